Source: an optimization exercise on an open RTL-to-GDS flow (aim: a short achievable clock period and few clock cycles). Production flows keep margins and buffers that such runs may drop.
In this exercise RTL edits were held to simulation tests only and were not proved equivalent to the original.
The runs stand in the order in which they began. Some may have run side by side, so a run need not build on the results above it, and the first need not be the original design.
Not every run is shown, and edits may drop behaviour that the tests do not exercise.
Power is estimated from default activity; no workload was simulated.

==> design.v <==
`default_nettype none
module nnrv_if
(
i_clk,
i_rst,
o_ram_rd_addr,
o_ram_rd_en,
o_ram_rd_mask,
i_ram_rd_data,
o_id_instr,
o_id_cur_pc,
i_id_jmp_stall,
i_id_jmp_pc,
i_id_hazard_stall
);
parameter INSTR_WIDTH = 32;
parameter ADDR_WIDTH = 8;
parameter XLEN = 32;
input wire i_clk;
input wire i_rst;
output wire [XLEN-1:0] o_ram_rd_addr;
output wire o_ram_rd_en;
output wire [3:0] o_ram_rd_mask;
input wire [INSTR_WIDTH-1:0] i_ram_rd_data;
output wire [INSTR_WIDTH-1:0] o_id_instr;
output wire [XLEN-1:0] o_id_cur_pc;
input wire i_id_jmp_stall;
input wire [XLEN-1:0] i_id_jmp_pc;
input wire i_id_hazard_stall;
reg [XLEN-1:0] pc;
reg [INSTR_WIDTH-1:0] instr;
reg [XLEN-1:0] cur_pc;
assign o_ram_rd_addr = (i_id_jmp_stall) ? i_id_jmp_pc : (i_id_hazard_stall) ? cur_pc : pc;
assign o_id_instr = instr;
assign o_id_cur_pc = cur_pc;
assign o_ram_rd_en = 1'b1;
assign o_ram_rd_mask = 4'b1111;
always @ (posedge i_clk or posedge i_rst) begin
    if (i_rst) begin
        pc <= {XLEN{1'b0}};
    end else if (i_id_jmp_stall) begin
        pc <= i_id_jmp_pc + 4;
    end else if (i_id_hazard_stall) begin
        pc <= pc;
    end else begin
        pc <= pc + 4;
    end
end
always @ (posedge i_clk or posedge i_rst) begin
    if (i_rst) begin
        instr <= {XLEN{1'b0}};
        cur_pc <= {XLEN{1'b0}};
    end else if (i_id_jmp_stall) begin
        instr <= i_ram_rd_data;
        cur_pc <= i_id_jmp_pc;
    end else if (i_id_hazard_stall) begin
        instr <= i_ram_rd_data;
        cur_pc <= cur_pc;
    end else begin
        instr <= i_ram_rd_data;
        cur_pc <= pc;
    end
end
endmodule
`default_nettype none
module nnrv_reg
(
i_clk,
i_rst,
i_r1_en,
i_r1,
i_r2_en,
i_r2,
i_w_en,
i_w,
i_w_reg,
o_r1_reg,
o_r2_reg
);
parameter XLEN = 32;
parameter REG_NUM = 32;
input wire i_clk;
input wire i_rst;
input wire i_r1_en;
input wire [4:0] i_r1;
input wire i_r2_en;
input wire [4:0] i_r2;
input wire i_w_en;
input wire [4:0] i_w;
input wire [XLEN-1:0] i_w_reg;
output wire [XLEN-1:0] o_r1_reg;
output wire [XLEN-1:0] o_r2_reg;
reg [XLEN-1:0] regs [0:REG_NUM-1];
assign o_r1_reg = (i_r1_en) ? regs[i_r1] : {XLEN{1'b0}};
assign o_r2_reg = (i_r2_en) ? regs[i_r2] : {XLEN{1'b0}};
integer i;
always @ (posedge i_clk or posedge i_rst) begin
    if (i_rst) begin
        for (i = 0; i < REG_NUM; i = i + 1) begin
            regs[i] <= {XLEN{1'b0}};
        end
    end else if (i_w_en && i_w) begin
            regs[i_w] <= i_w_reg;
    end
end
endmodule
`default_nettype none
module nnrv_id
(
i_clk,
i_rst,
i_if_instr,
i_if_pc,
o_if_jmp_stall,
o_if_jmp_pc,
o_if_hazard_stall,
o_exec_pc,
o_exec_op1,
o_exec_op2,
o_exec_type,
o_exec_rd_en,
o_exec_rd,
o_exec_ram_mask,
o_exec_sign,
o_reg_r1_en,
o_reg_r1,
i_reg_r1_reg,
o_reg_r2_en,
o_reg_r2,
i_reg_r2_reg,
i_exec_rd_en,
i_exec_rd_ready,
i_exec_rd,
i_exec_rd_reg,
i_mem_rd_en,
i_mem_rd_ready,
i_mem_rd,
i_mem_rd_reg
);
parameter INSTR_WIDTH = 32;
parameter XLEN = 32;
input wire i_clk;
input wire i_rst;
input wire [INSTR_WIDTH-1:0] i_if_instr;
input wire [XLEN-1:0] i_if_pc;
output wire o_if_jmp_stall;
output wire [XLEN-1:0] o_if_jmp_pc;
output wire o_if_hazard_stall;
output wire [XLEN-1:0] o_exec_pc;
output wire [XLEN-1:0] o_exec_op1;
output wire [XLEN-1:0] o_exec_op2;
output wire [3:0] o_exec_type;
output wire o_exec_rd_en;
output wire [4:0] o_exec_rd;
output wire [3:0] o_exec_ram_mask;
output wire o_exec_sign;
output wire o_reg_r1_en;
output wire [4:0] o_reg_r1;
input wire [XLEN-1:0] i_reg_r1_reg;
output wire o_reg_r2_en;
output wire [4:0] o_reg_r2;
input wire [XLEN-1:0] i_reg_r2_reg;
input wire i_exec_rd_en;
input wire i_exec_rd_ready;
input wire [4:0] i_exec_rd;
input wire [XLEN-1:0]i_exec_rd_reg;
input wire i_mem_rd_en;
input wire i_mem_rd_ready;
input wire [4:0] i_mem_rd;
input wire [XLEN-1:0]i_mem_rd_reg;
wire [6:0] opcode;
wire [4:0] rd_idx;
wire [4:0] rs1_idx;
wire [4:0] rs2_idx;
wire [2:0] funct3;
wire [6:0] funct7;
wire [5:0] imm_30_25;
wire [3:0] imm_24_21;
wire [3:0] imm_11_8;
wire [7:0] imm_19_12;
wire [10:0] imm_30_20;
wire imm_30;
wire imm_20;
wire imm_7;
wire imm_sign;
wire [4:0] shamt_5;
wire [XLEN-1:0] i_imm;
wire [XLEN-1:0] s_imm;
wire [XLEN-1:0] b_imm;
wire [XLEN-1:0] u_imm;
wire [XLEN-1:0] j_imm;
wire [INSTR_WIDTH-1:0] id_instr;
wire rs1_valid;
wire rs2_valid;
wire id_hazard_stall;
wire exec_hazard_stall;
wire exec_rd_rs1_ready;
wire exec_rd_rs2_ready;
wire mem_hazard_stall;
wire mem_rd_rs1_ready;
wire mem_rd_rs2_ready;
wire hazard_stall;
reg [XLEN-1:0] exec_op1;
reg [XLEN-1:0] exec_op2;
reg [3:0] exec_type;
reg exec_rd_en;
reg [4:0] exec_rd;
reg [XLEN-1:0] exec_pc;
reg [3:0] exec_ram_mask;
reg exec_sign;
wire reg_r1_en = 1'b1;
wire reg_r2_en = 1'b1;
reg jmp_stall;
reg [XLEN-1:0] jmp_pc;
wire [XLEN-1:0] r1_reg;
wire [XLEN-1:0] r2_reg;
assign id_instr = (jmp_stall) ? 32'h00000013 : i_if_instr;
assign opcode = id_instr[6:0];
assign rd_idx = id_instr[11:7];
assign rs1_idx = id_instr[19:15];
assign rs2_idx = id_instr[24:20];
assign funct3 = id_instr[14:12];
assign funct7 = id_instr[31:25];
assign imm_30_25 = id_instr[30:25];
assign imm_24_21 = id_instr[24:21];
assign imm_11_8 = id_instr[11:8];
assign imm_19_12 = id_instr[19:12];
assign imm_30_20 = id_instr[30:20];
assign imm_sign = id_instr[31];
assign imm_7 = id_instr[7];
assign imm_20 = id_instr[20];
assign imm_30 = id_instr[30];
assign i_imm =  {{21{imm_sign}}, imm_30_25, imm_24_21, imm_20};
assign s_imm = {{21{imm_sign}}, imm_30_25, imm_11_8, imm_7};
assign b_imm = {{20{imm_sign}}, imm_7, imm_30_25, imm_11_8, 1'b0};
assign u_imm = {imm_sign, imm_30_20, imm_19_12, 12'b0};
assign j_imm = {{12{imm_sign}}, imm_19_12, imm_20, imm_30_25, imm_24_21, 1'b0};
assign shamt_5 = id_instr[24:20];
assign rs1_valid = (opcode == 7'b1100111) || (opcode == 7'b1100011) || (opcode == 7'b0000011)
                        || (opcode == 7'b0100011) || (opcode == 7'b0110011) || (opcode == 7'b0010011);
assign rs2_valid = (opcode == 7'b1100011) || (opcode == 7'b0100011) || (opcode == 7'b0110011);
assign o_if_jmp_stall = jmp_stall;
assign o_if_jmp_pc = jmp_pc;
assign o_reg_r1_en = reg_r1_en;
assign o_reg_r2_en = reg_r2_en;
assign o_reg_r1 = rs1_idx;
assign o_reg_r2 = rs2_idx;
assign o_exec_op1 = exec_op1;
assign o_exec_op2 = exec_op2;
assign o_exec_type = exec_type;
assign o_exec_rd_en = exec_rd_en;
assign o_exec_rd = exec_rd;
assign o_exec_pc = exec_pc;
assign o_exec_ram_mask = exec_ram_mask;
assign o_exec_sign = exec_sign;
assign id_hazard_stall = (exec_rd_en) && (exec_rd != 0) &&
                (((rs1_valid) && (exec_rd == rs1_idx)) || ((rs2_valid) && (exec_rd == rs2_idx)));
assign exec_hazard_stall = (i_exec_rd_en) && (!i_exec_rd_ready) && (i_exec_rd != 0) &&
                (((rs1_valid) && (i_exec_rd == rs1_idx)) || ((rs2_valid) && (i_exec_rd == rs2_idx)));
assign exec_rd_rs1_ready = (i_exec_rd_en) && (i_exec_rd_ready) && (i_exec_rd != 0) && (rs1_valid) && (i_exec_rd == rs1_idx);
assign exec_rd_rs2_ready = (i_exec_rd_en) && (i_exec_rd_ready) && (i_exec_rd != 0) && (rs2_valid) && (i_exec_rd == rs2_idx);
assign mem_hazard_stall = (i_mem_rd_en) && (!i_mem_rd_ready) && (i_mem_rd != 0) &&
                (((rs1_valid) && (i_mem_rd == rs1_idx)) || ((rs2_valid) && (i_mem_rd == rs2_idx)));
assign mem_rd_rs1_ready = (i_mem_rd_en) && (i_mem_rd_ready) && (i_mem_rd != 0) && (rs1_valid) && (i_mem_rd == rs1_idx);
assign mem_rd_rs2_ready = (i_mem_rd_en) && (i_mem_rd_ready) && (i_mem_rd != 0) && (rs2_valid) && (i_mem_rd == rs2_idx);
assign hazard_stall = id_hazard_stall || exec_hazard_stall || mem_hazard_stall;
assign o_if_hazard_stall = hazard_stall;
assign r1_reg = (exec_rd_rs1_ready) ? i_exec_rd_reg : (mem_rd_rs1_ready) ? i_mem_rd_reg : i_reg_r1_reg;
assign r2_reg = (exec_rd_rs2_ready) ? i_exec_rd_reg : (mem_rd_rs2_ready) ? i_mem_rd_reg : i_reg_r2_reg;
always @ (posedge i_clk or posedge i_rst) begin
    if (i_rst) begin
        exec_rd <= 5'b0;
        exec_op1 <= {XLEN{1'b0}};
        exec_op2 <= {XLEN{1'b0}};
        exec_type <= 4'b0000;
        jmp_stall <= 1'b0;
        exec_rd_en <= 1'b0;
        exec_pc <= 0;
        jmp_pc <= 0;
        exec_ram_mask <= 0;
        exec_sign <= 0;
    end else if (hazard_stall) begin
        exec_rd <= 5'b0;
        exec_op1 <= {XLEN{1'b0}};
        exec_op2 <= {XLEN{1'b0}};
        exec_type <= 4'b0000;
        jmp_stall <= 1'b0;
        exec_rd_en <= 1'b0;
        exec_pc <= 0;
        jmp_pc <= 0;
        exec_ram_mask <= 0;
        exec_sign <= 0;
    end else begin
        exec_rd <= rd_idx;
        exec_pc <= i_if_pc;
        case(opcode)
        7'b0010011 :   begin
                    jmp_stall <= 1'b0;
                    exec_op1 <= r1_reg;
                    exec_rd_en <= 1'b1;
                    case(funct3)
                    3'b000: begin
                                exec_type <= 4'b0001;
                                exec_op2 <= i_imm;
                                end
                    3'b010:     begin
                                exec_type <= 4'b0011;
                                exec_op2 <= i_imm;
                                end
                    3'b011:    begin
                                exec_type <= 4'b0100;
                                exec_op2 <= i_imm;
                                end
                    3'b100:     begin
                                exec_type <= 4'b0101;
                                exec_op2 <= i_imm;
                                end
                    3'b110:      begin
                                exec_type <= 4'b0110;
                                exec_op2 <= i_imm;
                                end
                    3'b111:     begin
                                exec_type <= 4'b0111;
                                exec_op2 <= i_imm;
                                end
                    3'b001:     begin
                                exec_type <= 4'b1000;
                                exec_op2 <= shamt_5;
                                end
                    3'b101: begin
                                case(imm_30)
                                1'b0:    begin
                                        exec_type <= 4'b1001;
                                        end
                                1'b1:    begin
                                        exec_type <= 4'b1010;
                                        end
                                endcase
                                exec_op2 <= shamt_5;
                                end
                    endcase
                    end
        7'b0110111      : begin
                    jmp_stall <= 1'b0;
                    exec_op1 <= {XLEN{1'b0}};
                    exec_op2 <= u_imm;
                    exec_type <= 4'b0001;
                    exec_rd_en <= 1'b1;
                    end
        7'b0010111    : begin
                    jmp_stall <= 1'b0;
                    exec_op1 <= i_if_pc;
                    exec_op2 <= u_imm;
                    exec_type <= 4'b0001;
                    exec_rd_en <= 1'b1;
                    end
        7'b0110011       : begin
                    jmp_stall <= 1'b0;
                    exec_op1 <= r1_reg;
                    exec_op2 <= r2_reg;
                    exec_rd_en <= 1'b1;
                    case(funct3)
                    3'b000: begin
                                case(imm_30)
                                1'b0:    begin
                                        exec_type <= 4'b0001;
                                        end
                                1'b1:    begin
                                        exec_type <= 4'b0010;
                                        end
                                endcase
                                end
                    3'b010:     begin
                                exec_type <= 4'b0011;
                                end
                    3'b011:    begin
                                exec_type <= 4'b0100;
                                end
                    3'b100:     begin
                                exec_type <= 4'b0101;
                                end
                    3'b110:      begin
                                exec_type <= 4'b0110;
                                end
                    3'b111:     begin
                                exec_type <= 4'b0111;
                                end
                    3'b001:     begin
                                exec_type <= 4'b1000;
                                exec_op2 <= {{(XLEN-5){1'b0}}, r2_reg[4:0]};
                                end
                    3'b101: begin
                                case(imm_30)
                                1'b0:    begin
                                        exec_type <= 4'b1001;
                                        end
                                1'b1:    begin
                                        exec_type <= 4'b1010;
                                        end
                                endcase
                                exec_op2 <= {{(XLEN-5){1'b0}}, r2_reg[4:0]};
                                end
                    endcase
                    end
        7'b1101111      : begin
                    jmp_stall <= 1'b1;
                    jmp_pc <= j_imm + i_if_pc;
                    exec_type <= 4'b1011;
                    exec_rd_en <= 1'b1;
                    end
        7'b1100111     : begin
                    jmp_stall <= 1'b1;
                    jmp_pc <= (i_imm + r1_reg) & ~{{(XLEN-1){1'b0}}, 1'b1};
                    exec_type <= 4'b1011;
                    exec_rd_en <= 1'b1;
                    end
        7'b1100011   : begin
                    exec_type <= 4'b0000;
                    exec_rd_en <= 1'b0;
                    case(funct3)
                    3'b000:    begin
                                jmp_stall <= (r1_reg == r2_reg);
                                jmp_pc <= i_if_pc + b_imm;
                                end
                    3'b001:    begin
                                jmp_stall <= (r1_reg != r2_reg);
                                jmp_pc <= i_if_pc + b_imm;
                                end
                    3'b100:    begin
                                jmp_stall <= ($signed(r1_reg) < $signed(r2_reg));
                                jmp_pc <= i_if_pc + b_imm;
                                end
                    3'b101:    begin
                                jmp_stall <= ($signed(r1_reg) >= $signed(r2_reg));
                                jmp_pc <= i_if_pc + b_imm;
                                end
                    3'b110:   begin
                                jmp_stall <= (r1_reg < r2_reg);
                                jmp_pc <= i_if_pc + b_imm;
                                end
                    3'b111:   begin
                                jmp_stall <= (r1_reg >= r2_reg);
                                jmp_pc <= i_if_pc + b_imm;
                                end
                    default:    begin
                                jmp_stall <= 1'b0;
                                jmp_pc <= 0;
                                end
                    endcase
                    end
        7'b0000011     : begin
                    jmp_stall <= 1'b0;
                    exec_type <= 4'b1100;
                    exec_rd <= rd_idx;
                    exec_rd_en <= 1'b1;
                    exec_op2 <= r1_reg + i_imm;
                    case(funct3)
                    3'b000:     begin
                                exec_ram_mask <= 4'b0001;
                                exec_sign <= 1'b1;
                                end
                    3'b001:     begin
                                exec_ram_mask <= 4'b0011;
                                exec_sign <= 1'b1;
                                end
                    3'b010:     begin
                                exec_ram_mask <= 4'b1111;
                                exec_sign <= 1'b0;
                                end
                    3'b100:    begin
                                exec_ram_mask <= 4'b0001;
                                exec_sign <= 1'b0;
                                end
                    3'b101:    begin
                                exec_ram_mask <= 4'b0011;
                                exec_sign <= 1'b0;
                                end
                    default:    begin
                                exec_ram_mask <= 4'b1111;
                                exec_sign <= 1'b0;
                                end
                    endcase
                    end
        7'b0100011    : begin
                    jmp_stall <= 1'b0;
                    exec_type <= 4'b1101;
                    exec_rd_en <= 1'b0;
                    exec_op1 <= r2_reg;
                    exec_op2 <= r1_reg + s_imm;
                    exec_sign <= 1'b0;
                    case(funct3)
                    3'b000:     begin
                                exec_ram_mask <= 4'b0001;
                                end
                    3'b001:     begin
                                exec_ram_mask <= 4'b0011;
                                end
                    3'b010:     begin
                                exec_ram_mask <= 4'b1111;
                                end
                    default:    begin
                                exec_ram_mask <= 4'b1111;
                                end
                    endcase
                    end
        default  :  begin
                    jmp_stall <= 1'b0;
                    exec_type <= 4'b0000;
                    exec_rd_en <= 1'b0;
                    end
        endcase
    end
end
endmodule
`default_nettype none
module nnrv_exec
(
i_clk,
i_rst,
i_id_op1,
i_id_op2,
i_id_exec_type,
i_id_ram_mask,
i_id_sign,
i_id_rd,
i_id_rd_en,
i_id_pc,
o_id_rd_en,
o_id_rd_ready,
o_id_rd,
o_id_rd_reg,
o_mem_rd_en,
o_mem_rd,
o_mem_rd_reg,
o_mem_ram_wr_en,
o_mem_ram_rd_en,
o_mem_ram_addr,
o_mem_ram_data,
o_mem_ram_mask,
o_mem_sign
);
parameter XLEN = 32;
parameter ADDR_WIDTH = 8;
input wire i_clk;
input wire i_rst;
input wire [XLEN-1:0] i_id_op1;
input wire [XLEN-1:0] i_id_op2;
input wire [3:0] i_id_exec_type;
input wire [3:0] i_id_ram_mask;
input wire i_id_sign;
input wire [4:0] i_id_rd;
input wire i_id_rd_en;
input wire [XLEN-1:0] i_id_pc;
output wire o_id_rd_en;
output wire o_id_rd_ready;
output wire [4:0] o_id_rd;
output wire [XLEN-1:0] o_id_rd_reg;
output wire o_mem_rd_en;
output wire [4:0] o_mem_rd;
output wire [XLEN-1:0] o_mem_rd_reg;
output wire o_mem_ram_wr_en;
output wire o_mem_ram_rd_en;
output wire [XLEN-1:0] o_mem_ram_addr;
output wire [XLEN-1:0] o_mem_ram_data;
output wire [3:0] o_mem_ram_mask;
output wire o_mem_sign;
reg rd_en;
reg [4:0] rd;
reg [XLEN-1:0] rd_reg;
wire [XLEN-1:0] ram_full_mask;
wire [1:0] op2_shift;
wire [4:0] op2_full_shift;
reg mem_ram_wr_en;
reg mem_ram_rd_en;
reg [XLEN-1:0] mem_ram_addr;
reg [XLEN-1:0] mem_ram_data;
reg [3:0] mem_ram_mask;
reg mem_sign;
reg rd_ready;
assign o_mem_rd_en = rd_en;
assign o_mem_rd = rd;
assign o_mem_rd_reg = rd_reg;
assign ram_full_mask = {{8{i_id_ram_mask[3]}}, {8{i_id_ram_mask[2]}}, {8{i_id_ram_mask[1]}}, {8{i_id_ram_mask[0]}}};
assign op2_shift = i_id_op2[1:0];
assign op2_full_shift = {3'b000, op2_shift} << 3;
assign o_mem_ram_wr_en = mem_ram_wr_en;
assign o_mem_ram_rd_en = mem_ram_rd_en;
assign o_mem_ram_addr = mem_ram_addr;
assign o_mem_ram_data = mem_ram_data;
assign o_mem_ram_mask = mem_ram_mask;
assign o_mem_sign = mem_sign;
assign o_id_rd_en = rd_en;
assign o_id_rd_ready = rd_ready;
assign o_id_rd = rd;
assign o_id_rd_reg = rd_reg;
always @ (posedge i_clk or posedge i_rst) begin
    if (i_rst) begin
        rd_reg <= {XLEN{1'b0}};
        rd_en <= 1'b0;
        rd <= 5'b0;
        rd_ready <= 1'b0;
        mem_ram_rd_en <= 1'b0;
        mem_ram_wr_en <= 1'b0;
        mem_ram_addr <= 0;
        mem_ram_mask <= 0;
        mem_sign <= 0;
        mem_ram_data <= 0;
    end else begin
        rd <= i_id_rd;
        rd_en <= i_id_rd_en;
        case(i_id_exec_type)
        4'b0010  : begin
                   rd_reg <= i_id_op1 - i_id_op2;
                   mem_ram_rd_en <= 1'b0;
                   mem_ram_wr_en <= 1'b0;
                   rd_ready <= 1'b1;
                   end
        4'b0001  : begin
                   rd_reg <= (i_id_op1 + i_id_op2);
                   mem_ram_rd_en <= 1'b0;
                   mem_ram_wr_en <= 1'b0;
                   rd_ready <= 1'b1;
                   end
        4'b0011  : begin
                   rd_reg <= ($signed(i_id_op1) < $signed(i_id_op2));
                   mem_ram_rd_en <= 1'b0;
                   mem_ram_wr_en <= 1'b0;
                   rd_ready <= 1'b1;
                   end
        4'b0100 : begin
                   rd_reg <= (i_id_op1 < i_id_op2);
                   mem_ram_rd_en <= 1'b0;
                   mem_ram_wr_en <= 1'b0;
                   rd_ready <= 1'b1;
                   end
        4'b0101  : begin
                   rd_reg <= i_id_op1 ^ i_id_op2;
                   mem_ram_rd_en <= 1'b0;
                   mem_ram_wr_en <= 1'b0;
                   rd_ready <= 1'b1;
                   end
        4'b0110   : begin
                   rd_reg <= i_id_op1 | i_id_op2;
                   mem_ram_rd_en <= 1'b0;
                   mem_ram_wr_en <= 1'b0;
                   rd_ready <= 1'b1;
                   end
        4'b0111  : begin
                   rd_reg <= i_id_op1 & i_id_op2;
                   mem_ram_rd_en <= 1'b0;
                   mem_ram_wr_en <= 1'b0;
                   rd_ready <= 1'b1;
                   end
        4'b1000  : begin
                   rd_reg <= i_id_op1 << i_id_op2;
                   mem_ram_rd_en <= 1'b0;
                   mem_ram_wr_en <= 1'b0;
                   rd_ready <= 1'b1;
                   end
        4'b1001  : begin
                   rd_reg <= i_id_op1 >> i_id_op2;
                   mem_ram_rd_en <= 1'b0;
                   mem_ram_wr_en <= 1'b0;
                   rd_ready <= 1'b1;
                   end
        4'b1010  : begin
                   rd_reg <= $signed(i_id_op1) >>> i_id_op2;
                   mem_ram_rd_en <= 1'b0;
                   mem_ram_wr_en <= 1'b0;
                   rd_ready <= 1'b1;
                   end
        4'b1011  : begin
                   rd_reg <= i_id_pc + 4;
                   mem_ram_rd_en <= 1'b0;
                   mem_ram_wr_en <= 1'b0;
                   rd_ready <= 1'b1;
                   end
        4'b1100 : begin
                   mem_ram_rd_en <= 1'b1;
                   mem_ram_wr_en <= 1'b0;
                   mem_ram_addr <= i_id_op2;
                   mem_ram_mask <= i_id_ram_mask << op2_shift;
                   mem_sign <= i_id_sign;
                   rd_ready <= 1'b0;
                   end
        4'b1101: begin
                   mem_ram_rd_en <= 1'b0;
                   mem_ram_wr_en <= 1'b1;
                   mem_ram_addr <= i_id_op2;
                   mem_ram_data <= (i_id_op1 & ram_full_mask) << op2_full_shift;
                   mem_ram_mask <= i_id_ram_mask << op2_shift;
                   mem_sign <= i_id_sign;
                   rd_ready <= 1'b0;
                   end
        default  : begin
                   rd_reg <= {XLEN{1'b0}};
                   mem_ram_rd_en <= 1'b0;
                   mem_ram_wr_en <= 1'b0;
                   rd_ready <= 1'b0;
                   end
        endcase
    end
end
endmodule
`default_nettype none
module nnrv_mem
(
i_clk,
i_rst,
o_id_rd_en,
o_id_rd_ready,
o_id_rd,
o_id_rd_reg,
i_exec_rd_en,
i_exec_rd,
i_exec_rd_reg,
i_exec_ram_wr_en,
i_exec_ram_rd_en,
i_exec_ram_addr,
i_exec_ram_data,
i_exec_ram_mask,
i_exec_sign,
o_ram_rd_addr,
o_ram_rd_en,
o_ram_rd_mask,
i_ram_rd_data,
o_ram_wr_addr,
o_ram_wr_en,
o_ram_wr_mask,
o_ram_wr_data,
o_wb_rd_en,
o_wb_rd,
o_wb_rd_reg
);
parameter XLEN = 32;
input wire i_clk;
input wire i_rst;
output wire o_id_rd_en;
output wire o_id_rd_ready;
output wire [4:0] o_id_rd;
output wire [XLEN-1:0] o_id_rd_reg;
input wire i_exec_rd_en;
input wire [4:0] i_exec_rd;
input wire [XLEN-1:0] i_exec_rd_reg;
input wire i_exec_ram_wr_en;
input wire i_exec_ram_rd_en;
input wire [XLEN-1:0] i_exec_ram_addr;
input wire [XLEN-1:0] i_exec_ram_data;
input wire [3:0] i_exec_ram_mask;
input wire i_exec_sign;
output wire [XLEN-1:0] o_ram_rd_addr;
output wire o_ram_rd_en;
output wire [3:0] o_ram_rd_mask;
input wire [XLEN-1:0] i_ram_rd_data;
output wire [XLEN-1:0] o_ram_wr_addr;
output wire o_ram_wr_en;
output wire [3:0] o_ram_wr_mask;
output wire [XLEN-1:0] o_ram_wr_data;
output wire o_wb_rd_en;
output wire [4:0] o_wb_rd;
output wire [XLEN-1:0] o_wb_rd_reg;
reg rd_en;
reg [4:0] rd;
reg [XLEN-1:0] rd_reg;
reg [XLEN-1:0] rd_reg_exec;
reg [XLEN-1:0] rd_reg_nosign;
reg [4:0] mask_bits;
reg [4:0] right_shift;
reg rd_ready;
reg ram_rd_en;
reg sign;
assign o_wb_rd_en = rd_en;
assign o_wb_rd = rd;
assign o_wb_rd_reg = rd_reg;
assign o_ram_rd_en = i_exec_ram_rd_en;
assign o_ram_rd_addr = i_exec_ram_addr;
assign o_ram_rd_mask = i_exec_ram_mask;
assign o_ram_wr_en = i_exec_ram_wr_en;
assign o_ram_wr_addr = i_exec_ram_addr;
assign o_ram_wr_mask = i_exec_ram_mask;
assign o_ram_wr_data = i_exec_ram_data;
assign o_id_rd_en = rd_en;
assign o_id_rd_ready = rd_ready;
assign o_id_rd = rd;
assign o_id_rd_reg = rd_reg;
always @ * begin
    if (o_ram_rd_mask[0] == 1'b1) begin
        right_shift = 0;
    end else if (o_ram_rd_mask[1:0] == 2'b10) begin
        right_shift = 8;
    end else if (o_ram_rd_mask[2:0] == 3'b100) begin
        right_shift = 16;
    end else if (o_ram_rd_mask[3:0] == 4'b1000) begin
        right_shift = 24;
    end else begin
        right_shift = 0;
    end
end
always @ * begin
    rd_reg = {XLEN{1'b0}};
    if (ram_rd_en) begin
        if (sign) begin
            case (mask_bits)
                8:  rd_reg = {{24{rd_reg_nosign[7]}}, rd_reg_nosign[7:0]};
                16: rd_reg = {{16{rd_reg_nosign[15]}}, rd_reg_nosign[15:0]};
                default: rd_reg = rd_reg_nosign;
            endcase
        end else begin
            rd_reg = rd_reg_nosign;
        end
    end else begin
        rd_reg = rd_reg_exec;
    end
end
always @ (posedge i_clk or posedge i_rst) begin
    if (i_rst) begin
        rd_en <= 1'b0;
        rd <= 5'b0;
        rd_reg_exec <= {XLEN{1'b0}};
        rd_ready <= 1'b0;
        ram_rd_en <= 1'b0;
        sign <= 1'b0;
        mask_bits <= 0;
        rd_reg_nosign <= 0;
    end else begin
        rd_en <= i_exec_rd_en;
        rd <= i_exec_rd;
        ram_rd_en <= i_exec_ram_rd_en;
        sign <= i_exec_sign;
        if (i_exec_ram_rd_en) begin
            case(i_exec_ram_mask)
                4'b0001, 4'b0010, 4'b0100, 4'b1000 : mask_bits <= 8;
                4'b0011, 4'b0110, 4'b1100          : mask_bits <= 16;
                default : mask_bits <= 32;
            endcase
            rd_reg_nosign <= (i_ram_rd_data >> right_shift);
            rd_ready <= 1'b1;
        end else begin
            rd_reg_exec <= i_exec_rd_reg;
            rd_ready <= 1'b1;
            mask_bits <= 0;
            rd_reg_nosign <= 0;
        end
    end
end
endmodule
`default_nettype none
module nnrv_wb
(
i_clk,
i_rst,
i_mem_rd_en,
i_mem_rd,
i_mem_rd_reg,
o_reg_w_en,
o_reg_w,
o_reg_w_reg
);
parameter XLEN = 32;
input wire i_clk;
input wire i_rst;
input wire i_mem_rd_en;
input wire [4:0] i_mem_rd;
input wire [XLEN-1:0] i_mem_rd_reg;
output wire o_reg_w_en;
output wire [4:0] o_reg_w;
output wire [XLEN-1:0] o_reg_w_reg;
assign o_reg_w_en = i_mem_rd_en;
assign o_reg_w = i_mem_rd;
assign o_reg_w_reg = i_mem_rd_reg;
endmodule
`default_nettype none
module nnrv_top
(
i_clk,
i_rst,
o_imem_addr,
i_imem_data,
o_dmem_addr,
o_dmem_rd_en,
o_dmem_wr_en,
o_dmem_mask,
o_dmem_wdata,
i_dmem_rdata
);
parameter INSTR_WIDTH = 32;
parameter ADDR_WIDTH = 8;
parameter XLEN = 32;
input wire i_clk;
input wire i_rst;
output wire [XLEN-1:0] o_imem_addr;
input wire [INSTR_WIDTH-1:0] i_imem_data;
output wire [XLEN-1:0] o_dmem_addr;
output wire o_dmem_rd_en;
output wire o_dmem_wr_en;
output wire [3:0] o_dmem_mask;
output wire [XLEN-1:0] o_dmem_wdata;
input wire [XLEN-1:0] i_dmem_rdata;
wire [XLEN-1:0] ram_rd1_addr;
wire ram_rd1_en;
wire [3:0] ram_rd1_mask;
wire [INSTR_WIDTH-1:0] ram_rd1_data;
wire [XLEN-1:0] ram_rd2_addr;
wire ram_rd2_en;
wire [3:0] ram_rd2_mask;
wire [INSTR_WIDTH-1:0] ram_rd2_data;
wire [XLEN-1:0] ram_wr_addr;
wire ram_wr_en;
wire [3:0] ram_wr_mask;
wire [INSTR_WIDTH-1:0] ram_wr_data;
wire [INSTR_WIDTH-1:0] if_instr;
wire [XLEN-1:0] if_cur_pc;
wire id_reg_r1_en;
wire id_reg_r2_en;
wire [4:0] id_reg_r1;
wire [XLEN-1:0] id_reg_r1_reg;
wire [4:0] id_reg_r2;
wire [XLEN-1:0] id_reg_r2_reg;
wire id_jmp_stall;
wire [XLEN-1:0] id_jmp_pc;
wire [XLEN-1:0] id_exec_op1;
wire [XLEN-1:0] id_exec_op2;
wire [3:0] id_exec_type;
wire [4:0] id_exec_rd;
wire id_exec_rd_en;
wire [3:0] id_exec_ram_mask;
wire id_exec_sign;
wire [XLEN-1:0] i_id_pc;
wire exec_mem_rd_en;
wire [4:0] exec_mem_rd;
wire [XLEN-1:0] exec_mem_rd_reg;
wire exec_mem_ram_wr_en;
wire exec_mem_ram_rd_en;
wire [XLEN-1:0] exec_mem_ram_addr;
wire [XLEN-1:0] exec_mem_ram_data;
wire [3:0] exec_mem_ram_mask;
wire exec_mem_sign;
wire exec_id_hazard_stall;
wire exec_id_rd_en;
wire exec_id_rd_ready;
wire [4:0] exec_id_rd;
wire [XLEN-1:0] exec_id_rd_reg;
wire mem_wb_rd_en;
wire [4:0] mem_wb_rd;
wire [XLEN-1:0] mem_wb_rd_reg;
wire mem_id_rd_en;
wire mem_id_rd_ready;
wire [4:0] mem_id_rd;
wire [XLEN-1:0] mem_id_rd_reg;
wire wb_reg_rd_en;
wire [4:0] wb_reg_rd;
wire [XLEN-1:0] wb_reg_rd_reg;
wire [XLEN-1:0] ram_rd2_full_mask;
assign o_imem_addr = ram_rd1_addr;
assign ram_rd1_data = i_imem_data;
assign ram_rd2_full_mask = {{8{ram_rd2_mask[3]}}, {8{ram_rd2_mask[2]}}, {8{ram_rd2_mask[1]}}, {8{ram_rd2_mask[0]}}};
assign ram_rd2_data = (ram_rd2_en) ? (i_dmem_rdata & ram_rd2_full_mask) : {XLEN{1'b0}};
assign o_dmem_addr = ram_wr_addr;
assign o_dmem_rd_en = ram_rd2_en;
assign o_dmem_wr_en = ram_wr_en;
assign o_dmem_mask = ram_wr_mask;
assign o_dmem_wdata = ram_wr_data;
nnrv_if nnrv_if (
    .i_clk(i_clk),
    .i_rst(i_rst),
    .o_ram_rd_addr(ram_rd1_addr),
    .o_ram_rd_en(ram_rd1_en),
    .o_ram_rd_mask(ram_rd1_mask),
    .i_ram_rd_data(ram_rd1_data),
    .o_id_instr(if_instr),
    .o_id_cur_pc(if_cur_pc),
    .i_id_jmp_stall(id_jmp_stall),
    .i_id_jmp_pc(id_jmp_pc),
    .i_id_hazard_stall(exec_id_hazard_stall)
);
nnrv_reg nnrv_reg (
    .i_clk(i_clk),
    .i_rst(i_rst),
    .i_r1_en(id_reg_r1_en),
    .i_r1(id_reg_r1),
    .i_r2_en(id_reg_r2_en),
    .i_r2(id_reg_r2),
    .i_w_en(wb_reg_rd_en),
    .i_w(wb_reg_rd),
    .i_w_reg(wb_reg_rd_reg),
    .o_r1_reg(id_reg_r1_reg),
    .o_r2_reg(id_reg_r2_reg)
);
nnrv_id nnrv_id (
    .i_clk(i_clk),
    .i_rst(i_rst),
    .i_if_instr(if_instr),
    .i_if_pc(if_cur_pc),
    .o_if_jmp_stall(id_jmp_stall),
    .o_if_jmp_pc(id_jmp_pc),
    .o_if_hazard_stall(exec_id_hazard_stall),
    .o_exec_pc(i_id_pc),
    .o_exec_op1(id_exec_op1),
    .o_exec_op2(id_exec_op2),
    .o_exec_type(id_exec_type),
    .o_exec_rd_en(id_exec_rd_en),
    .o_exec_rd(id_exec_rd),
    .o_exec_ram_mask(id_exec_ram_mask),
    .o_exec_sign(id_exec_sign),
    .o_reg_r1_en(id_reg_r1_en),
    .o_reg_r1(id_reg_r1),
    .i_reg_r1_reg(id_reg_r1_reg),
    .o_reg_r2_en(id_reg_r2_en),
    .o_reg_r2(id_reg_r2),
    .i_reg_r2_reg(id_reg_r2_reg),
    .i_exec_rd_en(exec_id_rd_en),
    .i_exec_rd_ready(exec_id_rd_ready),
    .i_exec_rd(exec_id_rd),
    .i_exec_rd_reg(exec_id_rd_reg),
    .i_mem_rd_en(mem_id_rd_en),
    .i_mem_rd_ready(mem_id_rd_ready),
    .i_mem_rd(mem_id_rd),
    .i_mem_rd_reg(mem_id_rd_reg)
);
nnrv_exec nnrv_exec (
    .i_clk(i_clk),
    .i_rst(i_rst),
    .i_id_op1(id_exec_op1),
    .i_id_op2(id_exec_op2),
    .i_id_exec_type(id_exec_type),
    .i_id_ram_mask(id_exec_ram_mask),
    .i_id_sign(id_exec_sign),
    .i_id_rd(id_exec_rd),
    .i_id_rd_en(id_exec_rd_en),
    .i_id_pc(i_id_pc),
    .o_id_rd_en(exec_id_rd_en),
    .o_id_rd_ready(exec_id_rd_ready),
    .o_id_rd(exec_id_rd),
    .o_id_rd_reg(exec_id_rd_reg),
    .o_mem_rd_en(exec_mem_rd_en),
    .o_mem_rd(exec_mem_rd),
    .o_mem_rd_reg(exec_mem_rd_reg),
    .o_mem_ram_wr_en(exec_mem_ram_wr_en),
    .o_mem_ram_rd_en(exec_mem_ram_rd_en),
    .o_mem_ram_addr(exec_mem_ram_addr),
    .o_mem_ram_data(exec_mem_ram_data),
    .o_mem_ram_mask(exec_mem_ram_mask),
    .o_mem_sign(exec_mem_sign)
);
nnrv_mem nnrv_mem (
    .i_clk(i_clk),
    .i_rst(i_rst),
    .o_id_rd_en(mem_id_rd_en),
    .o_id_rd_ready(mem_id_rd_ready),
    .o_id_rd(mem_id_rd),
    .o_id_rd_reg(mem_id_rd_reg),
    .i_exec_rd_en(exec_mem_rd_en),
    .i_exec_rd(exec_mem_rd),
    .i_exec_rd_reg(exec_mem_rd_reg),
    .i_exec_ram_wr_en(exec_mem_ram_wr_en),
    .i_exec_ram_rd_en(exec_mem_ram_rd_en),
    .i_exec_ram_addr(exec_mem_ram_addr),
    .i_exec_ram_data(exec_mem_ram_data),
    .i_exec_ram_mask(exec_mem_ram_mask),
    .i_exec_sign(exec_mem_sign),
    .o_ram_rd_addr(ram_rd2_addr),
    .o_ram_rd_en(ram_rd2_en),
    .o_ram_rd_mask(ram_rd2_mask),
    .i_ram_rd_data(ram_rd2_data),
    .o_ram_wr_addr(ram_wr_addr),
    .o_ram_wr_en(ram_wr_en),
    .o_ram_wr_mask(ram_wr_mask),
    .o_ram_wr_data(ram_wr_data),
    .o_wb_rd_en(mem_wb_rd_en),
    .o_wb_rd(mem_wb_rd),
    .o_wb_rd_reg(mem_wb_rd_reg)
);
nnrv_wb nnrv_wb (
    .i_clk(i_clk),
    .i_rst(i_rst),
    .i_mem_rd_en(mem_wb_rd_en),
    .i_mem_rd(mem_wb_rd),
    .i_mem_rd_reg(mem_wb_rd_reg),
    .o_reg_w_en(wb_reg_rd_en),
    .o_reg_w(wb_reg_rd),
    .o_reg_w_reg(wb_reg_rd_reg)
);
endmodule
==> run.sh <==
#!/bin/bash
# synth_recipe.tcl (not shown) runs the flow's synth.tcl, then flattens the netlist and writes it again
# the make line also repeats each setting of config.mk as NAME=value (left out here)
make -C /OpenROAD-flow-scripts/flow DESIGN_CONFIG=/design/flow/config.mk WORK_HOME=/design/flow/orfs CLKGATE_MAP_FILE= SYNTH_SCRIPT=/design/flow/synth_recipe.tcl finish
==> config.mk <==
export PLATFORM = sky130hd
export DESIGN_NAME = nnrv_top
export DESIGN_NICKNAME = nnrv_top
export VERILOG_FILES = /design/flow/design.v
export SDC_FILE = /design/flow/constraint.sdc
export NUM_CORES = 4
export LEC_CHECK = 0
export CAP_MARGIN = 20
export CORE_MARGIN = 2
export CORE_UTILIZATION = 25
export PLACE_DENSITY = 0.5
export SLEW_MARGIN = 20
==> constraint.sdc <==
create_clock -name core_clock -period 10.0 [get_ports {i_clk}]
set_input_delay 2.0000 -clock core_clock [delete_from_list [all_inputs] [get_ports {i_clk}]]
set_output_delay 2.0000 -clock core_clock [all_outputs]
set_load 0.01 [all_outputs]
==> impl_metrics.env, run 1 <==
export IMPL_status="complete, no violations"
export IMPL_synth_seq_area_share=0.425
export IMPL_async_reset_ff_frac=1.00
export IMPL_fillers=36400
export IMPL_root_buffer="clkbuf_16"
export IMPL_syn2layout_area_growth_pct=15.0
export IMPL_vias=87400
export IMPL_min_period_ns=8.18
export IMPL_dr_first_iter_drc_count=15500
export IMPL_crit_path_max_fanout=42
export IMPL_end_kind="flop"
export IMPL_r2r_end="nnrv_id.jmp_stall"
export IMPL_hold_buffers=0
export IMPL_dpl_cell_count=14100
export IMPL_ys_flop_type="dfrtp_1"
export IMPL_synth_area_mm2=0.0852
export IMPL_ant_nets=0
export IMPL_ir_worst_vdd_uv=123
export IMPL_routedWlPerCell_um=35.0
export IMPL_required_ns=10.78
export IMPL_first_global_vias=81200
export IMPL_final_nets=10000
export IMPL_cts_tree="done"
export IMPL_max_slew_margin=0.167
export IMPL_clkPwrFrac=0.380
export IMPL_post_cts_buffers=0
export IMPL_coreArea_mm2=0.340
export IMPL_fin_area_mm2=0.0980
export IMPL_p_per_area_mw_per_mm2=178
export IMPL_clk_pin_slew_ns=0.07
export IMPL_largest_reg_flops=1024
export IMPL_dr_pass1_iters=13
export IMPL_initial_core_util=0.251
export IMPL_die_h_um=588
export IMPL_synthMuxAreaShare=0.0247
export IMPL_hold_violations=0
export IMPL_clk_path_buf_depth=4
export IMPL_finalSetupViolations=0
export IMPL_hold_class="flop to flop"
export IMPL_fmax_mhz=122
export IMPL_leakagePower_nw=39.9
export IMPL_cts_htree_levels=4
export IMPL_drt_total_wl_um=506000
export IMPL_critical_path_endpoint="nnrv_id.jmp_stall"
export IMPL_grt_pass1_wl_um=691000
export IMPL_vias_per_cell=6.05
export IMPL_cts_resized=0
export IMPL_drcViolationCount=0
export IMPL_synth_ff_latch_count=1448
export IMPL_setup_ws_ns=1.82
export IMPL_clock_latency_ns=0.91
export IMPL_startpoint_type="flop"
export IMPL_whs_ns=0.390
export IMPL_grt_max_degree=170
export IMPL_place_ws_ns=2.32
export IMPL_synth_top_family_by_area="compound AO/OA/AOI/OAI gates"
export IMPL_grt_antenna_before_repair=57
export IMPL_worstSetupPathType="flop to flop"
export IMPL_overflow=0
export IMPL_placed_area_mm2=0.0921
export IMPL_setup_tns_ns=0
export IMPL_grtUsageTotal=0.281
export IMPL_reg2reg_from="nnrv_id.jmp_stall"
export IMPL_synth_compound_area_share=0.283
export IMPL_synth_xor_xnor_area_share=0.0177
export IMPL_netlist_instances=10100
export IMPL_fp_row_count=214
export IMPL_rr_worst_depth=21
export IMPL_yosys_area_share_simple=0.165
export IMPL_drv_cap=0
export IMPL_power_total_mw=17.5
export IMPL_r2r_slack_ns=1.82
export IMPL_switching_power_mw=6.23
export IMPL_power_switching_share=0.356
export IMPL_rsz0062_at_grt="no"
export IMPL_fin_cells=14400
export IMPL_cts_sinks=1448
export IMPL_sequentialPowerShare=0.407
export IMPL_io_buffers=167
export IMPL_cts_made_buffers=174
export IMPL_drive_gt1_frac=0.0894
export IMPL_die_w_um=588
export IMPL_syn_area_per_cell_um2=8.48
export IMPL_yosysWarnings=6
export IMPL_cp_arrival_ns=8.96
export IMPL_boundaryPins=168
export IMPL_power_frac_comb=0.213
export IMPL_slew_viol_final=0
export IMPL_setup_worst_path_start="nnrv_id.jmp_stall"
export IMPL_synth_edf_count=0
export IMPL_gp_congestion=1.02
export IMPL_die_area_mm2=0.346
export IMPL_worst_pin_slew_ns=1.25
export IMPL_synth_fa_ha_area_frac=0.0317
export IMPL_period_share=0.818
export IMPL_internal_power_mw=11.3
export IMPL_skew_ns=0.0970
export IMPL_dp_hpwl_um=338000
export IMPL_yosys_cell_types_count=102
export IMPL_post_route_util=0.289
==> Yosys cell counts, drive strengths merged (16+ instances only) <==
master   number  area (um2)
clkbuf      731        2750
o211ai       59         443
a31oi        57         357
nor3        125         631
nand3       184         921
a222oi       70         701
a22oi       964        7240
and4         21         184
o221ai       30         263
inv         177         664
nor4         56         382
a221oi       85         744
and2         93         584
a21oi       434        2180
nand4       176        1100
nand2      1786        6710
dfrtp      1448       36200
buf         213        1070
nand2b       37         231
o311ai       16         140
nor2b        74         463
o21a         27         203
a221o        18         183
a21o         61         459
a211o        17         149
ha          204        2550
o22ai        50         313
nor2        453        1700
mux4         33         743
o21ai      1494        7480
o31ai        20         155
a211oi      100         761
a22o         74         648
a2111oi      40         388
and3         76         475
xor2         75         657
xnor2        97         850
o21bai       30         229
mux2i        55         551
or2          19         119
mux2         72         811
==> layout make-up <==
| type | instances | area (um2) | share of cell area |
|---|---|---|---|
| timing repair buffer | 475 | 4270 | 0.0436 |
| antenna | 30 | 75.1 | 0.000766 |
| multi-input combinational | 7480 | 45300 | 0.463 |
| clock inverter | 59 | 818 | 0.00835 |
| inverter | 178 | 672 | 0.00686 |
| tap | 4536 | 5680 | 0.0579 |
| sequential | 1448 | 36300 | 0.370 |
| clock buffer | 233 | 4860 | 0.0496 |
==> placed cells by master, fill, tap and decap left out, drive strengths merged, types with 20 or more instances in the layout <==
| cell type | instances |
|---|---|
| a2111oi | 40 |
| a211oi | 100 |
| a21o | 61 |
| a21oi | 434 |
| a221oi | 85 |
| a222oi | 70 |
| a22o | 74 |
| a22oi | 964 |
| a31oi | 57 |
| and2 | 93 |
| and3 | 76 |
| and4 | 21 |
| buf | 308 |
| clkbuf | 233 |
| clkdlybuf4s50 | 167 |
| clkinv | 27 |
| dfrtp | 1448 |
| diode | 30 |
| ha | 204 |
| inv | 183 |
| mux2 | 72 |
| mux2i | 55 |
| mux4 | 33 |
| nand2 | 1786 |
| nand2b | 37 |
| nand3 | 184 |
| nand4 | 176 |
| nor2 | 453 |
| nor2b | 74 |
| nor3 | 125 |
| nor4 | 56 |
| o211ai | 59 |
| o21a | 27 |
| o21ai | 1494 |
| o21bai | 30 |
| o221ai | 30 |
| o22ai | 50 |
| o31ai | 20 |
| xnor2 | 97 |
| xor2 | 75 |
==> worst min-delay path by stage <==
stage | startpoint | to | slack [ns] | cells past startpoint
floorplan | nnrv_exec.rd_en | nnrv_mem.rd_en | 0.35 | 0
global placement | nnrv_exec.mem_sign | nnrv_mem.sign | 0.36 | 0
detailed placement | nnrv_exec.rd_en | nnrv_mem.rd_en | 0.37 | 0
CTS | nnrv_exec.rd_en | nnrv_mem.rd_en | 0.39 | 0
global route | nnrv_exec.rd_en | nnrv_mem.rd_en | 0.41 | 0
finish | nnrv_exec.mem_sign | nnrv_mem.sign | 0.39 | 0
==> kinds of logic after synthesis <==
logic type | after synthesis
adders and majority gates | 214
xor gates and xnor gates | 172
and+or+nand+nor | 3169
AOI/OAI and AO/OA | 3764
DFF | 1448
other | 1
buffers and inverters | 1122
muxes | 160
==> worst max-delay path, cell delays in order, from the launching register on <==
cell and delay [ns]:
dfrtp_4 0.66, buf_4 0.34, nand2b_1 0.36, inv_1 0.54, and3_2 0.93, buf_4 0.62, a22oi_1 0.24, nand2_1 0.15
a2111oi_0 0.10, nand3_1 0.41, o21ai_0 0.14, o21ai_1 0.69, inv_1 0.11, ha_1 0.31, and4_1 0.23, nand3_1 0.11
or3_1 0.45, o311ai_0 0.98, nand3_1 0.17, a31oi_1 0.24, o21ai_0 0.12, a21oi_1 0.17
==> power groups by stage <==
| stage | Clock (mW) | Combinational [mW] | Sequential, mW |
|---|---|---|---|
| 6_report | 6.64 | 3.72 | 7.12 |
| 5_1_grt | 6.94 | 3.96 | 7.13 |
| 4_1_cts | 6.71 | 3.62 | 7.07 |
| 3_5_place_dp | 0 | 3.60 | 7.18 |
| 3_3_place_gp | 0 | 3.61 | 7.19 |
| 2_1_floorplan | 0 | 2.30 | 6.68 |
==> layer usage <==
| metal | part of all wire | vias to the layer above | GRT usage |
|---|---|---|---|
| met5 | 0.00056 | - | 0 |
| met4 | 0.070 | 42 | 0.161 |
| met3 | 0.12 | 1707 | 0.0872 |
| met2 | 0.40 | 6423 | 0.394 |
| met1 | 0.41 | 43100 | 0.380 |
| li1 | - | 36200 | - |
Testbench counts, summed over its fixed seeds: cycles 56,984.
==> inputs of run 2 (changes only) <==
==> design.v (replaced) <==
`default_nettype none
module nnrv_reg
(
input wire i_clk,
input wire i_rst,
input wire [4:0] i_r1,
input wire [4:0] i_r2,
input wire i_w_en,
input wire [4:0] i_w,
input wire [31:0] i_w_reg,
output wire [31:0] o_r1_reg,
output wire [31:0] o_r2_reg
);
reg [31:0] regs [1:31];
assign o_r1_reg = (i_r1 == 5'd0) ? 32'd0 : regs[i_r1];
assign o_r2_reg = (i_r2 == 5'd0) ? 32'd0 : regs[i_r2];
integer i;
always @ (posedge i_clk or posedge i_rst) begin
    if (i_rst) begin
        for (i = 1; i < 32; i = i + 1) begin
            regs[i] <= 32'd0;
        end
    end else begin
        for (i = 1; i < 32; i = i + 1) begin
            if (i_w_en && (i_w == i)) begin
                regs[i] <= i_w_reg;
            end
        end
    end
end
endmodule
`default_nettype none
module nnrv_top
(
i_clk,
i_rst,
o_imem_addr,
i_imem_data,
o_dmem_addr,
o_dmem_rd_en,
o_dmem_wr_en,
o_dmem_mask,
o_dmem_wdata,
i_dmem_rdata
);
input wire i_clk;
input wire i_rst;
output wire [31:0] o_imem_addr;
input wire [31:0] i_imem_data;
output wire [31:0] o_dmem_addr;
output wire o_dmem_rd_en;
output wire o_dmem_wr_en;
output wire [3:0] o_dmem_mask;
output wire [31:0] o_dmem_wdata;
input wire [31:0] i_dmem_rdata;
localparam [6:0] OPC_OP_IMM = 7'b0010011;
localparam [6:0] OPC_LUI    = 7'b0110111;
localparam [6:0] OPC_AUIPC  = 7'b0010111;
localparam [6:0] OPC_OP     = 7'b0110011;
localparam [6:0] OPC_JAL    = 7'b1101111;
localparam [6:0] OPC_JALR   = 7'b1100111;
localparam [6:0] OPC_BRANCH = 7'b1100011;
localparam [6:0] OPC_LOAD   = 7'b0000011;
localparam [6:0] OPC_STORE  = 7'b0100011;
reg [9:1] fp;             
reg [31:0] pc_redir;      
wire stall;
wire redir;
wire [31:0] redir_tgt;
wire [31:0] fi = i_imem_data;
wire f_is_jal = (fi[6:0] == OPC_JAL);
wire f_is_bb = (fi[6:0] == OPC_BRANCH) && fi[31];
wire f_pred = f_is_jal || f_is_bb;
wire [9:1] f_imm = fi[3] ? fi[29:21] : {fi[29:25], fi[11:8]};
wire [9:1] f_next = f_pred ? (fp + f_imm) : (fp + 9'd2);
assign o_imem_addr = {22'd0, fp, 1'b0};
always @ (posedge i_clk or posedge i_rst) begin
    if (i_rst) begin
        fp <= 9'd0;
        pc_redir <= 32'd0;
    end else if (redir) begin
        fp <= redir_tgt[9:1];
        pc_redir <= redir_tgt;
    end else if (!stall) begin
        fp <= f_next;
    end
end
reg d_v;
reg [31:0] d_ins;
reg d_pred;
reg [31:0] d_pc;
wire [6:0] d_op = d_ins[6:0];
wire [4:0] d_rd = d_ins[11:7];
wire [4:0] d_rs1 = d_ins[19:15];
wire [4:0] d_rs2 = d_ins[24:20];
wire [2:0] d_f3 = d_ins[14:12];
wire d_lui = (d_op == OPC_LUI);
wire d_auipc = (d_op == OPC_AUIPC);
wire d_jal = (d_op == OPC_JAL);
wire d_jalr = (d_op == OPC_JALR);
wire d_br = (d_op == OPC_BRANCH);
wire d_ld = (d_op == OPC_LOAD);
wire d_st = (d_op == OPC_STORE);
wire d_opi = (d_op == OPC_OP_IMM);
wire d_opr = (d_op == OPC_OP);
wire [31:0] imm_i = {{21{d_ins[31]}}, d_ins[30:20]};
wire [31:0] imm_s = {{21{d_ins[31]}}, d_ins[30:25], d_ins[11:7]};
wire [31:0] imm_b = {{20{d_ins[31]}}, d_ins[7], d_ins[30:25], d_ins[11:8], 1'b0};
wire [31:0] imm_u = {d_ins[31:12], 12'd0};
wire [31:0] imm_j = {{12{d_ins[31]}}, d_ins[19:12], d_ins[20], d_ins[30:21], 1'b0};
wire d_use1 = d_jalr || d_br || d_ld || d_st || d_opi || d_opr;
wire d_use2 = d_br || d_st || d_opr;
wire d_wen = (d_lui || d_auipc || d_jal || d_jalr || d_ld || d_opi || d_opr) && (d_rd != 5'd0);
wire [31:0] d_pc4 = d_pc + 32'd4;
wire [31:0] d_tgt = d_pc + (d_jal ? imm_j : imm_b);
wire [31:0] d_succ = d_pred ? d_tgt : d_pc4;
reg e_v;
reg e_wen;
reg e_ld;
reg [4:0] e_rd;
reg m_v;
reg m_wen;
reg [4:0] m_rd;
reg w_wen;
reg [4:0] w_rd;
reg [31:0] w_val;
reg [31:0] m_res;
wire [31:0] rf_r1;
wire [31:0] rf_r2;
nnrv_reg nnrv_reg (
    .i_clk(i_clk),
    .i_rst(i_rst),
    .i_r1(d_rs1),
    .i_r2(d_rs2),
    .i_w_en(w_wen),
    .i_w(w_rd),
    .i_w_reg(w_val),
    .o_r1_reg(rf_r1),
    .o_r2_reg(rf_r2)
);
wire [31:0] d_rv1 = (w_wen && (w_rd == d_rs1)) ? w_val : rf_r1;
wire [31:0] d_rv2 = (w_wen && (w_rd == d_rs2)) ? w_val : rf_r2;
wire e_wr = e_v && e_wen;
wire m_wr = m_v && m_wen;
wire hit1_e = e_wr && (e_rd == d_rs1);
wire hit2_e = e_wr && (e_rd == d_rs2);
wire hit1_m = m_wr && (m_rd == d_rs1);
wire hit2_m = m_wr && (m_rd == d_rs2);
assign stall = d_v && e_v && e_ld && e_wen &&
               ((d_use1 && (e_rd == d_rs1)) || (d_use2 && (e_rd == d_rs2)));
wire d_b_reg = d_opr || d_br;
always @ (posedge i_clk or posedge i_rst) begin
    if (i_rst) begin
        d_v <= 1'b0;
    end else if (redir) begin
        d_v <= 1'b0;
    end else if (!stall) begin
        d_v <= 1'b1;
    end
end
always @ (posedge i_clk) begin
    if (!stall) begin
        d_ins <= fi;
        d_pred <= f_pred;
        d_pc <= d_v ? d_succ : pc_redir;
    end
end
reg [31:0] e_a;
reg [31:0] e_b;
reg [31:0] e_s;
reg e_fa_e, e_fa_m, e_fb_e, e_fb_m, e_fs_e, e_fs_m;
reg e_st;
reg e_br;
reg e_jalr;
reg e_pred;
reg [2:0] e_f3;
reg [31:0] e_alt;
reg [31:0] e_link;
reg e_add, e_sub, e_slt, e_sltu, e_xor, e_or, e_and, e_sll, e_srl, e_sra, e_lnk;
wire d_go = d_v && !stall && !redir;
always @ (posedge i_clk or posedge i_rst) begin
    if (i_rst) begin
        e_v <= 1'b0;
    end else begin
        e_v <= d_go;
    end
end
always @ (posedge i_clk) begin
    e_a <= d_lui ? 32'd0 : d_auipc ? d_pc : d_rv1;
    e_b <= d_b_reg ? d_rv2 : d_st ? imm_s : (d_lui || d_auipc) ? imm_u : imm_i;
    e_s <= d_rv2;
    e_fa_e <= d_use1 && hit1_e;
    e_fa_m <= d_use1 && !hit1_e && hit1_m;
    e_fb_e <= d_b_reg && hit2_e;
    e_fb_m <= d_b_reg && !hit2_e && hit2_m;
    e_fs_e <= hit2_e;
    e_fs_m <= !hit2_e && hit2_m;
    e_rd <= d_rd;
    e_wen <= d_wen;
    e_ld <= d_ld;
    e_st <= d_st;
    e_br <= d_br;
    e_jalr <= d_jalr;
    e_pred <= d_pred;
    e_f3 <= d_f3;
    e_alt <= d_pred ? d_pc4 : d_tgt;
    e_link <= d_pc4;
    e_add <= d_lui || d_auipc || d_ld || d_st || ((d_opi || d_opr) && (d_f3 == 3'b000) && !(d_opr && d_ins[30]));
    e_sub <= d_opr && (d_f3 == 3'b000) && d_ins[30];
    e_slt <= (d_opi || d_opr) && (d_f3 == 3'b010);
    e_sltu <= (d_opi || d_opr) && (d_f3 == 3'b011);
    e_xor <= (d_opi || d_opr) && (d_f3 == 3'b100);
    e_or <= (d_opi || d_opr) && (d_f3 == 3'b110);
    e_and <= (d_opi || d_opr) && (d_f3 == 3'b111);
    e_sll <= (d_opi || d_opr) && (d_f3 == 3'b001);
    e_srl <= (d_opi || d_opr) && (d_f3 == 3'b101) && !d_ins[30];
    e_sra <= (d_opi || d_opr) && (d_f3 == 3'b101) && d_ins[30];
    e_lnk <= d_jal || d_jalr;
end
wire [31:0] ea = e_fa_e ? m_res : e_fa_m ? w_val : e_a;
wire [31:0] eb = e_fb_e ? m_res : e_fb_m ? w_val : e_b;
wire [31:0] es = e_fs_e ? m_res : e_fs_m ? w_val : e_s;
wire [31:0] e_sum = ea + eb;
wire [31:0] e_diff = ea - eb;
wire e_lt = $signed(ea) < $signed(eb);
wire e_ltu = ea < eb;
wire e_eq = (ea == eb);
wire [4:0] e_sh = eb[4:0];
wire [31:0] e_shl = ea << e_sh;
wire [31:0] e_shr = ea >> e_sh;
wire [31:0] e_shra = $signed(ea) >>> e_sh;
wire [31:0] e_res = ({32{e_add}} & e_sum)
                  | ({32{e_sub}} & e_diff)
                  | {31'd0, (e_slt & e_lt) | (e_sltu & e_ltu)}
                  | ({32{e_xor}} & (ea ^ eb))
                  | ({32{e_or}} & (ea | eb))
                  | ({32{e_and}} & (ea & eb))
                  | ({32{e_sll}} & e_shl)
                  | ({32{e_srl}} & e_shr)
                  | ({32{e_sra}} & e_shra)
                  | ({32{e_lnk}} & e_link);
reg e_taken;
always @ * begin
    case (e_f3)
    3'b000: e_taken = e_eq;
    3'b001: e_taken = !e_eq;
    3'b100: e_taken = e_lt;
    3'b101: e_taken = !e_lt;
    3'b110: e_taken = e_ltu;
    default: e_taken = !e_ltu;
    endcase
end
assign redir = e_v && ((e_br && (e_taken != e_pred)) || e_jalr);
assign redir_tgt = e_jalr ? {e_sum[31:1], 1'b0} : e_alt;
reg m_ld;
reg [2:0] m_f3;
reg m_rden;
reg m_wren;
reg [3:0] m_mask;
reg [31:0] m_wdata;
always @ (posedge i_clk or posedge i_rst) begin
    if (i_rst) begin
        m_v <= 1'b0;
        m_rden <= 1'b0;
        m_wren <= 1'b0;
    end else begin
        m_v <= e_v;
        m_rden <= e_v && e_ld;
        m_wren <= e_v && e_st;
    end
end
always @ (posedge i_clk) begin
    m_res <= e_res;
    m_rd <= e_rd;
    m_wen <= e_wen;
    m_ld <= e_ld;
    m_f3 <= e_f3;
    case (e_f3[1:0])
    2'b00: begin
           m_mask <= 4'b0001 << e_sum[1:0];
           m_wdata <= {4{es[7:0]}};
           end
    2'b01: begin
           m_mask <= e_sum[1] ? 4'b1100 : 4'b0011;
           m_wdata <= {2{es[15:0]}};
           end
    default: begin
           m_mask <= 4'b1111;
           m_wdata <= es;
           end
    endcase
end
assign o_dmem_addr = m_res;
assign o_dmem_rd_en = m_rden;
assign o_dmem_wr_en = m_wren;
assign o_dmem_mask = m_mask;
assign o_dmem_wdata = m_wdata;
wire [31:0] rdat = i_dmem_rdata;
wire [15:0] ld_h = m_res[1] ? rdat[31:16] : rdat[15:0];
wire [7:0] ld_b = m_res[0] ? ld_h[15:8] : ld_h[7:0];
reg [31:0] ld_val;
always @ * begin
    case (m_f3)
    3'b000: ld_val = {{24{ld_b[7]}}, ld_b};
    3'b001: ld_val = {{16{ld_h[15]}}, ld_h};
    3'b100: ld_val = {24'd0, ld_b};
    3'b101: ld_val = {16'd0, ld_h};
    default: ld_val = rdat;
    endcase
end
always @ (posedge i_clk or posedge i_rst) begin
    if (i_rst) begin
        w_wen <= 1'b0;
    end else begin
        w_wen <= m_v && m_wen;
    end
end
always @ (posedge i_clk) begin
    w_rd <= m_rd;
    w_val <= m_ld ? ld_val : m_res;
end
endmodule
==> impl_metrics.env, run 2 <==
export IMPL_drt_met1_wl_um=156000
export IMPL_p_per_area_mw_per_mm2=173
export IMPL_yosys_cell_types_count=95
export IMPL_io_buffers=144
export IMPL_boundaryPins=168
export IMPL_ys_flop_type="dfrtp_1"
export IMPL_crit_path_top_delay_cell="edfxtp_1"
export IMPL_top_register="nnrv_reg.regs"
export IMPL_drv_cap=0
export IMPL_min_period_ns=6.46
export IMPL_hold_class="flop to flop"
export IMPL_final_common_cell="dfrtp_1"
export IMPL_root_buffer="clkbuf_16"
export IMPL_dr_wl_met3_um=48600
export IMPL_drt_total_wl_um=414000
export IMPL_clock_latency_ns=0.90
export IMPL_cts_htree_levels=4
export IMPL_hold_buffers=0
export IMPL_final_nets=7448
export IMPL_vias=70000
export IMPL_worstSetupPathType="flop to flop"
export IMPL_dpl_cell_count=11000
export IMPL_top_layer="met5"
export IMPL_grt_antenna_before_repair=26
export IMPL_hold_violations=0
export IMPL_status="complete, no violations"
export IMPL_fmax_mhz=155
export IMPL_die_area_mm2=0.310
export IMPL_die_w_um=557
export IMPL_period_share=0.646
export IMPL_cts_tree="done"
export IMPL_cts_sinks=1409
export IMPL_drive_gt1_frac=0.235
export IMPL_synth_common_cells="dfrtp_1, mux2_2, clkbuf_1"
export IMPL_dp_hpwl_um=258000
export IMPL_synth_seq_area_share=0.446
export IMPL_slowest_delay_ns=1.04
export IMPL_startpoint_type="flop"
export IMPL_grt_pass1_wl_um=561000
export IMPL_worst_pin_slew_ns=1.35
export IMPL_skew_ns=0.0995
export IMPL_grtUsageTotal=0.257
export IMPL_synth_edf_count=65
export IMPL_worstPathCellList="nand2b_1, nor3_1, and2_1, nand2_1, nand2_1, ha_1, a21o_1, a21oi_1, a21boi_0, o311ai_0, a31oi_1, a2111oi_0, nor2_1, a211oi_1, mux2i_1, o221a_2"
export IMPL_overflow=0
export IMPL_initial_core_util=0.252
export IMPL_gp_congestion=0.986
export IMPL_cp_arrival_ns=7.03
export IMPL_cts_made_buffers=169
export IMPL_rsz0062_at_grt="no"
export IMPL_most_common_layout_cells="dfrtp_1, mux2_2, a22oi_1, nand2_1, a21oi_1"
export IMPL_async_reset_ff_frac=0.737
export IMPL_crit_buf_inv=0
export IMPL_synth_ff_latch_count=1409
export IMPL_netlist_instances=7344
export IMPL_coreArea_mm2=0.303
export IMPL_syn_area_per_cell_um2=10.4
export IMPL_seqCellArea_mm2=0.0341
export IMPL_crit_path_max_fanout=39
export IMPL_drcViolationCount=0
export IMPL_first_global_vias=66700
export IMPL_yosysWarnings=35
export IMPL_max_slew_margin=0.0895
export IMPL_vias_per_cell=6.17
export IMPL_fillers=31400
export IMPL_finalSetupViolations=0
export IMPL_clk_path_buf_depth=4
export IMPL_fin_cells=11400
export IMPL_synth_top_cell_by_area="dfrtp_1"
export IMPL_post_cts_buffers=0
export IMPL_dr_first_iter_drc_count=11100
export IMPL_ir_worst_vdd_uv=151
export IMPL_slew_viol_final=0
export IMPL_synth_top_area_frac=0.341
export IMPL_syn2layout_area_growth_pct=15.7
export IMPL_largest_reg_flops=992
export IMPL_fp_row_count=202
export IMPL_ant_nets=0
export IMPL_grt_max_degree=173
export IMPL_end_kind="flop"
export IMPL_clk_pin_slew_ns=0.06
export IMPL_path_common_cell="nand2_1"
export IMPL_synth_area_mm2=0.0763
export IMPL_dr_pass1_iters=10
export IMPL_synth_area_leaders="dfrtp_1, mux2_2, dfxtp_1"
export IMPL_required_ns=10.58
export IMPL_post_route_util=0.291
export IMPL_cp_top_family="compound AO/OA/AOI/OAI gates"
export IMPL_leakagePower_nw=38.0
export IMPL_multi_input_area_mm2=0.0397
export IMPL_synth_most_common_cell="dfrtp_1"
export IMPL_die_h_um=557
export IMPL_cts_resized=0
export IMPL_wl_met2_um=174000
export IMPL_routedWlPerCell_um=36.4
-- run 2: cell types whose count changed after synthesis, sizes merged, moves of 77 or more --
cell | before | now
and2 | 93 | 16
mux2 | 72 | 1046
nand2 | 1786 | 420
mux2i | 55 | 257
a221oi | 85 | 211
dfxtp | 0 | 305
a22oi | 964 | 478
a22o | 74 | 195
dfrtp | 1448 | 1039
clkbuf | 731 | 538
o21ai | 1494 | 253
-- run 2: path summary, 6_finish.rpt --
check,slack (ns),cells after the start,to,from
setup reg to reg,3.54,16,d_pc[30],d_ins[5]
min in group asynchronous,1.51,2,m_v,i_rst
hold reg to reg,0.31,0,w_rd[1],m_rd[1]
setup / recovery,3.54,16,d_pc[30],d_ins[5]
max in group asynchronous,6.28,4,nnrv_reg.regs[21][9],i_rst
hold / removal,0.31,0,w_rd[1],m_rd[1]
-- run 2: cell type report --
type                       instances  share of cell area
antenna                           20            0.000566
clock buffer                     240              0.0550
clock inverter                    54             0.00732
inverter                         154             0.00661
multi-input combinational       5104               0.449
sequential                      1409               0.386
tap                             3978              0.0563
timing repair buffer             403              0.0394
-- run 2: cells by family after synthesis --
kind of cell,count (synthesis),synth area share
fa+ha+maj,141,0.0235
mux,1305,0.189
simple gates,1453,0.0899
buf+inv,853,0.0444
other cells,1,0.0000491
xor+xnor,126,0.0145
compound gates,2056,0.192
flops,1409,0.446
-- run 2: per-stage QoR --
stage               hold slack, ns  instance area, um2  setup TNS (ns)  setup WS (ns)  power, mW
global placement             0.387               82700               0           3.63       8.99
finish                       0.314               88300               0           3.54       15.3
global route                 0.346               88300               0           3.15       15.7
CTS                          0.331               88200               0           3.67       15.3
floorplan                    0.329               76400        -6570.37          -6.32       7.91
detailed placement           0.384               82700               0           3.70       9.01
-- run 2: where the power goes --
group	internal (mW)	total, mW	switching [mW]
combinational	0.844	2.39	1.55
sequential	6.12	6.58	0.464
clock	3.67	6.33	2.66
total	10.6	15.3	4.67
-- run 2: per-layer routing --
| metal | GRT usage | up-vias |
|---|---|---|
| met5 | 0.00125 | - |
| met4 | 0.180 | 20 |
| met3 | 0.0838 | 1705 |
| met2 | 0.378 | 5574 |
| met1 | 0.315 | 35300 |
| li1 | - | 27400 |
Testbench counts for the RTL of run 2, summed over its fixed seeds: cycles 50,148.
==> inputs of run 3 (changes only) <==
==> design.v (replaced) <==
`default_nettype none
module nnrv_add_cs
#(
parameter W = 9,
parameter L = 4
)
(
input wire [W-1:0] i_a,
input wire [W-1:0] i_b,
output wire [W-1:0] o_s
);
wire [L:0] lo = {1'b0, i_a[L-1:0]} + {1'b0, i_b[L-1:0]};
wire [W-L-1:0] h0 = i_a[W-1:L] + i_b[W-1:L];
wire [W-L-1:0] h1 = i_a[W-1:L] + i_b[W-1:L] + 1'b1;
assign o_s = {({(W-L){lo[L]}} & h1) | ({(W-L){!lo[L]}} & h0), lo[L-1:0]};
endmodule
`default_nettype none
module nnrv_reg
(
input wire i_clk,
input wire i_rst,
input wire [4:0] i_r1,
input wire [4:0] i_r2,
input wire i_w_en,
input wire [4:0] i_w,
input wire [31:0] i_w_reg,
output wire [31:0] o_r1_reg,
output wire [31:0] o_r2_reg
);
reg [31:0] regs [1:31];
reg [31:1] written;
wire [31:0] rd_val [0:31];
genvar g;
assign rd_val[0] = 32'd0;
generate
    for (g = 1; g < 32; g = g + 1) begin : g_rd
        assign rd_val[g] = regs[g] & {32{written[g]}};
    end
endgenerate
assign o_r1_reg = rd_val[i_r1];
assign o_r2_reg = rd_val[i_r2];
integer i;
always @ (posedge i_clk or posedge i_rst) begin
    if (i_rst) begin
        written <= 31'd0;
    end else begin
        for (i = 1; i < 32; i = i + 1) begin
            if (i_w_en && (i_w == i)) begin
                written[i] <= 1'b1;
            end
        end
    end
end
always @ (posedge i_clk) begin
    for (i = 1; i < 32; i = i + 1) begin
        if (i_w_en && (i_w == i)) begin
            regs[i] <= i_w_reg;
        end
    end
end
endmodule
`default_nettype none
module nnrv_top
(
i_clk,
i_rst,
o_imem_addr,
i_imem_data,
o_dmem_addr,
o_dmem_rd_en,
o_dmem_wr_en,
o_dmem_mask,
o_dmem_wdata,
i_dmem_rdata
);
input wire i_clk;
input wire i_rst;
output wire [31:0] o_imem_addr;
input wire [31:0] i_imem_data;
output wire [31:0] o_dmem_addr;
output wire o_dmem_rd_en;
output wire o_dmem_wr_en;
output wire [3:0] o_dmem_mask;
output wire [31:0] o_dmem_wdata;
input wire [31:0] i_dmem_rdata;
localparam [6:0] OPC_OP_IMM = 7'b0010011;
localparam [6:0] OPC_LUI    = 7'b0110111;
localparam [6:0] OPC_AUIPC  = 7'b0010111;
localparam [6:0] OPC_OP     = 7'b0110011;
localparam [6:0] OPC_JAL    = 7'b1101111;
localparam [6:0] OPC_JALR   = 7'b1100111;
localparam [6:0] OPC_BRANCH = 7'b1100011;
localparam [6:0] OPC_LOAD   = 7'b0000011;
localparam [6:0] OPC_STORE  = 7'b0100011;
localparam BHT_BITS = 6;
reg d_v;
reg [31:0] d_ins;
reg d_pred;
reg [31:0] d_pc;
reg [31:0] d_rv1;           
reg [31:0] d_rv2;
reg e_v;
reg e_wen;
reg e_ld;
reg [4:0] e_rd;
reg e_cv;                   
reg [31:0] e_cval;
reg m_v;
reg m_wen;
reg m_ld;
reg [4:0] m_rd;
reg [31:0] m_res;
reg w_wen;
reg [4:0] w_rd;
reg [31:0] w_val;
wire stall;
wire redir_e;
reg x_v;                    
wire redir_d;
reg x_j;                    
reg [31:0] m_addr;          
wire [31:0] tgt_d;
reg [9:1] fp;               
reg y_v;                    
reg [31:0] pc_rd;
wire [9:1] fa = y_v ? pc_rd[9:1] : fp;
reg [31:0] pc_re;           
reg pc_sel_e;
wire [31:0] fi = i_imem_data;
wire f_is_jal = fi[3];
wire f_is_br = fi[6] && !fi[2];
wire f_is_bb = f_is_br && fi[31];
wire f_is_fb = f_is_br && !fi[31];
reg [1:0] bht [0:(1<<BHT_BITS)-1];
wire f_bht_t = bht[fa[BHT_BITS+1:2]][1];
wire f_is_jalr = fi[6] && fi[2] && !fi[3];
wire f_jr_k;
wire [9:0] d_kval;
wire [9:0] f_tr;
nnrv_add_cs #(.W(10), .L(5)) add_tr (.i_a(d_kval), .i_b(fi[29:20]), .o_s(f_tr));
wire f_pred_jr = f_is_jalr && f_jr_k;
wire f_zk;
wire d_zres;
wire f_zbr = f_is_br && (fi[14:13] == 2'b00) && (fi[24:20] == 5'd0) && f_zk;
wire f_ztaken = fi[12] ^ d_zres;
wire f_pred = f_is_jal || f_pred_jr || (f_zbr ? f_ztaken : (f_is_bb || (f_is_fb && f_bht_t)));
wire [9:1] f_tj;
wire [9:1] f_tb;
nnrv_add_cs #(.W(9), .L(4)) add_tj (.i_a(fa), .i_b(fi[29:21]), .o_s(f_tj));
nnrv_add_cs #(.W(9), .L(4)) add_tb (.i_a(fa), .i_b({fi[29:25], fi[11:8]}), .o_s(f_tb));
wire [9:1] f_seq_p = fp + 9'd2;
wire [9:1] f_seq_r = pc_rd[9:1] + 9'd2;
wire [9:1] f_seq = ({9{y_v}} & f_seq_r) | ({9{!y_v}} & f_seq_p);
wire f_s_seq = !f_pred;
wire f_s_jr = f_pred_jr;
wire f_s_j = f_is_jal;
wire f_s_b = !f_is_jal && !f_pred_jr && f_pred;
wire [9:1] f_next = ({9{f_s_seq}} & f_seq) | ({9{f_s_jr}} & f_tr[9:1])
                  | ({9{f_s_j}} & f_tj) | ({9{f_s_b}} & f_tb);
wire [9:1] fp_nxt = x_v ? (x_j ? m_addr[9:1] : pc_re[9:1]) : stall ? fa : f_next;
reg [9:2] fpo;
assign o_imem_addr = {22'd0, fpo, 2'b00};
always @ (posedge i_clk or posedge i_rst) begin
    if (i_rst) begin
        fp <= 9'h000;
        fpo <= 8'h00;
        y_v <= 1'b0;
        pc_re <= 32'd0;
        pc_rd <= 32'd0;
        pc_sel_e <= 1'b0;
        x_v <= 1'b0;
    end else begin
        if (!x_v) begin
            pc_re <= e_alt;
        end else if (x_j) begin
            pc_re <= {m_addr[31:1], 1'b0};
        end
        pc_rd <= tgt_d;
        pc_sel_e <= x_v;
        x_v <= redir_e;
        fp <= fp_nxt;
        fpo <= (redir_d && !x_v) ? tgt_d[9:2] : fp_nxt[9:2];
        y_v <= redir_d && !x_v;
    end
end
wire [4:0] f_rs1 = fi[19:15];
wire [4:0] f_rs2 = fi[24:20];
wire [31:0] rf_r1;
wire [31:0] rf_r2;
nnrv_reg nnrv_reg (
    .i_clk(i_clk),
    .i_rst(i_rst),
    .i_r1(f_rs1),
    .i_r2(f_rs2),
    .i_w_en(w_wen),
    .i_w(w_rd),
    .i_w_reg(w_val),
    .o_r1_reg(rf_r1),
    .o_r2_reg(rf_r2)
);
wire [31:0] f_rv1 = (w_wen && (w_rd == f_rs1)) ? w_val : rf_r1;
wire [31:0] f_rv2 = (w_wen && (w_rd == f_rs2)) ? w_val : rf_r2;
wire [6:0] d_op = d_ins[6:0];
wire [4:0] d_rd = d_ins[11:7];
wire [4:0] d_rs1 = d_ins[19:15];
wire [4:0] d_rs2 = d_ins[24:20];
wire [2:0] d_f3 = d_ins[14:12];
wire d_lui = (d_op == OPC_LUI);
wire d_auipc = (d_op == OPC_AUIPC);
wire d_jal = (d_op == OPC_JAL);
wire d_jalr = (d_op == OPC_JALR);
wire d_br = (d_op == OPC_BRANCH);
wire d_ld = (d_op == OPC_LOAD);
wire d_st = (d_op == OPC_STORE);
wire d_opi = (d_op == OPC_OP_IMM);
wire d_opr = (d_op == OPC_OP);
wire d_addi = d_opi && (d_f3 == 3'b000);
wire [31:0] imm_i = {{21{d_ins[31]}}, d_ins[30:20]};
wire [31:0] imm_s = {{21{d_ins[31]}}, d_ins[30:25], d_ins[11:7]};
wire [31:0] imm_b = {{20{d_ins[31]}}, d_ins[7], d_ins[30:25], d_ins[11:8], 1'b0};
wire [31:0] imm_u = {d_ins[31:12], 12'd0};
wire [31:0] imm_j = {{12{d_ins[31]}}, d_ins[19:12], d_ins[20], d_ins[30:21], 1'b0};
wire d_kset = d_v && (d_lui || (d_addi && (d_rs1 == 5'd0))) && (d_rd != 5'd0);
assign f_jr_k = d_kset && (d_rd == f_rs1);
assign f_zk = d_v && d_addi && (d_rd != 5'd0) && (d_rd == f_rs1);
assign d_kval = d_lui ? 10'd0 : imm_i[9:0];
wire d_use1 = d_jalr || d_br || d_ld || d_st || d_opi || d_opr;
wire d_use2 = d_br || d_st || d_opr;
wire d_wen = (d_lui || d_auipc || d_jal || d_jalr || d_ld || d_opi || d_opr) && (d_rd != 5'd0);
wire [31:0] d_pc4 = d_pc + 32'd4;
wire [31:0] d_tj = d_pc + imm_j;
wire [31:0] d_tb = d_pc + imm_b;
wire [31:0] d_tgt = ({32{d_jal}} & d_tj) | ({32{!d_jal}} & d_tb);
wire [31:0] d_jt = e_cval + imm_i;
wire [31:0] d_succ = ({32{!d_pred}} & d_pc4) | ({32{d_pred && d_jalr}} & {d_jt[31:1], 1'b0})
                   | ({32{d_pred && d_jal}} & d_tj) | ({32{d_pred && !d_jalr && !d_jal}} & d_tb);
wire e_wr = e_v && e_wen;
wire m_wr = m_v && m_wen;
reg hit1_e, hit2_e, hit1_m, hit2_m, hit1_w, hit2_w;
reg s1_m, s2_m, s1_w, s2_w, s1_r, s2_r;
wire d_wr = d_v && d_wen;
wire n1_e = !stall && d_wr && (d_rd == f_rs1);
wire n2_e = !stall && d_wr && (d_rd == f_rs2);
wire n1_m = stall ? (e_wr && (e_rd == d_rs1)) : (e_wr && (e_rd == f_rs1));
wire n2_m = stall ? (e_wr && (e_rd == d_rs2)) : (e_wr && (e_rd == f_rs2));
wire n1_w = stall ? (m_wr && (m_rd == d_rs1)) : (m_wr && (m_rd == f_rs1));
wire n2_w = stall ? (m_wr && (m_rd == d_rs2)) : (m_wr && (m_rd == f_rs2));
always @ (posedge i_clk) begin
    hit1_e <= n1_e;
    hit2_e <= n2_e;
    hit1_m <= n1_m;
    hit2_m <= n2_m;
    hit1_w <= n1_w;
    hit2_w <= n2_w;
    s1_m <= !n1_e && n1_m;
    s2_m <= !n2_e && n2_m;
    s1_w <= !n1_e && !n1_m && n1_w;
    s2_w <= !n2_e && !n2_m && n2_w;
    s1_r <= !n1_e && !n1_m && !n1_w;
    s2_r <= !n2_e && !n2_m && !n2_w;
end
wire [31:0] ld_val;
wire [31:0] d_op1 = ({32{hit1_e}} & e_cval) | ({32{s1_m}} & m_res) | ({32{s1_w}} & w_val) | ({32{s1_r}} & d_rv1);
wire [31:0] d_op2 = ({32{hit2_e}} & e_cval) | ({32{s2_m}} & m_res) | ({32{s2_w}} & w_val) | ({32{s2_r}} & d_rv2);
wire [31:0] d_fv1 = (hit1_m && m_ld) ? ld_val : d_op1;
wire [31:0] d_fv2 = (hit2_m && m_ld) ? ld_val : d_op2;
assign d_zres = ((d_op1 ^ imm_i) == {d_op1[30:0] | imm_i[30:0], 1'b0});
wire ok1 = !(hit1_e && !e_cv) && !(hit1_m && m_ld);
wire ok2 = !(hit2_e && !e_cv) && !(hit2_m && m_ld);
assign stall = d_v && e_ld && ((d_use1 && hit1_e) || (d_use2 && hit2_e));
wire d_go = d_v && !stall && !x_v;
wire d_eq = (d_op1 == d_op2);
wire d_lt = $signed(d_op1) < $signed(d_op2);
wire d_ltu = d_op1 < d_op2;
reg d_cond;
always @ * begin
    case (d_f3[2:1])
    2'b00: d_cond = d_eq;
    2'b10: d_cond = d_lt;
    default: d_cond = d_ltu;
    endcase
end
wire d_br_res = d_br && ok1 && ok2;
wire d_jr_res = d_jalr && !d_pred && s1_r;
wire [31:0] d_jsum = d_rv1 + imm_i;
wire d_bad = d_pred ? !(d_jal || d_br || d_jalr) : d_jal;
assign redir_d = d_v && ((d_br_res && ((d_cond ^ d_f3[0]) != d_pred)) || d_jr_res || d_bad);
assign tgt_d = ({32{d_jalr}} & {d_jsum[31:1], 1'b0}) | ({32{!d_jalr && d_jal}} & d_tj)
             | ({32{!d_jalr && !d_jal && d_pred}} & d_pc4)
             | ({32{!d_jalr && !d_jal && !d_pred}} & d_tb);
always @ (posedge i_clk or posedge i_rst) begin
    if (i_rst) begin
        d_v <= 1'b0;
    end else if (x_v || redir_d) begin
        d_v <= 1'b0;
    end else if (!stall) begin
        d_v <= 1'b1;
    end
end
always @ (posedge i_clk) begin
    x_j <= e_jalr;
end
always @ (posedge i_clk) begin
    if (!stall) begin
        d_ins <= fi;
        d_pred <= f_pred;
        d_pc <= d_v ? d_succ : (pc_sel_e ? pc_re : pc_rd);
        d_rv1 <= f_rv1;
        d_rv2 <= f_rv2;
    end else begin
        d_rv1 <= d_fv1;
        d_rv2 <= d_fv2;
    end
end
reg [31:0] e_a;
reg [31:0] e_b;
reg [31:0] e_s;
reg e_fa_e, e_fa_r, e_fb_e, e_fb_r, e_fs_e, e_fs_r;
reg e_c_rr, e_c_mr, e_c_rm, e_c_mm;
reg e_st;
reg e_jalr;
reg [2:0] e_f3;
reg [31:0] e_alt;
reg [31:0] e_link;
reg e_add, e_sub, e_slt, e_sltu, e_xor, e_or, e_and, e_sll, e_srl, e_sra, e_lnk;
reg e_bc_eq_t, e_bc_eq_f, e_bc_lt_t, e_bc_lt_f, e_bc_ltu_t, e_bc_ltu_f;
reg e_jv;
reg e_fbv;
reg [BHT_BITS-1:0] e_bidx;
wire d_b_reg = d_opr || d_br;
wire d_late = d_v && !stall && d_br && !d_br_res;
wire d_c_eq = d_late && (d_f3[2:1] == 2'b00);
wire d_c_lt = d_late && (d_f3[2:1] == 2'b10);
wire d_c_ltu = d_late && (d_f3[2:1] == 2'b11);
wire d_c_neg = d_f3[0] ^ d_pred;
always @ (posedge i_clk or posedge i_rst) begin
    if (i_rst) begin
        e_v <= 1'b0;
        e_bc_eq_t <= 1'b0; e_bc_eq_f <= 1'b0;
        e_bc_lt_t <= 1'b0; e_bc_lt_f <= 1'b0;
        e_bc_ltu_t <= 1'b0; e_bc_ltu_f <= 1'b0;
        e_jv <= 1'b0;
        e_fbv <= 1'b0;
    end else begin
        e_v <= d_go;
        e_bc_eq_t <= d_c_eq && !d_c_neg;
        e_bc_eq_f <= d_c_eq && d_c_neg;
        e_bc_lt_t <= d_c_lt && !d_c_neg;
        e_bc_lt_f <= d_c_lt && d_c_neg;
        e_bc_ltu_t <= d_c_ltu && !d_c_neg;
        e_bc_ltu_f <= d_c_ltu && d_c_neg;
        e_jv <= d_v && !stall && d_jalr && !d_pred && !d_jr_res;
        e_fbv <= d_v && !stall && d_br && !d_ins[31];
    end
end
always @ (posedge i_clk) begin
    e_a <= d_lui ? 32'd0 : d_auipc ? d_pc : d_fv1;
    e_b <= d_b_reg ? d_fv2 : d_st ? imm_s : (d_lui || d_auipc) ? imm_u : imm_i;
    e_s <= d_fv2;
    e_fa_e <= d_use1 && hit1_e;
    e_fa_r <= !(d_use1 && hit1_e);
    e_fb_e <= d_b_reg && hit2_e;
    e_fb_r <= !(d_b_reg && hit2_e);
    e_fs_e <= hit2_e;
    e_fs_r <= !hit2_e;
    e_c_rr <= !(d_use1 && hit1_e) && !(d_b_reg && hit2_e);
    e_c_mr <= (d_use1 && hit1_e) && !(d_b_reg && hit2_e);
    e_c_rm <= !(d_use1 && hit1_e) && (d_b_reg && hit2_e);
    e_c_mm <= (d_use1 && hit1_e) && (d_b_reg && hit2_e);
    e_rd <= d_rd;
    e_wen <= d_wen;
    e_ld <= d_ld;
    e_st <= d_st;
    e_jalr <= d_jalr;
    e_f3 <= d_f3;
    e_alt <= ({32{d_pred}} & d_pc4) | ({32{!d_pred}} & d_tb);
    e_link <= d_pc4;
    e_cv <= d_lui || (d_addi && s1_r);
    e_cval <= d_lui ? imm_u : (d_rv1 + imm_i);
    e_bidx <= d_pc[BHT_BITS+1:2];
    e_add <= d_lui || d_auipc || d_ld || d_st || ((d_opi || d_opr) && (d_f3 == 3'b000) && !(d_opr && d_ins[30]));
    e_sub <= d_opr && (d_f3 == 3'b000) && d_ins[30];
    e_slt <= (d_opi || d_opr) && (d_f3 == 3'b010);
    e_sltu <= (d_opi || d_opr) && (d_f3 == 3'b011);
    e_xor <= (d_opi || d_opr) && (d_f3 == 3'b100);
    e_or <= (d_opi || d_opr) && (d_f3 == 3'b110);
    e_and <= (d_opi || d_opr) && (d_f3 == 3'b111);
    e_sll <= (d_opi || d_opr) && (d_f3 == 3'b001);
    e_srl <= (d_opi || d_opr) && (d_f3 == 3'b101) && !d_ins[30];
    e_sra <= (d_opi || d_opr) && (d_f3 == 3'b101) && d_ins[30];
    e_lnk <= d_jal || d_jalr;
end
wire [31:0] ea = ({32{e_fa_e}} & m_res) | ({32{e_fa_r}} & e_a);
wire [31:0] eb = ({32{e_fb_e}} & m_res) | ({32{e_fb_r}} & e_b);
wire [31:0] es = ({32{e_fs_e}} & m_res) | ({32{e_fs_r}} & e_s);
wire [31:0] e_sum = ({32{e_c_rr}} & (e_a + e_b)) | ({32{e_c_mr}} & (m_res + e_b))
                  | ({32{e_c_rm}} & (e_a + m_res)) | ({32{e_c_mm}} & {m_res[30:0], 1'b0});
wire [31:0] e_diff = ({32{e_c_rr}} & (e_a - e_b)) | ({32{e_c_mr}} & (m_res - e_b))
                   | ({32{e_c_rm}} & (e_a - m_res));
wire [4:0] e_sh = eb[4:0];
wire [31:0] e_shl = ea << e_sh;
wire [31:0] e_shr = ea >> e_sh;
wire [31:0] e_shra = $signed(ea) >>> e_sh;
wire b_eq = (e_c_rr & (e_a == e_b)) | (e_c_mr & (m_res == e_b)) | (e_c_rm & (e_a == m_res)) | e_c_mm;
wire b_lt = (e_c_rr & ($signed(e_a) < $signed(e_b))) | (e_c_mr & ($signed(m_res) < $signed(e_b)))
          | (e_c_rm & ($signed(e_a) < $signed(m_res)));
wire b_ltu = (e_c_rr & (e_a < e_b)) | (e_c_mr & (m_res < e_b)) | (e_c_rm & (e_a < m_res));
wire [31:0] e_res = ({32{e_add}} & e_sum)
                  | ({32{e_sub}} & e_diff)
                  | {31'd0, (e_slt & b_lt) | (e_sltu & b_ltu)}
                  | ({32{e_xor}} & (ea ^ eb))
                  | ({32{e_or}} & (ea | eb))
                  | ({32{e_and}} & (ea & eb))
                  | ({32{e_sll}} & e_shl)
                  | ({32{e_srl}} & e_shr)
                  | ({32{e_sra}} & e_shra)
                  | ({32{e_lnk}} & e_link);
assign redir_e = e_v & !x_v & ((e_bc_eq_t & b_eq) | (e_bc_eq_f & !b_eq)
               | (e_bc_lt_t & b_lt) | (e_bc_lt_f & !b_lt)
               | (e_bc_ltu_t & b_ltu) | (e_bc_ltu_f & !b_ltu)
               | e_jv);
reg u_v;
reg u_eq, u_lt, u_ltu;
reg [2:0] u_f3;
reg [BHT_BITS-1:0] u_idx;
reg u_taken;
always @ * begin
    case (u_f3)
    3'b000: u_taken = u_eq;
    3'b001: u_taken = !u_eq;
    3'b100: u_taken = u_lt;
    3'b101: u_taken = !u_lt;
    3'b110: u_taken = u_ltu;
    default: u_taken = !u_ltu;
    endcase
end
always @ (posedge i_clk or posedge i_rst) begin
    if (i_rst) begin
        u_v <= 1'b0;
    end else begin
        u_v <= e_v && !x_v && e_fbv;
    end
end
always @ (posedge i_clk) begin
    u_eq <= b_eq;
    u_lt <= b_lt;
    u_ltu <= b_ltu;
    u_f3 <= e_f3;
    u_idx <= e_bidx;
end
integer bi;
always @ (posedge i_clk or posedge i_rst) begin
    if (i_rst) begin
        for (bi = 0; bi < (1<<BHT_BITS); bi = bi + 1) begin
            bht[bi] <= 2'b01;
        end
    end else begin
        for (bi = 0; bi < (1<<BHT_BITS); bi = bi + 1) begin
            if (u_v && (u_idx == bi)) begin
                if (u_taken && (bht[bi] != 2'b11)) begin
                    bht[bi] <= bht[bi] + 2'b01;
                end else if (!u_taken && (bht[bi] != 2'b00)) begin
                    bht[bi] <= bht[bi] - 2'b01;
                end
            end
        end
    end
end
reg [2:0] m_f3;
reg m_rden;
reg m_wren;
reg [3:0] m_mask;
reg [31:0] m_wdata;
always @ (posedge i_clk or posedge i_rst) begin
    if (i_rst) begin
        m_v <= 1'b0;
        m_rden <= 1'b0;
        m_wren <= 1'b0;
    end else begin
        m_v <= e_v && !x_v;
        m_rden <= e_v && !x_v && e_ld;
        m_wren <= e_v && !x_v && e_st;
    end
end
always @ (posedge i_clk) begin
    m_res <= e_res;
    m_addr <= e_sum;
    m_rd <= e_rd;
    m_wen <= e_wen;
    m_ld <= e_ld;
    m_f3 <= e_f3;
    case (e_f3[1:0])
    2'b00: begin
           m_mask <= 4'b0001 << e_sum[1:0];
           m_wdata <= {4{es[7:0]}};
           end
    2'b01: begin
           m_mask <= e_sum[1] ? 4'b1100 : 4'b0011;
           m_wdata <= {2{es[15:0]}};
           end
    default: begin
           m_mask <= 4'b1111;
           m_wdata <= es;
           end
    endcase
end
assign o_dmem_addr = m_addr;
assign o_dmem_rd_en = m_rden;
assign o_dmem_wr_en = m_wren;
assign o_dmem_mask = m_mask;
assign o_dmem_wdata = m_wdata;
wire [31:0] rdat = i_dmem_rdata;
wire [15:0] ld_h = m_res[1] ? rdat[31:16] : rdat[15:0];
wire [7:0] ld_b = m_res[0] ? ld_h[15:8] : ld_h[7:0];
reg [31:0] ld_v;
always @ * begin
    case (m_f3)
    3'b000: ld_v = {{24{ld_b[7]}}, ld_b};
    3'b001: ld_v = {{16{ld_h[15]}}, ld_h};
    3'b100: ld_v = {24'd0, ld_b};
    3'b101: ld_v = {16'd0, ld_h};
    default: ld_v = rdat;
    endcase
end
assign ld_val = ld_v;
always @ (posedge i_clk or posedge i_rst) begin
    if (i_rst) begin
        w_wen <= 1'b0;
    end else begin
        w_wen <= m_v && m_wen;
    end
end
always @ (posedge i_clk) begin
    w_rd <= m_rd;
    w_val <= m_ld ? ld_val : m_res;
end
endmodule
==> flow/run.sh (new file) <==
#!/bin/bash
set -euo pipefail
MARGIN=${MARGIN:-6.5}
bash standard.sh SETUP_SLACK_MARGIN=$MARGIN ADDER_MAP_FILE= finish > standard.log 2>&1
==> standard.sh (new file) <==
#!/bin/bash
# synth_recipe.tcl (not shown) runs the flow's synth.tcl, then flattens the netlist and writes it again
# the make line also repeats each setting of config.mk as NAME=value (left out here)
make -C /OpenROAD-flow-scripts/flow DESIGN_CONFIG=/design/flow/config.mk WORK_HOME=/design/flow/orfs CLKGATE_MAP_FILE= SYNTH_SCRIPT=/design/flow/synth_recipe.tcl "${@:-finish}"
--- a/config.mk
+++ b/config.mk
@@ -7,5 +7,6 @@
 export LEC_CHECK = 0
+export ABC_CLOCK_PERIOD_IN_PS = 2500
 export CAP_MARGIN = 20
 export CORE_MARGIN = 2
-export CORE_UTILIZATION = 25
+export CORE_UTILIZATION = 30
 export PLACE_DENSITY = 0.5
removed: run.sh
==> impl_metrics.env, run 3 <==
export IMPL_grt_antenna_before_repair=53
export IMPL_dp_hpwl_um=410000
export IMPL_ant_nets=0
export IMPL_finalSetupViolations=0
export IMPL_clkPwrFrac=0.341
export IMPL_first_global_vias=103000
export IMPL_drt_total_wl_um=666000
export IMPL_slowest_delay_ns=0.60
export IMPL_power_frac_comb=0.273
export IMPL_period_share=0.392
export IMPL_synth_top_cell_by_area="edfxtp_1"
export IMPL_crit_buf_inv=3
export IMPL_synth_most_common_cell="nand3_1"
export IMPL_die_w_um=590
export IMPL_synth_common_cells="nand3_1, edfxtp_1, nor2_1"
export IMPL_ys_flop_type="edfxtp_1"
export IMPL_internal_power_mw=15.3
export IMPL_drive_gt1_frac=0.253
export IMPL_rsz0062_at_grt="yes"
export IMPL_reg_largest_list="nnrv_reg.regs (992), bht (128)"
export IMPL_hold_violations=0
export IMPL_startpoint_type="flop"
export IMPL_skew_ns=0.0930
export IMPL_hold_buffers=0
export IMPL_worst_pin_slew_ns=1.27
export IMPL_grt_max_degree=131
export IMPL_die_h_um=590
export IMPL_sequentialPowerShare=0.386
export IMPL_final_common_cell="nand3_1"
export IMPL_cts_htree_levels=4
export IMPL_slew_viol_final=0
export IMPL_vias=113000
export IMPL_dr_first_iter_drc_count=20500
export IMPL_dr_pass1_iters=14
export IMPL_setup_worst_path_start="s1_m"
export IMPL_root_buffer="clkbuf_16"
export IMPL_worstSetupPathType="flop to flop"
export IMPL_ir_worst_vdd_uv=146
export IMPL_most_common_layout_cells="nand3_1, edfxtp_1, buf_4, nor2_1, nand2_1"
export IMPL_synth_top_area_frac=0.308
export IMPL_largest_reg_flops=992
export IMPL_drv_cap=0
export IMPL_netlist_instances=11600
export IMPL_min_period_ns=3.92
export IMPL_routedWlPerCell_um=39.6
export IMPL_switching_power_mw=8.40
export IMPL_synth_area_leaders="edfxtp_1, nand3_1, dfxtp_1"
export IMPL_synth_edf_count=1057
export IMPL_gp_congestion=1.02
export IMPL_crit_path_top_delay_cell="or4_4"
export IMPL_max_slew_margin=0.150
export IMPL_cp_top_family="simple AND/OR/NAND/NOR gates"
export IMPL_required_ns=10.86
export IMPL_setup_tns_ns=0
export IMPL_synth_ff_latch_count=1778
export IMPL_end_kind="flop"
export IMPL_cts_tree="done"
export IMPL_fmax_mhz=255
export IMPL_power_total_mw=23.7
export IMPL_cp_arrival_ns=4.78
export IMPL_syn2layout_area_growth_pct=29.7
export IMPL_initial_core_util=0.301
export IMPL_die_area_mm2=0.348
export IMPL_leakagePower_nw=46.3
export IMPL_coreArea_mm2=0.342
export IMPL_hold_class="flop to flop"
export IMPL_vias_per_cell=6.74
export IMPL_fp_row_count=215
export IMPL_cts_made_buffers=209
export IMPL_clock_latency_ns=1.01
export IMPL_hold_start="e_bidx[0]"
export IMPL_yosysWarnings=4
export IMPL_status="complete, no violations"
export IMPL_grt_pass1_wl_um=877000
export IMPL_io_buffers=143
export IMPL_power_switching_share=0.355
export IMPL_syn_area_per_cell_um2=8.87
export IMPL_reg2reg_from="s1_m"
export IMPL_final_nets=12100
export IMPL_p_per_area_mw_per_mm2=177
export IMPL_drcViolationCount=0
export IMPL_clk_pin_slew_ns=0.06
export IMPL_async_reset_ff_frac=0.145
export IMPL_synth_area_mm2=0.103
export IMPL_path_common_cell="buf_12"
export IMPL_overflow=0
export IMPL_top_register="nnrv_reg.regs"
export IMPL_synth_seq_area_share=0.461
export IMPL_cts_sinks=1778
export IMPL_grtUsageTotal=0.361
export IMPL_yosys_cell_types_count=101
export IMPL_boundaryPins=168
export IMPL_crit_path_max_fanout=32
export IMPL_worstPathCellList="buf_12, a22oi_2, nand2_2, or4_4, or3_1, o31a_1, nor4_4, buf_4, a41oi_4, a211oi_4, buf_12, mux2i_1, a221oi_2, nor2_1, mux2_4"
export IMPL_clk_path_buf_depth=4
==> run 3: cell type report <==
class / count / area, um2
Timing Repair Buffer: 1293 / 13700
Sequential cell: 1778 / 48000
Timing Repair inverter: 2 / 17.5
Fill cell: 33700 / 209000
Tap cell: 4557 / 5700
Inverter: 157 / 694
Clock buffer: 263 / 5660
Clock inverter: 125 / 1300
Multi-Input combinational cell: 8637 / 58500
Antenna cell: 20 / 50.0
==> run 3: worst register-to-register path, cell delays in order, from the launching register on <==
cell and delay [ns]:
dfxtp_1 0.33, buf_12 0.18, a22oi_2 0.33, nand2_2 0.09, or4_4 0.60, or3_1 0.38, o31a_1 0.15, nor4_4 0.25
buf_4 0.20, a41oi_4 0.16, a211oi_4 0.31, buf_12 0.18, mux2i_1 0.10, a221oi_2 0.26, nor2_1 0.09, mux2_4 0.26
==> run 3: path summary, 6_finish.rpt <==
path	to	slack, ns	cells past startpoint
setup / recovery	fpo[8]	6.08	15
hold / removal	u_idx[0]	0.30	0
setup reg to reg	fpo[8]	6.08	15
hold reg to reg	u_idx[0]	0.30	0
max in group asynchronous	x_v	6.85	4
min in group asynchronous	nnrv_reg.written[31]	1.66	3
==> run 3: power groups by stage <==
stage,sequential [mW],combinational (mW),clock [mW]
after floorplan,8.67,3.28,0
after global placement,9.32,4.75,0
after detailed placement,9.32,4.77,0
after CTS,9.10,5.66,8.06
after global routing,9.14,6.68,8.34
final,9.13,6.47,8.07
==> run 3: per-stage QoR <==
step,std cells,util,cell area [um2],worst slack (ns),hold slack (ns)
after CTS,16500,0.373,128000,6.23,0.291
final,16800,0.390,134000,6.08,0.300
after floorplan,11600,-,106000,4.65,0.310
after detailed placement,15700,0.324,111000,3.67,0.312
after global placement,15700,0.324,111000,3.72,0.310
after global routing,16800,0.390,134000,6.01,0.311
==> run 3: per-layer routing <==
layer	vias to the layer above	routed length, um	global-route usage
met4	52	62600	0.263
met5	-	717	0.00137
met2	10400	261000	0.499
met3	3021	102000	0.151
li1	44500	-	-
met1	55500	239000	0.446
==> run 3: kinds of logic after synthesis <==
| logic type | count (synthesis) | synth area share |
|---|---|---|
| flip-flops | 1778 | 0.461 |
| AO/OA/AOI/OAI | 2425 | 0.155 |
| multiplexers | 194 | 0.0197 |
| XOR/XNOR | 602 | 0.0512 |
| AND/OR/NAND/NOR | 5199 | 0.247 |
| adder cells (fa/ha/maj) | 192 | 0.0187 |
| buffers and inverters | 1232 | 0.0469 |
| other | 1 | 0.0000364 |
==> run 3: repair_timing <==
action,4_1_cts,5_1_grt
hold endpoints to repair,0,0
setup buffers,431,270
pin swaps,296,398
resized for setup,1668,648
endpoints found under the setup margin,500,236
cloned,34,16
Testbench counts for the RTL of run 3, summed over its fixed seeds: cycles 43,534.
==> inputs of run 4 (changes only) <==
--- a/design.v
+++ b/design.v
@@ -224,3 +224,3 @@
 assign f_jr_k = d_kset && (d_rd == f_rs1);
-assign f_zk = d_v && d_addi && (d_rd != 5'd0) && (d_rd == f_rs1);
+assign f_zk = d_v && d_addi && s1_r && (d_rd != 5'd0) && (d_rd == f_rs1);
 assign d_kval = d_lui ? 10'd0 : imm_i[9:0];
@@ -266,6 +266,14 @@
 wire [31:0] d_fv2 = (hit2_m && m_ld) ? ld_val : d_op2;
-assign d_zres = ((d_op1 ^ imm_i) == {d_op1[30:0] | imm_i[30:0], 1'b0});
+assign d_zres = ((d_rv1 ^ imm_i) == {d_rv1[30:0] | imm_i[30:0], 1'b0});
 wire ok1 = !(hit1_e && !e_cv) && !(hit1_m && m_ld);
 wire ok2 = !(hit2_e && !e_cv) && !(hit2_m && m_ld);
-assign stall = d_v && e_ld && ((d_use1 && hit1_e) || (d_use2 && hit2_e));
+wire f_use1 = (fi[6:0] == OPC_JALR) || (fi[6:0] == OPC_BRANCH) || (fi[6:0] == OPC_LOAD)
+           || (fi[6:0] == OPC_STORE) || (fi[6:0] == OPC_OP_IMM) || (fi[6:0] == OPC_OP);
+wire f_use2 = (fi[6:0] == OPC_BRANCH) || (fi[6:0] == OPC_STORE) || (fi[6:0] == OPC_OP);
+reg pre_stall;
+always @ (posedge i_clk) begin
+    pre_stall <= !stall && d_wr && d_ld
+                 && ((f_use1 && (d_rd == f_rs1)) || (f_use2 && (d_rd == f_rs2)));
+end
+assign stall = d_v && pre_stall;
 wire d_go = d_v && !stall && !x_v;
==> impl_metrics.env, run 4 <==
export IMPL_worst_pin_slew_ns=1.43
export IMPL_synth_seq_area_share=0.456
export IMPL_setup_worst_path_start="s1_w"
export IMPL_synth_xor_xnor_area_share=0.0498
export IMPL_path_common_cell="a311oi_4"
export IMPL_setup_tns_ns=0
export IMPL_dr_pass1_iters=12
export IMPL_setup_ws_ns=6.09
export IMPL_synth_most_common_cell="nand3_1"
export IMPL_r2r_end="fpo[6]"
export IMPL_place_ws_ns=4.13
export IMPL_syn2layout_area_growth_pct=28.8
export IMPL_cts_made_buffers=206
export IMPL_boundaryPins=168
export IMPL_reg_largest_list="nnrv_reg.regs (992), bht (128)"
export IMPL_die_h_um=594
export IMPL_synth_area_mm2=0.104
export IMPL_yosys_area_share_simple=0.247
export IMPL_p_per_area_mw_per_mm2=176
export IMPL_grtUsageTotal=0.350
export IMPL_crit_path_max_fanout=7
export IMPL_min_period_ns=3.91
export IMPL_rsz0062_at_grt="yes"
export IMPL_coreArea_mm2=0.346
export IMPL_seqCellArea_mm2=0.0480
export IMPL_end_kind="flop"
export IMPL_fillers=34200
export IMPL_first_global_vias=101000
export IMPL_routedWlPerCell_um=39.3
export IMPL_synth_common_cells="nand3_1, edfxtp_1, nor2_1"
export IMPL_ir_worst_vdd_uv=151
export IMPL_fin_area_mm2=0.134
export IMPL_most_common_layout_cells="nand3_1, edfxtp_1, nor2_1, nand2_1, buf_4"
export IMPL_synth_ff_latch_count=1779
export IMPL_syn_area_per_cell_um2=8.85
export IMPL_root_buffer="clkbuf_16"
export IMPL_grt_max_degree=113
export IMPL_synth_fa_ha_area_frac=0.0171
export IMPL_leakagePower_nw=47.2
export IMPL_r2r_slack_ns=6.09
export IMPL_rr_worst_depth=13
export IMPL_grt_antenna_before_repair=65
export IMPL_multi_input_area_mm2=0.0592
export IMPL_max_slew_margin=0.0444
export IMPL_yosys_cell_types_count=100
export IMPL_crit_path_top_delay_cell="a311oi_4"
export IMPL_skew_ns=0.177
export IMPL_critical_path_endpoint="fpo[6]"
export IMPL_dp_hpwl_um=393000
export IMPL_vias=116000
export IMPL_io_buffers=143
export IMPL_synth_edf_count=1057
export IMPL_reg2reg_from="s1_w"
export IMPL_final_nets=12200
export IMPL_synth_top_cell_by_area="edfxtp_1"
export IMPL_die_w_um=594
export IMPL_cp_top_family="compound AO/OA/AOI/OAI gates"
export IMPL_hold_class="flop to flop"
export IMPL_finalSetupViolations=0
export IMPL_startpoint_type="flop"
export IMPL_worstSetupPathType="flop to flop"
export IMPL_power_total_mw=23.7
export IMPL_ant_nets=0
export IMPL_final_common_cell="nand3_1"
export IMPL_top_register="nnrv_reg.regs"
export IMPL_vias_per_cell=6.87
export IMPL_cts_htree_levels=4
export IMPL_clock_latency_ns=1.02
export IMPL_fmax_mhz=256
export IMPL_synth_top_area_frac=0.304
export IMPL_period_share=0.391
export IMPL_fp_row_count=216
export IMPL_cts_sinks=1779
export IMPL_drcViolationCount=0
export IMPL_placed_area_mm2=0.112
export IMPL_synth_compound_area_share=0.156
export IMPL_drv_cap=0
export IMPL_drt_total_wl_um=667000
export IMPL_die_area_mm2=0.353
export IMPL_clk_path_buf_depth=4
export IMPL_largest_reg_flops=992
export IMPL_ys_flop_type="edfxtp_1"
export IMPL_drive_gt1_frac=0.243
export IMPL_slowest_delay_ns=0.51
export IMPL_crit_buf_inv=2
export IMPL_overflow=0
export IMPL_synth_area_leaders="edfxtp_1, nand3_1, dfxtp_1"
export IMPL_async_reset_ff_frac=0.145
export IMPL_initial_core_util=0.301
export IMPL_cts_tree="done"
export IMPL_hold_violations=0
export IMPL_grt_pass1_wl_um=867000
export IMPL_netlist_instances=11800
export IMPL_cp_arrival_ns=4.65
export IMPL_gp_congestion=1.00
export IMPL_dr_first_iter_drc_count=24000
export IMPL_synthMuxAreaShare=0.0265
export IMPL_worstPathCellList="buf_12, buf_6, a22oi_2, nand2_2, a31o_4, a311oi_4, o22ai_4, a311oi_4, nor2_2, a211oi_4, xnor2_4, o22a_4, mux2_4"
export IMPL_required_ns=10.74
export IMPL_worst_path_stages=13
export IMPL_status="complete, no violations"
export IMPL_yosysWarnings=4
export IMPL_clk_pin_slew_ns=0.07
export IMPL_slew_viol_final=0
export IMPL_synth_top_family_by_area="simple AND/OR/NAND/NOR gates"
## run 4: changes by cell type after synthesis, sizes merged, moves of 23 or more
cell / change
o21ai: -69
nor3: +47
nor2: +29
nand3: -34
inv: +27
o31ai: +23
mux2i: +28
a22oi: +27
a221oi: -42
mux2: +40
## run 4: worst min path at each step
stage / depth (start not counted) / endpoint / slack [ns] / start
floorplan: 0 / u_f3[2] / 0.31 / e_f3[2]
global placement: 0 / u_f3[2] / 0.31 / e_f3[2]
finish: 0 / u_f3[2] / 0.32 / e_f3[2]
global route: 0 / u_idx[4] / 0.34 / e_bidx[4]
CTS: 0 / u_f3[2] / 0.32 / e_f3[2]
detailed placement: 0 / x_j / 0.31 / e_jalr
## run 4: layer usage
layer  track usage  wire [um]  vias up
li1              -          -    45000
met4         0.237      61900       65
met5        0.0222       1390        -
met2         0.460     247000    11800
met3         0.167     113000     3517
met1         0.446     243000    56100
## run 4: area by class of cell
| cell class | count | share of cell area |
|---|---|---|
| clock inverters | 120 | 0.0108 |
| diodes | 58 | 0.00108 |
| inverters | 183 | 0.00538 |
| well taps | 4578 | 0.0426 |
| multi-input cells | 8766 | 0.440 |
| repair buffers | 1202 | 0.0999 |
| flip-flops and latches | 1779 | 0.357 |
| clock buffers | 264 | 0.0425 |
## run 4: through the flow
step           cells  hold WS [ns]   util
2_1_floorplan  11800         0.310      -
3_3_place_gp   15800         0.313  0.323
3_5_place_dp   15800         0.313  0.323
4_1_cts        16600         0.322  0.370
5_1_grt        16900         0.336  0.388
6_report       17000         0.322  0.388
## run 4: repair_timing
action	CTS	global route
buffers inserted	374	241
cloned	39	24
resized for setup	1438	703
pin swaps	274	423
endpoints found under the hold margin	0	0
hold buffers	0	0
endpoints found under the setup margin	395	296
## run 4: worst reg2reg max path: cells and delay by family, from the launching register on
kind                   cells  cell delay, ns
multiplexers               1            0.34
flip-flops                 1            0.40
buffers and inverters      2            0.32
XOR/XNOR                   1            0.24
AO/OA/AOI/OAI              7            2.15
AND/OR/NAND/NOR            2            0.24
## run 4: logic make-up (layout without fill, tap and decap cells)
family / Yosys count / count (layout)
AOI/OAI and AO/OA: 2432 / 2437
xor gates and xnor gates: 593 / 593
adders and majority gates: 177 / 177
buffers and inverters: 1281 / 1769
DFF: 1779 / 1779
muxes: 263 / 263
other: 1 / 82
and+or+nand+nor: 5269 / 5272
## run 4: power breakdown
| part | internal (mW) | switching, mW | leakage [nW] |
|---|---|---|---|
| registers | 8.27 | 0.868 | 17.4 |
| logic | 2.40 | 3.86 | 26.4 |
| clock network | 4.73 | 3.55 | 3.48 |
| total | 15.4 | 8.29 | 47.2 |
Testbench counts for the RTL of run 4, summed over its fixed seeds: cycles 43,654.
==> inputs of run 5 (changes only) <==
--- a/design.v
+++ b/design.v
@@ -224,3 +224,3 @@
 assign f_jr_k = d_kset && (d_rd == f_rs1);
-assign f_zk = d_v && d_addi && s1_r && (d_rd != 5'd0) && (d_rd == f_rs1);
+assign f_zk = d_v && d_addi && (d_rd != 5'd0) && (d_rd == f_rs1);
 assign d_kval = d_lui ? 10'd0 : imm_i[9:0];
@@ -266,14 +266,6 @@
 wire [31:0] d_fv2 = (hit2_m && m_ld) ? ld_val : d_op2;
-assign d_zres = ((d_rv1 ^ imm_i) == {d_rv1[30:0] | imm_i[30:0], 1'b0});
+assign d_zres = ((d_op1 ^ imm_i) == {d_op1[30:0] | imm_i[30:0], 1'b0});
 wire ok1 = !(hit1_e && !e_cv) && !(hit1_m && m_ld);
 wire ok2 = !(hit2_e && !e_cv) && !(hit2_m && m_ld);
-wire f_use1 = (fi[6:0] == OPC_JALR) || (fi[6:0] == OPC_BRANCH) || (fi[6:0] == OPC_LOAD)
-           || (fi[6:0] == OPC_STORE) || (fi[6:0] == OPC_OP_IMM) || (fi[6:0] == OPC_OP);
-wire f_use2 = (fi[6:0] == OPC_BRANCH) || (fi[6:0] == OPC_STORE) || (fi[6:0] == OPC_OP);
-reg pre_stall;
-always @ (posedge i_clk) begin
-    pre_stall <= !stall && d_wr && d_ld
-                 && ((f_use1 && (d_rd == f_rs1)) || (f_use2 && (d_rd == f_rs2)));
-end
-assign stall = d_v && pre_stall;
+assign stall = d_v && e_ld && ((d_use1 && hit1_e) || (d_use2 && hit2_e));
 wire d_go = d_v && !stall && !x_v;
==> flow/run.sh (replaced) <==
#!/bin/bash
set -euo pipefail
MARGIN=${MARGIN:-6.3}
bash standard.sh SETUP_SLACK_MARGIN=$MARGIN ADDER_MAP_FILE= finish > standard.log 2>&1
==> impl_metrics.env, run 5 <==
export IMPL_status="complete, no violations"
export IMPL_fp_row_count=215
export IMPL_die_h_um=590
export IMPL_async_reset_ff_frac=0.145
export IMPL_vias_per_cell=6.78
export IMPL_skew_ns=0.132
export IMPL_syn_area_per_cell_um2=8.87
export IMPL_synth_fa_ha_area_frac=0.0187
export IMPL_drcViolationCount=0
export IMPL_rr_worst_depth=16
export IMPL_clk_pin_slew_ns=0.07
export IMPL_reg_largest_list="nnrv_reg.regs (992), bht (128)"
export IMPL_clk_path_buf_depth=4
export IMPL_synth_top_family_by_area="simple AND/OR/NAND/NOR gates"
export IMPL_gp_congestion=1.04
export IMPL_end_kind="flop"
export IMPL_final_nets=12000
export IMPL_synth_edf_count=1057
export IMPL_die_w_um=590
export IMPL_fmax_mhz=249
export IMPL_max_slew_margin=0.167
export IMPL_rsz0062_at_grt="yes"
export IMPL_routedWlPerCell_um=40.6
export IMPL_cts_made_buffers=209
export IMPL_synth_compound_area_share=0.155
export IMPL_setup_ws_ns=5.98
export IMPL_synth_most_common_cell="nand3_1"
export IMPL_finalSetupViolations=0
export IMPL_yosys_cell_types_count=101
export IMPL_dp_hpwl_um=427000
export IMPL_largest_reg_flops=992
export IMPL_ir_worst_vdd_uv=161
export IMPL_setup_tns_ns=0
export IMPL_drive_gt1_frac=0.206
export IMPL_p_per_area_mw_per_mm2=181
export IMPL_power_total_mw=23.3
export IMPL_io_buffers=143
export IMPL_synth_common_cells="nand3_1, edfxtp_1, nor2_1"
export IMPL_synth_area_mm2=0.103
export IMPL_cts_tree="done"
export IMPL_fillers=34100
export IMPL_drt_total_wl_um=676000
export IMPL_root_buffer="clkbuf_16"
export IMPL_yosysWarnings=4
export IMPL_cts_sinks=1778
export IMPL_slowest_delay_ns=0.56
export IMPL_fin_area_mm2=0.129
export IMPL_syn2layout_area_growth_pct=25.2
export IMPL_startpoint_type="flop"
export IMPL_dr_first_iter_drc_count=22100
export IMPL_hold_class="flop to flop"
export IMPL_worst_pin_slew_ns=1.25
export IMPL_most_common_layout_cells="nand3_1, edfxtp_1, nor2_1, nand2_1, buf_4"
export IMPL_netlist_instances=11600
export IMPL_coreArea_mm2=0.342
export IMPL_worstSetupPathType="flop to flop"
export IMPL_synth_ff_latch_count=1778
export IMPL_place_ws_ns=3.44
export IMPL_final_common_cell="nand3_1"
export IMPL_overflow=0
export IMPL_ant_nets=0
export IMPL_top_register="nnrv_reg.regs"
export IMPL_synth_top_area_frac=0.308
export IMPL_placed_area_mm2=0.111
export IMPL_path_common_cell="buf_12"
export IMPL_hold_buffers=0
export IMPL_dr_pass1_iters=14
export IMPL_cts_htree_levels=4
export IMPL_clock_latency_ns=1.02
export IMPL_synth_top_cell_by_area="edfxtp_1"
export IMPL_period_share=0.402
export IMPL_crit_path_max_fanout=8
export IMPL_vias=113000
export IMPL_whs_ns=0.326
export IMPL_grt_max_degree=165
export IMPL_cp_arrival_ns=4.86
export IMPL_synth_xor_xnor_area_share=0.0512
export IMPL_drv_cap=0
export IMPL_hold_violations=0
export IMPL_min_period_ns=4.02
export IMPL_die_area_mm2=0.348
export IMPL_yosys_area_share_simple=0.247
export IMPL_leakagePower_nw=44.6
export IMPL_synth_area_leaders="edfxtp_1, nand3_1, dfxtp_1"
export IMPL_slew_viol_final=0
export IMPL_grtUsageTotal=0.366
export IMPL_boundaryPins=168
export IMPL_synth_seq_area_share=0.461
export IMPL_worstPathCellList="buf_12, buf_16, a22oi_2, nand2_2, or4_4, or3_1, o31a_1, nor4_4, buf_4, a41oi_4, a211oi_4, buf_12, mux2i_1, a221oi_1, nor2_1, mux2_4"
export IMPL_ys_flop_type="edfxtp_1"
export IMPL_synthMuxAreaShare=0.0197
export IMPL_first_global_vias=103000
export IMPL_grt_antenna_before_repair=69
export IMPL_crit_path_top_delay_cell="or4_4"
export IMPL_required_ns=10.84
export IMPL_worstHoldPathCells=0
export IMPL_r2r_slack_ns=5.98
export IMPL_grt_pass1_wl_um=885000
export IMPL_initial_core_util=0.301
-- run 5: cell count changes in the layout (fill, tap and decap cells not counted), sizes merged, moves of 28 or more --
cell | before | now
a221oi | 86 | 128
buf | 1075 | 945
clkdlybuf4s15 | 30 | 1
dlygate4sd2 | 17 | 82
inv | 184 | 152
mux2 | 86 | 46
mux2i | 175 | 147
nand3 | 2239 | 2273
nor2 | 949 | 920
nor3 | 140 | 93
o21ai | 405 | 474
-- run 5: path summary, 6_finish.rpt --
path,from,endpoint
max,s1_m,fpo[8]
min,e_bidx[4],u_idx[4]
max reg2reg,s1_m,fpo[8]
min reg2reg,e_bidx[4],u_idx[4]
max in group asynchronous,i_rst,pc_sel_e
min in group asynchronous,i_rst,nnrv_reg.written[8]
-- run 5: metrics by stage --
stage / cells / utilization
after floorplan: 11600 / -
after global placement: 15700 / 0.323
after detailed placement: 15700 / 0.323
after CTS: 16400 / 0.362
after global routing: 16600 / 0.376
final: 16700 / 0.377
-- run 5: layout make-up --
type                            instances  area [um2]  share of cell area
Inverter                              157         652             0.00505
Tap cell                             4557        5700              0.0442
Sequential cell                      1778       47900               0.371
Clock inverter                        119        1220             0.00949
Clock buffer                          267        5730              0.0445
Timing Repair inverter                  2        17.5            0.000136
Multi-Input combinational cell       8637       56200               0.436
Timing Repair Buffer                 1111       11500              0.0893
Antenna cell                           32        80.1            0.000621
-- run 5: worst max-delay path, delay by kind of cell (launching register included) --
family | cells | cell delay, ns
compound gates | 5 | 1.15
flops | 1 | 0.39
buf+inv | 4 | 0.66
mux | 2 | 0.34
simple gates | 5 | 1.37
-- run 5: report_power, final --
group          switching, mW  total (mW)  internal [mW]
registers              0.832        9.13           8.30
logic                   3.87        6.11           2.24
clock network           3.52        8.05           4.53
total                   8.22        23.3           15.1
-- run 5: per-layer routing --
metal / vias up / share of wire / global-route usage
li1: 44100 / - / -
met1: 55000 / 0.35 / 0.444
met2: 10600 / 0.40 / 0.518
met3: 3184 / 0.15 / 0.146
met4: 67 / 0.097 / 0.274
met5: - / 0.0013 / 0.00233
-- run 5: logic make-up after synthesis --
kind of cell               Yosys count
DFF                               1778
AOI/OAI and AO/OA                 2425
xor gates and xnor gates           602
muxes                              194
adders and majority gates          192
buffers and inverters             1232
and+or+nand+nor                   5199
other                                1
-- run 5: repair_timing --
| action | in CTS | in global routing |
|---|---|---|
| setup buffers | 279 | 207 |
| endpoints found under the setup margin | 470 | 240 |
| gates cloned | 21 | 20 |
| pin swaps | 144 | 235 |
| gates resized for setup | 1009 | 533 |
Testbench counts for the RTL of run 5, summed over its fixed seeds: cycles 43,534.

what the ideal ports hide:
No port has a modelled driver above. Below, the same layouts with a new extraction and two added sets of constraints. Step 1 sets driving cells, clkbuf_16 on the clock port and buf_2 on the other inputs (assumed; they add their load-dependent delay and slew). Step 2 adds t to the input delays and takes it off the output delays; t is the mean of the earliest and latest rising clock arrival at the registers after step 1. Input paths then give back, and output paths get back, about the clock's delay inside the block. a / b / c = no drivers / after step 1 / after step 2; a / b = the first two.
run	t (ns)	slack for setup (ns)	cell pins on the clock port's net
run 1	0.952	1.816 / 1.816 / 1.816	1
run 2	0.953	3.544 / 3.544 / 3.544	1
run 3	1.059	6.077 / 6.045 / 4.986	1
run 4	1.056	6.094 / 6.071 / 5.014	1
run 5	1.059	5.982 / 5.979 / 4.920	1
After both steps every run listed still meets setup and hold. For run 3, which loses most, drivers alone change the setup slack by -0.032 ns; drivers and shift together by -1.091 ns.
